This is an optimization exercise on Yosys and OpenROAD, whose aim is small area, a short achievable clock period and few clock cycles, not a production implementation.
Where RTL was checked, it was by simulation tests only, not by an equivalence proof against the original.
The runs stand in the order in which they began. Some may have run side by side, so a run need not build on the results above it, and the first need not be the original design.
Not every run is shown, and edits may drop behaviour that the tests do not exercise.
The RTL of run 1 was laid out without a check of its function.
Power figures rest on the tool's default switching activity, not on a simulated workload.

**flow/design.v**
```verilog
module MUX_4 #(
    parameter DATA_WIDTH = 32
) (
    input [1:0] sel,
    input [DATA_WIDTH-1:0] data0,
    input [DATA_WIDTH-1:0] data1,
    input [DATA_WIDTH-1:0] data2,
    input [DATA_WIDTH-1:0] data3,
    output reg [DATA_WIDTH-1:0] ans
);
    always @(*) begin
        case (sel)
            3'b000: ans = data0;
            3'b001: ans = data1;
            3'b010: ans = data2;
            3'b011: ans = data3;
        endcase
    end
endmodule
module MUX_8 #(
    parameter DATA_WIDTH = 32
) (
    input [2:0] sel,
    input [DATA_WIDTH-1:0] data0,
    input [DATA_WIDTH-1:0] data1,
    input [DATA_WIDTH-1:0] data2,
    input [DATA_WIDTH-1:0] data3,
    input [DATA_WIDTH-1:0] data4,
    input [DATA_WIDTH-1:0] data5,
    input [DATA_WIDTH-1:0] data6,
    input [DATA_WIDTH-1:0] data7,
    output reg [DATA_WIDTH-1:0] ans
);
    always @(*) begin
        case (sel)
            3'b000: ans = data0;
            3'b001: ans = data1;
            3'b010: ans = data2;
            3'b011: ans = data3;
            3'b100: ans = data4;
            3'b101: ans = data5;
            3'b110: ans = data6;
            3'b111: ans = data7;
        endcase
    end
endmodule
module PC (
    input clk,
    input reset,
    input [2:0] next_pc_op,
    input       stall,
    input [31:0] rs_data_D,
    input [31:0] rt_data_D,
    input [15:0] imm_D,
    input [25:0] j_address_D,
    output [31:0] pc_out
);
    reg [31:0] pc;   
    reg [31:0] next_pc;
    assign pc_out = pc;
    reg [4:0] rs_top;
    reg [4:0] rt_top;
    integer   i;
    always @(*) begin
        rs_top = 5'd0;
        rt_top = 5'd0;
        for (i = 0; i < 32; i = i + 1) begin
            if (rs_data_D[i]) rs_top = i;
            if (rt_data_D[i]) rt_top = i;
        end
    end
    always @(*) begin
        if (stall) next_pc = pc;
        else begin
            case (next_pc_op)
                3'd1:   
                next_pc = (rs_data_D == rt_data_D) ? pc + {{14{imm_D[15]}}, imm_D, 2'b00} : pc + 32'd4;
                3'd2:   
                next_pc = {pc[31:28], j_address_D, 2'b00};
                3'd3:   
                next_pc = rs_data_D;
                3'd4:   
                next_pc = (rs_data_D != rt_data_D) ? pc + {{14{imm_D[15]}}, imm_D, 2'b00} : pc + 32'd4;
                3'd5:   
                next_pc = (rs_data_D != 0 & rt_data_D != 0 & rs_top == rt_top) ? pc + {{14{imm_D[15]}}, imm_D, 2'b00} : pc + 32'd4;
                default: next_pc = pc + 32'd4;
            endcase
        end
    end
    always @(posedge clk) begin
        if (reset) begin
            pc <= 32'h3000;
        end else begin
            pc <= next_pc;
        end
    end
endmodule
module D_reg (
    input clk,
    input reset,
    input [31:0] in_pc,
    input [31:0] in_instr,
    input stall,
    output [31:0] out_pc,
    output [31:0] out_instr
);
    reg [31:0] pc_D;
    reg [31:0] instr_D;
    assign out_pc    = pc_D;
    assign out_instr = instr_D;
    always @(posedge clk) begin
        if (reset) begin
            pc_D    <= 32'h3000;
            instr_D <= 32'b0;
        end else begin
            if (stall) begin
                pc_D    <= pc_D;
                instr_D <= instr_D;
            end else begin
                pc_D    <= in_pc;
                instr_D <= in_instr;
            end
        end
    end
endmodule
module CU_D (
    input [31:0] instr,
    output [25:21] rs,
    output [20:16] rt,
    output [15:11] rd,
    output [ 10:6] shamt,
    output [ 15:0] imm,
    output [ 25:0] j_address,
    output reg [2:0] next_pc_op,   
    output reg [2:0] ext_op,       
    input [4:0] reg_addr_E,   
    input [4:0] reg_addr_M,
    input [4:0] reg_addr_W,
    input      [1:0] Tnew_E,
    input      [1:0] Tnew_M,
    output reg [1:0] Tnew,
    input start,
    input busy,
    output reg stall,
    output reg [1:0] fwd_rs_data_D_op,
    output reg [1:0] fwd_rt_data_D_op,
    input lwm_E,
    input lwm_M
);
    wire [5:0] op = instr[31:26];
    assign rs    = instr[25:21];
    assign rt    = instr[20:16];
    assign rd    = instr[15:11];
    assign shamt = instr[10:6];
    wire [5:0] func = instr[5:0];
    assign imm       = instr[15:0];
    assign j_address = instr[25:0];
    wire R = (op == 6'b000000);
    wire add = R & (func == 6'b100000);
    wire sub = R & (func == 6'b100010);
    wire jr = R & (func == 6'b001000);
    wire sll = R & (func == 6'b000000);
    wire ori = (op == 6'b001101);
    wire lw = (op == 6'b100011);
    wire sw = (op == 6'b101011);
    wire beq = (op == 6'b000100);
    wire lui = (op == 6'b001111);
    wire jal = (op == 6'b000011);
    wire instr_and = R & (func == 6'b100100);
    wire instr_or = R & (func == 6'b100101);
    wire slt = R & (func == 6'b101010);
    wire sltu = R & (func == 6'b101011);
    wire addi = (op == 6'b001000);
    wire andi = (op == 6'b001100);
    wire lb = (op == 6'b100000);
    wire lh = (op == 6'b100001);
    wire sb = (op == 6'b101000);
    wire sh = (op == 6'b101001);
    wire bne = (op == 6'b000101);
    wire mult = R & (func == 6'b011000);
    wire multu = R & (func == 6'b011001);
    wire div = R & (func == 6'b011010);
    wire divu = R & (func == 6'b011011);
    wire mfhi = R & (func == 6'b010000);
    wire mflo = R & (func == 6'b010010);
    wire mthi = R & (func == 6'b010001);
    wire mtlo = R & (func == 6'b010011);
    wire bds = R & (func == 6'b001010);
    wire lwm = (op == 6'b101100);
    wire btheq = (op == 6'b101111);
    wire cal_r = (add | sub | sll | instr_and | instr_or | slt | sltu);
    wire cal_i = (ori | lui | addi | andi);
    wire load = (lw | lb | lh);
    wire store = (sw | sb | sh);
    wire md = (mult | multu | div | divu | bds);
    ;
    reg [1:0] Tuse_rs;
    reg [1:0] Tuse_rt;
    reg       stall_rs_E;
    reg       stall_rs_M;
    reg       stall_rt_E;
    reg       stall_rt_M;
    always @(*) begin
        if (beq) next_pc_op = 3'd1;
        else if (jal) next_pc_op = 3'd2;
        else if (jr) next_pc_op = 3'd3;
        else if (bne) next_pc_op = 3'd4;
        else if (btheq) next_pc_op = 3'd5;
        else next_pc_op = 3'd0;
        if (load | store | addi | lwm) ext_op = 3'd0;   
        else if (ori | lui | andi) ext_op = 3'd1;   
        else if (sll) ext_op = 3'd2;   
        else ext_op = 3'd3;   
        if (beq | jr | bne | btheq) Tuse_rs = 2'd0;
        else if ((cal_r & ~sll) | cal_i | load | store | md | mthi | mtlo | lwm) Tuse_rs = 2'd1;
        else Tuse_rs = 2'd3;   
        if (beq | bne | btheq) Tuse_rt = 2'd0;
        else if (cal_r | md) Tuse_rt = 2'd1;
        else if (store) Tuse_rt = 2'd2;
        else Tuse_rt = 2'd3;   
        if (beq | jr | jal | bne | btheq) Tnew = 2'd0;   
        else if (cal_r | cal_i | mfhi | mflo) Tnew = 2'd1;
        else if (load) Tnew = 2'd2;
        else if (lwm) Tnew = 2'd3;
        else Tnew = 2'd0;   
        stall_rs_E = (Tuse_rs < Tnew_E) & (rs != 5'd0 & rs == reg_addr_E);   
        stall_rs_M = (Tuse_rs < Tnew_M) & (rs != 5'd0 & rs == reg_addr_M);
        stall_rt_E = (Tuse_rt < Tnew_E) & (rt != 5'd0 & rt == reg_addr_E);
        stall_rt_M = (Tuse_rt < Tnew_M) & (rt != 5'd0 & rt == reg_addr_M);
        stall      = (lwm_E | lwm_M) | (stall_rs_E | stall_rs_M) | (stall_rt_E | stall_rt_M) | ((busy | start) & (md | mfhi | mflo | mthi | mtlo));
        if (rs == reg_addr_E & rs != 5'd0 & Tnew_E == 2'b00) fwd_rs_data_D_op = 2'd3;
        else if (rs == reg_addr_M & rs != 5'd0 & Tnew_M == 2'b00) fwd_rs_data_D_op = 2'd2;
        else if (rs == reg_addr_W & rs != 5'd0) fwd_rs_data_D_op = 2'd1;
        else fwd_rs_data_D_op = 2'd0;
        if (rt == reg_addr_E & rt != 5'd0 & Tnew_E == 2'b00) fwd_rt_data_D_op = 2'd3;
        else if (rt == reg_addr_M & rt != 5'd0 & Tnew_M == 2'b00) fwd_rt_data_D_op = 2'd2;
        else if (rt == reg_addr_W & rt != 5'd0) fwd_rt_data_D_op = 2'd1;
        else fwd_rt_data_D_op = 2'd0;
    end
endmodule
module EXT (
    input [2:0] ext_op,
    input [15:0] imm,
    input [ 4:0] shamt,
    output reg [31:0] ext
);
    always @(*) begin
        case (ext_op)
            3'd0: ext = {{16{imm[15]}}, imm};   
            3'd1: ext = {{16{1'b0}}, imm};   
            3'd2: ext = {{27{1'b0}}, shamt};   
            default: ext = 0;   
        endcase
    end
endmodule
module GRF (
    input         reset,
    input         clk,
    input  [31:0] pc,
    input  [ 4:0] rs,
    input  [ 4:0] rt,
    input  [ 4:0] reg_addr,
    input  [31:0] reg_data,
    output [31:0] rs_data,
    output [31:0] rt_data
);
    reg [31:0] registers[31:0];
    assign rs_data = (reg_addr == rs & rs != 5'd0) ? reg_data : registers[rs];
    assign rt_data = (reg_addr == rt & rt != 5'd0) ? reg_data : registers[rt];
    integer i;
    always @(posedge clk) begin
        if (reset) begin
            for (i = 0; i < 32; i = i + 1) begin
                registers[i] <= 0;
            end
        end else begin
            if (reg_addr != 5'd0) begin
                registers[reg_addr] <= reg_data;
            end
        end
    end
endmodule
module E_reg (
    input clk,
    input reset,
    input [31:0] in_pc,
    input [31:0] in_instr,
    input [31:0] in_rs_data,
    input [31:0] in_rt_data,
    input [31:0] in_ext,
    input [ 1:0] in_Tnew,
    input stall,
    output [31:0] out_pc,
    output [31:0] out_instr,
    output [31:0] out_rs_data,
    output [31:0] out_rt_data,
    output [31:0] out_ext,
    output [ 1:0] out_Tnew
);
    reg [31:0] pc_E;
    reg [31:0] instr_E;
    reg [31:0] rs_data_E;
    reg [31:0] rt_data_E;
    reg [31:0] ext_E;
    reg [ 1:0] Tnew_E;
    assign out_pc      = pc_E;
    assign out_instr   = instr_E;
    assign out_rs_data = rs_data_E;
    assign out_rt_data = rt_data_E;
    assign out_ext     = ext_E;
    assign out_Tnew    = Tnew_E;
    always @(posedge clk) begin
        if (reset) begin
            pc_E      <= 32'h3000;
            instr_E   <= 32'b0;
            rs_data_E <= 32'b0;
            rt_data_E <= 32'b0;
            ext_E     <= 32'b0;
            Tnew_E    <= 2'b0;
        end else begin
            pc_E      <= stall ? 32'h3000 : in_pc;
            instr_E   <= stall ? 32'b0 : in_instr;
            rs_data_E <= stall ? 32'b0 : in_rs_data;
            rt_data_E <= stall ? 32'b0 : in_rt_data;
            ext_E     <= stall ? 32'b0 : in_ext;
            Tnew_E    <= stall ? 2'b0 : in_Tnew;
        end
    end
endmodule
module CU_E (
    input [31:0] instr,
    output [25:21] rs,
    output [20:16] rt,
    output [15:11] rd,
    output [ 10:6] shamt,
    output [ 15:0] imm,
    output [ 25:0] j_address,
    output reg [3:0] alu_op,   
    output reg [3:0] md_op,    
    output reg [4:0] reg_addr,   
    input [4:0] reg_addr_M,
    input [4:0] reg_addr_W,
    input [1:0] Tnew_M,
    output reg [1:0] fwd_rs_data_E_op,
    output reg [1:0] fwd_rt_data_E_op,
    output lwm
);
    wire [5:0] op = instr[31:26];
    assign rs    = instr[25:21];
    assign rt    = instr[20:16];
    assign rd    = instr[15:11];
    assign shamt = instr[10:6];
    wire [5:0] func = instr[5:0];
    assign imm       = instr[15:0];
    assign j_address = instr[25:0];
    wire R = (op == 6'b000000);
    wire add = R & (func == 6'b100000);
    wire sub = R & (func == 6'b100010);
    wire jr = R & (func == 6'b001000);
    wire sll = R & (func == 6'b000000);
    wire ori = (op == 6'b001101);
    wire lw = (op == 6'b100011);
    wire sw = (op == 6'b101011);
    wire beq = (op == 6'b000100);
    wire lui = (op == 6'b001111);
    wire jal = (op == 6'b000011);
    wire instr_and = R & (func == 6'b100100);
    wire instr_or = R & (func == 6'b100101);
    wire slt = R & (func == 6'b101010);
    wire sltu = R & (func == 6'b101011);
    wire andi = (op == 6'b001100);
    wire addi = (op == 6'b001000);
    wire lb = (op == 6'b100000);
    wire lh = (op == 6'b100001);
    wire sb = (op == 6'b101000);
    wire sh = (op == 6'b101001);
    wire bne = (op == 6'b000101);
    wire mult = R & (func == 6'b011000);
    wire multu = R & (func == 6'b011001);
    wire div = R & (func == 6'b011010);
    wire divu = R & (func == 6'b011011);
    wire mfhi = R & (func == 6'b010000);
    wire mflo = R & (func == 6'b010010);
    wire mthi = R & (func == 6'b010001);
    wire mtlo = R & (func == 6'b010011);
    wire bds = R & (func == 6'b001010);
    assign lwm = (op == 6'b101100);
    wire btheq = (op == 6'b101111);
    wire cal_r = (add | sub | sll | instr_and | instr_or | slt | sltu);
    wire cal_i = (ori | lui | addi | andi);
    wire load = (lw | lb | lh);
    wire store = (sw | sb | sh);
    wire md = (mult | multu | div | divu | bds);
    always @(*) begin
        if (add) alu_op = 4'd0;
        else if (sub) alu_op = 4'd1;
        else if (ori) alu_op = 4'd2;
        else if (load | store | lwm) alu_op = 4'd3;
        else if (lui) alu_op = 4'd4;
        else if (sll) alu_op = 4'd5;
        else if (addi) alu_op = 4'd6;
        else if (instr_and) alu_op = 4'd7;
        else if (instr_or) alu_op = 4'd8;
        else if (slt) alu_op = 4'd9;
        else if (sltu) alu_op = 4'd10;
        else if (andi) alu_op = 4'd11;
        else alu_op = 4'd0;
        if (mult) md_op = 4'd1;
        else if (multu) md_op = 4'd2;
        else if (div) md_op = 4'd3;
        else if (divu) md_op = 4'd4;
        else if (mfhi) md_op = 4'd5;
        else if (mflo) md_op = 4'd6;
        else if (mthi) md_op = 4'd7;
        else if (mtlo) md_op = 4'd8;
        else if (bds) md_op = 4'd9;
        else md_op = 4'd0;
        if (cal_r | mfhi | mflo) reg_addr = rd;   
        else if (load | cal_i) reg_addr = rt;   
        else if (jal) reg_addr = 5'd31;   
        else reg_addr = 5'd0;   
        if (rs == reg_addr_M & rs != 5'd0 & Tnew_M == 2'b00) fwd_rs_data_E_op = 2'd2;
        else if (rs == reg_addr_W & rs != 5'd0) fwd_rs_data_E_op = 2'd1;
        else fwd_rs_data_E_op = 2'd0;
        if (rt == reg_addr_M & rt != 5'd0 & Tnew_M == 2'b00) fwd_rt_data_E_op = 2'd2;
        else if (rt == reg_addr_W & rt != 5'd0) fwd_rt_data_E_op = 2'd1;
        else fwd_rt_data_E_op = 2'd0;
    end
endmodule
module ALU (
    input  [31:0] rs,
    input  [31:0] rt,
    input  [31:0] ext,
    input  [ 3:0] alu_op,
    output [31:0] alu_out
);
    reg [31:0] ans;
    assign alu_out = ans;
    always @(*) begin
        case (alu_op)
            4'd0: ans = rs + rt;   
            4'd1: ans = rs - rt;   
            4'd2: ans = rs | ext;   
            4'd3: ans = rs + ext;   
            4'd4: ans = ext << 5'd16;   
            4'd5: ans = rt << ext;   
            4'd6: ans = rs + ext;   
            4'd7: ans = rs & rt;   
            4'd8: ans = rs | rt;   
            4'd9: ans = ($signed(rs) < $signed(rt)) ? 1 : 0;   
            4'd10: ans = rs < rt ? 1 : 0;   
            4'd11: ans = rs & ext;   
            default: ans = 0;
        endcase
    end
endmodule
module MD (
    input clk,
    input reset,
    input [ 3:0] md_op,
    input [31:0] rs,
    input [31:0] rt,
    output start,
    output busy,
    output reg [31:0] hi,
    output reg [31:0] lo,
    output [31:0] md_out
);
    reg [ 3:0] md_op_reg;
    reg [31:0] rs_reg;
    reg [31:0] rt_reg;
    reg [ 3:0] cnt;   
    reg [ 3:0] next_cnt;
    reg [31:0] next_hi;
    reg [31:0] next_lo;
    assign start  = (md_op != 4'd0 & md_op <= 4'd4) | md_op == 4'd9;
    assign busy   = (cnt != 4'b0);
    assign md_out = (md_op == 4'd5) ? hi : (md_op == 4'd6) ? lo : 32'b0;
    always @(*) begin
        if (md_op == 4'd1 | md_op == 4'd2) next_cnt = 4'd5;   
        else if (md_op == 4'd3 | md_op == 4'd4) next_cnt = 4'd10;   
        else if (md_op == 4'd9) next_cnt = 4'd10;   
        else if (busy) next_cnt = cnt - 4'd1;
        else next_cnt = 4'd0;
        if (md_op_reg == 4'd1 & cnt == 4'd1)   
            {next_hi, next_lo} = $signed(rs_reg) * $signed(rt_reg);
        else if (md_op_reg == 4'd2 & cnt == 4'd1)   
            {next_hi, next_lo} = rs_reg * rt_reg;
        else if (md_op == 4'd7) begin
            next_hi = rs;
            next_lo = lo;
        end else if (md_op == 4'd8) begin
            next_hi = hi;
            next_lo = rs;
        end else begin
            next_hi = hi;
            next_lo = lo;
        end
    end
    always @(posedge clk) begin
        if (reset) begin
            md_op_reg <= 4'b0;
            cnt       <= 4'b0;
            hi        <= 32'b0;
            lo        <= 32'b0;
            rs_reg    <= 32'b0;
            rt_reg    <= 32'b0;
        end else begin   
            md_op_reg <= start ? md_op : md_op_reg;
            cnt       <= next_cnt;
            hi        <= next_hi;
            lo        <= next_lo;
            rs_reg    <= start ? rs : rs_reg;
            rt_reg    <= start ? rt : rt_reg;
        end
    end
endmodule
module M_reg (
    input clk,
    input reset,
    input [31:0] in_pc,
    input [31:0] in_instr,
    input [31:0] in_rs_data,
    input [31:0] in_rt_data,
    input [31:0] in_ext,
    input [31:0] in_alu_out,
    input [31:0] in_md_out,
    input [ 1:0] in_Tnew,
    output [31:0] out_pc,
    output [31:0] out_instr,
    output [31:0] out_rs_data,
    output [31:0] out_rt_data,
    output [31:0] out_ext,
    output [31:0] out_alu_out,
    output [31:0] out_md_out,
    output [ 1:0] out_Tnew
);
    reg [31:0] pc_M;
    reg [31:0] instr_M;
    reg [31:0] rs_data_M;
    reg [31:0] rt_data_M;
    reg [31:0] ext_M;
    reg [31:0] alu_out_M;
    reg [31:0] md_out_M;
    reg [ 1:0] Tnew_M;
    assign out_pc      = pc_M;
    assign out_instr   = instr_M;
    assign out_rs_data = rs_data_M;
    assign out_rt_data = rt_data_M;
    assign out_ext     = ext_M;
    assign out_alu_out = alu_out_M;
    assign out_md_out  = md_out_M;
    assign out_Tnew    = Tnew_M;
    always @(posedge clk) begin
        if (reset) begin
            pc_M      <= 32'h3000;
            instr_M   <= 32'b0;
            rs_data_M <= 32'b0;
            rt_data_M <= 32'b0;
            ext_M     <= 32'b0;
            alu_out_M <= 32'b0;
            md_out_M  <= 32'b0;
            Tnew_M    <= 2'b0;
        end else begin
            pc_M      <= in_pc;
            instr_M   <= in_instr;
            rs_data_M <= in_rs_data;
            rt_data_M <= in_rt_data;
            ext_M     <= in_ext;
            alu_out_M <= in_alu_out;
            md_out_M  <= in_md_out;
            Tnew_M    <= in_Tnew;
        end
    end
endmodule
module CU_M (
    input [31:0] instr,
    output [25:21] rs,
    output [20:16] rt,
    output [15:11] rd,
    output [ 10:6] shamt,
    output [ 15:0] imm,
    output [ 25:0] j_address,
    input      [31:0] mem_addr,
    input      [31:0] fwd_rt_data,
    output reg [ 2:0] dm_op,
    output reg [ 3:0] m_data_byteen,
    output reg [31:0] m_data_wdata,
    output reg [4:0] reg_addr,   
    output reg [1:0] give_M_op,
    input      [4:0] reg_addr_W,
    output reg       fwd_rt_data_M_op,
    output lwm
);
    wire [5:0] op = instr[31:26];
    assign rs    = instr[25:21];
    assign rt    = instr[20:16];
    assign rd    = instr[15:11];
    assign shamt = instr[10:6];
    wire [5:0] func = instr[5:0];
    assign imm       = instr[15:0];
    assign j_address = instr[25:0];
    wire R = (op == 6'b000000);
    wire add = R & (func == 6'b100000);
    wire sub = R & (func == 6'b100010);
    wire jr = R & (func == 6'b001000);
    wire sll = R & (func == 6'b000000);
    wire ori = (op == 6'b001101);
    wire lw = (op == 6'b100011);
    wire sw = (op == 6'b101011);
    wire beq = (op == 6'b000100);
    wire lui = (op == 6'b001111);
    wire jal = (op == 6'b000011);
    wire instr_and = R & (func == 6'b100100);
    wire instr_or = R & (func == 6'b100101);
    wire slt = R & (func == 6'b101010);
    wire sltu = R & (func == 6'b101011);
    wire andi = (op == 6'b001100);
    wire addi = (op == 6'b001000);
    wire lb = (op == 6'b100000);
    wire lh = (op == 6'b100001);
    wire sb = (op == 6'b101000);
    wire sh = (op == 6'b101001);
    wire bne = (op == 6'b000101);
    wire mult = R & (func == 6'b011000);
    wire multu = R & (func == 6'b011001);
    wire div = R & (func == 6'b011010);
    wire divu = R & (func == 6'b011011);
    wire mfhi = R & (func == 6'b010000);
    wire mflo = R & (func == 6'b010010);
    wire mthi = R & (func == 6'b010001);
    wire mtlo = R & (func == 6'b010011);
    wire bds = R & (func == 6'b001010);
    assign lwm = (op == 6'b101100);
    wire btheq = (op == 6'b101111);
    wire cal_r = (add | sub | sll | instr_and | instr_or | slt | sltu);
    wire cal_i = (ori | lui | addi | andi);
    wire load = (lw | lb | lh);
    wire store = (sw | sb | sh);
    wire md = (mult | multu | div | divu | bds);
    always @(*) begin
        if (0) dm_op = 3'd1;   
        else if (lb) dm_op = 3'd2;   
        else if (0) dm_op = 3'd3;   
        else if (lh) dm_op = 3'd4;   
        else dm_op = 3'd0;   
        if (sw) m_data_byteen = 4'b1111;
        else if (sh) m_data_byteen = mem_addr[1] ? 4'b1100 : 4'b0011;
        else if (sb) begin
            case (mem_addr[1:0])
                2'b00:   m_data_byteen = 4'b0001;
                2'b01:   m_data_byteen = 4'b0010;
                2'b10:   m_data_byteen = 4'b0100;
                2'b11:   m_data_byteen = 4'b1000;
                default: m_data_byteen = 4'b0000;
            endcase
        end else m_data_byteen = 4'b0000;
        if (sb) begin   
            case (mem_addr[1:0])
                2'b00:   m_data_wdata = fwd_rt_data << 5'd0;
                2'b01:   m_data_wdata = fwd_rt_data << 5'd8;
                2'b10:   m_data_wdata = fwd_rt_data << 5'd16;
                2'b11:   m_data_wdata = fwd_rt_data << 5'd24;
                default: m_data_wdata = fwd_rt_data;
            endcase
        end else if (sh) begin   
            case (mem_addr[1])
                1'b0:    m_data_wdata = fwd_rt_data << 5'd0;
                1'b1:    m_data_wdata = fwd_rt_data << 5'd16;
                default: m_data_wdata = fwd_rt_data;
            endcase
        end else if (sw) m_data_wdata = fwd_rt_data;
        else m_data_wdata = fwd_rt_data;
        if (jal) give_M_op = 2'd0;   
        else if (cal_r | cal_i) give_M_op = 2'd1;   
        else if (mfhi | mflo) give_M_op = 2'd2;   
        else give_M_op = 2'd0;
        if (cal_r | mfhi | mflo) reg_addr = rd;   
        else if (load | cal_i) reg_addr = rt;   
        else if (jal) reg_addr = 5'd31;   
        else reg_addr = 5'd0;   
        if (rt == reg_addr_W & rt != 5'd0) fwd_rt_data_M_op = 1'd1;
        else fwd_rt_data_M_op = 1'd0;
    end
endmodule
module BE (
    input [ 1:0] mem_addr,   
    input [31:0] mem_data,   
    input [ 2:0] dm_op,      
    output reg [31:0] dm_out   
);
    always @(*) begin
        case (dm_op)
            3'd0: dm_out = mem_data;   
            3'd1: begin   
                case (mem_addr[1:0])
                    2'b00:   dm_out = {{24{1'b0}}, mem_data[7:0]};
                    2'b01:   dm_out = {{24{1'b0}}, mem_data[15:8]};
                    2'b10:   dm_out = {{24{1'b0}}, mem_data[23:16]};
                    2'b11:   dm_out = {{24{1'b0}}, mem_data[31:24]};
                    default: dm_out = 0;
                endcase
            end
            3'd2: begin   
                case (mem_addr[1:0])
                    2'b00:   dm_out = {{24{mem_data[7]}}, mem_data[7:0]};
                    2'b01:   dm_out = {{24{mem_data[15]}}, mem_data[15:8]};
                    2'b10:   dm_out = {{24{mem_data[23]}}, mem_data[23:16]};
                    2'b11:   dm_out = {{24{mem_data[31]}}, mem_data[31:24]};
                    default: dm_out = 0;
                endcase
            end
            3'd3: begin   
                case (mem_addr[1])
                    1'b0: dm_out = {{16{1'b0}}, mem_data[15:0]};
                    1'b1: dm_out = {{16{1'b0}}, mem_data[31:16]};
                    default: dm_out = 0;
                endcase
            end
            3'd4: begin   
                case (mem_addr[1])
                    1'b0: dm_out = {{16{mem_data[15]}}, mem_data[15:0]};
                    1'b1: dm_out = {{16{mem_data[31]}}, mem_data[31:16]};
                    default: dm_out = 0;
                endcase
            end
            default: dm_out = mem_data;
        endcase
    end
endmodule
module W_reg (
    input clk,
    input reset,
    input [31:0] in_pc,
    input [31:0] in_instr,
    input [31:0] in_rs_data,
    input [31:0] in_rt_data,
    input [31:0] in_ext,
    input [31:0] in_alu_out,
    input [31:0] in_dm_out,
    input [31:0] in_md_out,
    output [31:0] out_pc,
    output [31:0] out_instr,
    output [31:0] out_rs_data,
    output [31:0] out_rt_data,
    output [31:0] out_ext,
    output [31:0] out_alu_out,
    output [31:0] out_dm_out,
    output [31:0] out_md_out
);
    reg [31:0] pc_W;
    reg [31:0] instr_W;
    reg [31:0] rs_data_W;
    reg [31:0] rt_data_W;
    reg [31:0] ext_W;
    reg [31:0] alu_out_W;
    reg [31:0] dm_out_W;
    reg [31:0] md_out_W;
    assign out_pc      = pc_W;
    assign out_instr   = instr_W;
    assign out_rs_data = rs_data_W;
    assign out_rt_data = rt_data_W;
    assign out_ext     = ext_W;
    assign out_alu_out = alu_out_W;
    assign out_dm_out  = dm_out_W;
    assign out_md_out  = md_out_W;
    always @(posedge clk) begin
        if (reset) begin
            pc_W      <= 32'h3000;
            instr_W   <= 32'b0;
            rs_data_W <= 32'b0;
            rt_data_W <= 32'b0;
            ext_W     <= 32'b0;
            alu_out_W <= 32'b0;
            dm_out_W  <= 32'b0;
            md_out_W  <= 32'b0;
        end else begin
            pc_W      <= in_pc;
            instr_W   <= in_instr;
            rs_data_W <= in_rs_data;
            rt_data_W <= in_rt_data;
            ext_W     <= in_ext;
            alu_out_W <= in_alu_out;
            dm_out_W  <= in_dm_out;
            md_out_W  <= in_md_out;
        end
    end
endmodule
module CU_W (
    input [31:0] instr,
    output [25:21] rs,
    output [20:16] rt,
    output [15:11] rd,
    output [ 10:6] shamt,
    output [ 15:0] imm,
    output [ 25:0] j_address,
    output reg [4:0] reg_addr,
    output reg [2:0] give_W_op,
    input [31:0] dm_lwm,
    input [31:0] rt_data
);
    wire [5:0] op = instr[31:26];
    assign rs    = instr[25:21];
    assign rt    = instr[20:16];
    assign rd    = instr[15:11];
    assign shamt = instr[10:6];
    wire [5:0] func = instr[5:0];
    assign imm       = instr[15:0];
    assign j_address = instr[25:0];
    wire R = (op == 6'b000000);
    wire add = R & (func == 6'b100000);
    wire sub = R & (func == 6'b100010);
    wire jr = R & (func == 6'b001000);
    wire sll = R & (func == 6'b000000);
    wire ori = (op == 6'b001101);
    wire lw = (op == 6'b100011);
    wire sw = (op == 6'b101011);
    wire beq = (op == 6'b000100);
    wire lui = (op == 6'b001111);
    wire jal = (op == 6'b000011);
    wire instr_and = R & (func == 6'b100100);
    wire instr_or = R & (func == 6'b100101);
    wire slt = R & (func == 6'b101010);
    wire sltu = R & (func == 6'b101011);
    wire andi = (op == 6'b001100);
    wire addi = (op == 6'b001000);
    wire lb = (op == 6'b100000);
    wire lh = (op == 6'b100001);
    wire sb = (op == 6'b101000);
    wire sh = (op == 6'b101001);
    wire bne = (op == 6'b000101);
    wire mult = R & (func == 6'b011000);
    wire multu = R & (func == 6'b011001);
    wire div = R & (func == 6'b011010);
    wire divu = R & (func == 6'b011011);
    wire mfhi = R & (func == 6'b010000);
    wire mflo = R & (func == 6'b010010);
    wire mthi = R & (func == 6'b010001);
    wire mtlo = R & (func == 6'b010011);
    wire bds = R & (func == 6'b001010);
    wire lwm = (op == 6'b101100);
    wire btheq = (op == 6'b101111);
    wire cal_r = (add | sub | sll | instr_and | instr_or | slt | sltu);
    wire cal_i = (ori | lui | addi | andi);
    wire load = (lw | lb | lh);
    wire store = (sw | sb | sh);
    wire md = (mult | multu | div | divu | bds);
    always @(*) begin
        if (cal_r | mfhi | mflo) reg_addr = rd;   
        else if (load | cal_i) reg_addr = rt;   
        else if (jal) reg_addr = 5'd31;   
        else if (lwm) begin
            reg_addr = dm_lwm - rt_data;
        end else reg_addr = 5'd0;   
        if (jal) give_W_op = 3'd0;   
        else if (cal_r | cal_i) give_W_op = 3'd1;   
        else if (mfhi | mflo) give_W_op = 3'd2;   
        else if (load | lwm) give_W_op = 3'd3;   
        else give_W_op = 3'd0;   
    end
endmodule
module mips (
    input clk,
    input reset,
    output [31:0] i_inst_addr,     
    input  [31:0] i_inst_rdata,    
    input  [31:0] m_data_rdata,    
    output [31:0] m_data_addr,     
    output [31:0] m_data_wdata,    
    output [ 3:0] m_data_byteen,   
    output [31:0] m_inst_addr,     
    output        w_grf_we,
    output [ 4:0] w_grf_addr,
    output [31:0] w_grf_wdata,
    output [31:0] w_inst_addr
);
    wire         lwm_E;
    wire         lwm_M;
    wire [ 31:0] instr_F;
    wire [ 31:0] pc_F;
    wire [25:21] rs_F;
    wire [20:16] rt_F;
    wire [15:11] rd_F;
    wire [ 10:6] shamt_F;
    wire [ 15:0] imm_F;
    wire [ 25:0] j_address_F;
    wire [  2:0] next_pc_op_F;
    wire [ 31:0] pc_D;
    wire [ 31:0] instr_D;
    wire [25:21] rs_D;
    wire [20:16] rt_D;
    wire [15:11] rd_D;
    wire [ 10:6] shamt_D;
    wire [ 15:0] imm_D;
    wire [ 25:0] j_address_D;
    wire [ 31:0] rs_data_D;
    wire [ 31:0] rt_data_D;
    wire [  2:0] ext_op_D;   
    wire [ 31:0] ext_D;
    wire [  1:0] Tuse_rs;   
    wire [  1:0] Tuse_rt;
    wire [  1:0] Tnew;
    wire         stall;
    wire [  1:0] fwd_rs_data_D_op;
    wire [  1:0] fwd_rt_data_D_op;
    wire [ 31:0] fwd_rs_data_D;
    wire [ 31:0] fwd_rt_data_D;
    wire [ 31:0] pc_E;
    wire [ 31:0] instr_E;
    wire [25:21] rs_E;
    wire [20:16] rt_E;
    wire [15:11] rd_E;
    wire [ 10:6] shamt_E;
    wire [ 15:0] imm_E;
    wire [ 25:0] j_address_E;
    wire [ 31:0] rs_data_E;
    wire [ 31:0] rt_data_E;
    wire [ 31:0] ext_E;
    wire [  3:0] alu_op_E;   
    wire [ 31:0] alu_out_E;
    wire [  3:0] md_op;   
    wire         start;
    wire         busy;
    wire [ 31:0] hi;
    wire [ 31:0] lo;
    wire [ 31:0] md_out_E;
    wire [  1:0] Tnew_E;
    wire [  4:0] reg_addr_E;
    wire [ 31:0] give_E;
    wire [  1:0] fwd_rs_data_E_op;
    wire [  1:0] fwd_rt_data_E_op;
    wire [ 31:0] fwd_rs_data_E;
    wire [ 31:0] fwd_rt_data_E;
    wire [ 31:0] pc_M;
    wire [ 31:0] instr_M;
    wire [25:21] rs_M;
    wire [20:16] rt_M;
    wire [15:11] rd_M;
    wire [ 10:6] shamt_M;
    wire [ 15:0] imm_M;
    wire [ 25:0] j_address_M;
    wire [ 31:0] rs_data_M;
    wire [ 31:0] rt_data_M;
    wire [ 31:0] ext_M;
    wire [ 31:0] alu_out_M;
    wire [ 31:0] md_out_M;
    wire [  2:0] dm_op_M;
    wire [ 31:0] dm_out_M;
    wire [  1:0] Tnew_M;
    wire [  4:0] reg_addr_M;
    wire [  1:0] give_M_op;
    wire [ 31:0] give_M;
    wire         fwd_rt_data_M_op;
    wire [ 31:0] fwd_rt_data_M;
    wire [ 31:0] pc_W;
    wire [ 31:0] instr_W;
    wire [25:21] rs_W;
    wire [20:16] rt_W;
    wire [15:11] rd_W;
    wire [ 10:6] shamt_W;
    wire [ 15:0] imm_W;
    wire [ 25:0] j_address_W;
    wire [ 31:0] rs_data_W;
    wire [ 31:0] rt_data_W;
    wire [ 31:0] ext_W;
    wire [ 31:0] alu_out_W;
    wire [ 31:0] md_out_W;
    wire [ 31:0] dm_out_W;
    wire [  4:0] reg_addr_W;   
    wire [  2:0] give_W_op;
    wire [ 31:0] give_W;
    assign i_inst_addr = pc_F;
    assign instr_F     = i_inst_rdata;
    PC u_PC (
        .clk  (clk),
        .reset(reset),
        .next_pc_op(next_pc_op_F),
        .stall     (stall),
        .rs_data_D  (fwd_rs_data_D),   
        .rt_data_D  (fwd_rt_data_D),
        .imm_D      (imm_D),
        .j_address_D(j_address_D),
        .pc_out(pc_F)
    );
    D_reg u_D_reg (
        .clk  (clk),
        .reset(reset),
        .in_pc   (pc_F),
        .in_instr(instr_F),
        .stall(stall),
        .out_pc   (pc_D),
        .out_instr(instr_D)
    );
    MUX_4 u_MUX_4_fwd_rs_data_D (
        .sel  (fwd_rs_data_D_op),
        .data3(give_E),
        .data2(give_M),
        .data1(give_W),
        .data0(rs_data_D),
        .ans(fwd_rs_data_D)
    );
    MUX_4 u_MUX_4_fwd_rt_data_D (
        .sel  (fwd_rt_data_D_op),
        .data3(give_E),
        .data2(give_M),
        .data1(give_W),
        .data0(rt_data_D),
        .ans(fwd_rt_data_D)
    );
    CU_D u_CU_D (
        .instr(instr_D),
        .rs       (rs_D),
        .rt       (rt_D),
        .rd       (rd_D),
        .shamt    (shamt_D),
        .imm      (imm_D),
        .j_address(j_address_D),
        .next_pc_op(next_pc_op_F),
        .ext_op(ext_op_D),
        .reg_addr_E(reg_addr_E),
        .reg_addr_M(reg_addr_M),
        .reg_addr_W(reg_addr_W),
        .Tnew_E(Tnew_E),
        .Tnew_M(Tnew_M),
        .Tnew  (Tnew),
        .busy (busy),   
        .start(start),
        .stall(stall),
        .fwd_rs_data_D_op(fwd_rs_data_D_op),
        .fwd_rt_data_D_op(fwd_rt_data_D_op),
        .lwm_E(lwm_E),
        .lwm_M(lwm_M)
    );
    GRF u_GRF (
        .reset(reset),
        .clk  (clk),
        .pc   (pc_W),
        .rs     (rs_D),
        .rt     (rt_D),
        .rs_data(rs_data_D),
        .rt_data(rt_data_D),
        .reg_data(give_W),
        .reg_addr(reg_addr_W)   
    );
    assign w_grf_we    = 1'b1;
    assign w_grf_addr  = reg_addr_W;
    assign w_grf_wdata = give_W;
    assign w_inst_addr = pc_W;
    EXT u_EXT (
        .ext_op(ext_op_D),
        .imm   (imm_D),
        .shamt (shamt_D),
        .ext(ext_D)
    );
    E_reg u_E_reg (
        .clk  (clk),
        .reset(reset),
        .in_pc     (pc_D),
        .in_instr  (instr_D),
        .in_rs_data(fwd_rs_data_D),
        .in_rt_data(fwd_rt_data_D),
        .in_ext    (ext_D),
        .in_Tnew   (Tnew),
        .stall(stall),
        .out_pc     (pc_E),
        .out_instr  (instr_E),
        .out_rs_data(rs_data_E),
        .out_rt_data(rt_data_E),
        .out_ext    (ext_E),
        .out_Tnew   (Tnew_E)
    );
    assign give_E = pc_E + 32'd8;
    MUX_4 u_MUX_4_fwd_rs_data_E (
        .sel  (fwd_rs_data_E_op),
        .data3(32'd0),
        .data2(give_M),
        .data1(give_W),
        .data0(rs_data_E),
        .ans(fwd_rs_data_E)
    );
    MUX_4 u_MUX_4_fwd_rt_data_E (
        .sel  (fwd_rt_data_E_op),
        .data3(32'd0),
        .data2(give_M),
        .data1(give_W),
        .data0(rt_data_E),
        .ans(fwd_rt_data_E)
    );
    CU_E u_CU_E (
        .instr(instr_E),
        .rs       (rs_E),
        .rt       (rt_E),
        .rd       (rd_E),
        .shamt    (shamt_E),
        .imm      (imm_E),
        .j_address(j_address_E),
        .alu_op(alu_op_E),
        .md_op (md_op),
        .reg_addr(reg_addr_E),
        .reg_addr_M(reg_addr_M),
        .reg_addr_W(reg_addr_W),
        .Tnew_M          (Tnew_M),
        .fwd_rs_data_E_op(fwd_rs_data_E_op),
        .fwd_rt_data_E_op(fwd_rt_data_E_op),
        .lwm(lwm_E)
    );
    ALU u_ALU (
        .rs    (fwd_rs_data_E),
        .rt    (fwd_rt_data_E),
        .ext   (ext_E),
        .alu_op(alu_op_E),
        .alu_out(alu_out_E)
    );
    MD u_MD (
        .clk  (clk),
        .reset(reset),
        .md_op(md_op),
        .rs   (fwd_rs_data_E),
        .rt   (fwd_rt_data_E),
        .start (start),
        .busy  (busy),
        .hi    (hi),
        .lo    (lo),
        .md_out(md_out_E)
    );
    M_reg u_M_reg (
        .clk  (clk),
        .reset(reset),
        .in_pc     (pc_E),
        .in_instr  (instr_E),
        .in_rs_data(fwd_rs_data_E),
        .in_rt_data(fwd_rt_data_E),
        .in_ext    (ext_E),
        .in_alu_out(alu_out_E),
        .in_md_out (md_out_E),
        .in_Tnew   (Tnew_E > 2'b1 ? Tnew_E - 2'b1 : 2'b0),
        .out_pc     (pc_M),
        .out_instr  (instr_M),
        .out_rs_data(rs_data_M),
        .out_rt_data(rt_data_M),
        .out_ext    (ext_M),
        .out_alu_out(alu_out_M),
        .out_md_out (md_out_M),
        .out_Tnew   (Tnew_M)
    );
    MUX_4 u_MUX_4_give_M (
        .sel  (give_M_op),
        .data0(pc_M + 32'd8),
        .data1(alu_out_M),
        .data2(md_out_M),
        .data3(32'd0),
        .ans(give_M)
    );
    assign fwd_rt_data_M = (fwd_rt_data_M_op == 1'd1) ? give_W : rt_data_M;
    CU_M u_CU_M (
        .instr(instr_M),
        .rs       (rs_M),
        .rt       (rt_M),
        .rd       (rd_M),
        .shamt    (shamt_M),
        .imm      (imm_M),
        .j_address(j_address_M),
        .mem_addr     (alu_out_M),
        .fwd_rt_data  (fwd_rt_data_M),   
        .m_data_byteen(m_data_byteen),   
        .dm_op        (dm_op_M),
        .m_data_wdata (m_data_wdata),    
        .reg_addr(reg_addr_M),
        .fwd_rt_data_M_op(fwd_rt_data_M_op),
        .reg_addr_W      (reg_addr_W),
        .give_M_op(give_M_op),
        .lwm(lwm_M)
    );
    assign m_data_addr = alu_out_M;   
    assign m_inst_addr = pc_M;
    BE u_BE (
        .mem_addr(alu_out_M[1:0]),
        .mem_data(m_data_rdata),
        .dm_op   (dm_op_M),
        .dm_out(dm_out_M)
    );
    W_reg u_W_reg (
        .clk  (clk),
        .reset(reset),
        .in_pc     (pc_M),
        .in_instr  (instr_M),
        .in_rs_data(rs_data_M),
        .in_rt_data(fwd_rt_data_M),
        .in_ext    (ext_M),
        .in_alu_out(alu_out_M),
        .in_dm_out (dm_out_M),
        .in_md_out (md_out_M),
        .out_pc     (pc_W),
        .out_instr  (instr_W),
        .out_rs_data(rs_data_W),
        .out_rt_data(rt_data_W),
        .out_ext    (ext_W),
        .out_alu_out(alu_out_W),
        .out_dm_out (dm_out_W),
        .out_md_out (md_out_W)
    );
    MUX_8 u_MUX_8_give_W (   
        .sel  (give_W_op),
        .data0(pc_W + 32'd8),
        .data1(alu_out_W),
        .data2(md_out_W),
        .data3(dm_out_W),
        .data4(32'd0),
        .data5(32'd0),
        .data6(32'd0),
        .data7(32'd0),
        .ans(give_W)
    );
    CU_W u_CU_W (
        .instr(instr_W),
        .rs       (rs_W),
        .rt       (rt_W),
        .rd       (rd_W),
        .shamt    (shamt_W),
        .imm      (imm_W),
        .j_address(j_address_W),
        .reg_addr (reg_addr_W),
        .give_W_op(give_W_op),
        .dm_lwm (dm_out_W),
        .rt_data(rt_data_W)
    );
endmodule
```
**flow/run.sh**
```bash
#!/bin/bash
# synth_recipe.tcl (not shown) runs the flow's synth.tcl, then flattens the netlist and writes it again
# the make line also repeats each setting of config.mk as NAME=value (left out here)
make -C /OpenROAD-flow-scripts/flow DESIGN_CONFIG=/design/flow/config.mk WORK_HOME=/design/flow/orfs CLKGATE_MAP_FILE= SYNTH_SCRIPT=/design/flow/synth_recipe.tcl finish
```
**flow/config.mk**
```make
export PLATFORM = sky130hd
export DESIGN_NAME = mips
export DESIGN_NICKNAME = mips
export VERILOG_FILES = /design/flow/design.v
export SDC_FILE = /design/flow/constraint.sdc
export NUM_CORES = 4
export LEC_CHECK = 0
export CAP_MARGIN = 20
export CORE_MARGIN = 2
export CORE_UTILIZATION = 40
export PLACE_DENSITY = 0.6
export SLEW_MARGIN = 20
```
**flow/constraint.sdc**
```tcl
create_clock -name core_clock -period 15.0 [get_ports {clk}]
set_input_delay 3.0000 -clock core_clock [delete_from_list [all_inputs] [get_ports {clk}]]
set_output_delay 3.0000 -clock core_clock [all_outputs]
set_load 0.01 [all_outputs]
```
==> results of run 1 <==
==> worst register-to-register path: cells and delay by family (launching register included) <==
kind / cells / cell delay (ps)
multiplexers: 2 / 610
buffers and inverters: 5 / 750
adder cells (fa/ha/maj): 3 / 790
flip-flops: 1 / 330
AO/OA/AOI/OAI: 20 / 6140
AND/OR/NAND/NOR: 7 / 2000
==> worst paths after layout <==
path	to	depth (start not counted)
setup / recovery	u_M_reg.alu_out_M[31]$_SDFF_PP0_	37
hold / removal	u_E_reg.pc_E[22]$_SDFF_PP0_	1
setup reg to reg	u_M_reg.alu_out_M[31]$_SDFF_PP0_	37
hold reg to reg	u_E_reg.pc_E[22]$_SDFF_PP0_	1
==> metrics by stage <==
step                util [%]  worst slack [ps]  power (mW)  cells  area, um^2
finish                 44.53              4179       23.00  19302      161200
global route           44.51              3774       23.46  19273      161100
CTS                    44.48              4406       22.42  19255      161000
detailed placement     42.67              4490       17.43  18900      154400
global placement       42.64              4486       17.46  18893      154300
floorplan                  -              6585       12.36  14370      145300
==> kinds of logic after synthesis <==
| group | count (synthesis) | share of synthesized area (%) |
|---|---|---|
| compound gates | 1894 | 8.568 |
| xor+xnor | 372 | 2.244 |
| fa+ha+maj | 1970 | 24.61 |
| buf+inv | 2934 | 7.666 |
| flops | 1715 | 30.71 |
| mux | 964 | 12.31 |
| other cells | 2 | 0.005173 |
| simple gates | 4488 | 13.89 |
==> metal layers <==
layer	part of all wire (%)	vias to the layer above	routed length, um	global-route usage [%]
met5	0.062	-	371	0.1568
met4	8.1	38	48540	21.68
met3	11	1620	64030	7.878
met2	44	7053	261400	48.80
met1	38	58569	225300	41.68
li1	-	48174	-	-
==> layout make-up <==
cell class / instances / area, um^2
fillers: 34290 / 200800
multi-input cells: 9721 / 90440
diodes: 44 / 110.1
inverters: 1967 / 7383
clock buffers: 262 / 5482
clock inverters: 93 / 1065
well taps: 4794 / 5998
flip-flops and latches: 1715 / 44620
repair buffers: 706 / 6071
==> Yosys cell counts (30+ instances only) <==
cell type     n
o211ai_1     63
buf_1        91
edfxtp_1   1024
nor2_1     1775
nor4_1       84
nand2b_1     94
inv_1      1961
fa_1       1476
buf_2        53
a21oi_1     537
mux4_2      651
clkbuf_1    813
a21o_1      106
o221ai_1     32
a22oi_1      95
nand3_1     166
o21bai_1     34
xnor2_1     243
o21a_1       58
ha_1        493
nand4_1      72
o31ai_1      30
a31oi_1      55
xor2_1      129
o21ai_1      38
or3_1        45
a221oi_1     67
and3_1       81
o21ai_0     336
mux2i_1     254
mux2_2       54
o22ai_1      73
nor2b_1     224
dfxtp_1     691
and2_1      331
a211oi_1     82
nor3_1      156
nand2_1    1326
==> power groups by stage <==
stage	Sequential [mW]	Combinational [mW]	Clock (mW)
2_1_floorplan	5.65	6.71	0
5_1_grt	5.93	12.3	5.20
3_5_place_dp	5.98	11.5	0
6_report	5.91	12.1	5.01
3_3_place_gp	5.97	11.5	0
4_1_cts	5.88	11.5	5.02
==> cells in the final DEF, fill, tap and decap left out, types with 55 or more instances in the layout <==
master              n
clkdlybuf4s50_1   265
fa_1             1476
and3_1             81
xor2_1            126
o22ai_1            73
nand2b_1           64
nand2_1          1294
nor3_1            148
o211ai_1           63
nand4_1            72
mux4_2            651
a211oi_1           78
clkbuf_16         201
buf_4             429
and2_1            331
a221oi_1           63
inv_1            1961
nor2b_1           222
a22oi_1            95
a21o_1            105
edfxtp_1         1024
a21oi_1           531
dfxtp_1           675
nor4_1             75
nor2_1           1770
nand3_1           160
xnor2_1           242
a31oi_1            55
mux2i_1           248
o21ai_0           333
ha_1              493
==> metrics.yaml, run 1 <==
power:
  swShare_pct: 46.79
  leakage_nw: 64.94
  p_per_area_nw_per_um2: 142.7
  p_switching_mw: 10.76
  clockPowerShare_pct: 21.8
  ir_drop_mv: 0.2032
  seqPwrFrac_pct: 25.7
  p_int_mw: 12.24
  power_frac_comb_pct: 52.5
cts:
  clkTransAtPathRegs_ps: 60
  clk_latency_ps: 920
  post-cts-setup-buffer-count: 0
  htreeDepth: 4
  postCtsHoldBufs: 0
  clock_sinks: 1715
  cts_buffers: 197
  cts-root-buf: "clkbuf_16"
  ctsResizeCount: 0
  clk_path_buf_depth: 4
  cts_tree: "built"
final_layout:
  drive_gt1_share_pct: 11.79
  area_delta_synth_final_pct: 11.01
  regMostFlops: "u_GRF.registers"
  nets: 16343
  largest_register_ffs: 1024
outcome:
  status: "timing/DRC/antenna clean"
floorplan:
  start_util_pct: 40.11
  die_y_um: 606.5
  core_um2: 362000
  die_area_um2: 367800
  num_rows: 221
  die_x_um: 606.5
  num_io_pins: 268
critical_path:
  end_kind: "flop"
  path_class: "reg -> reg"
  arrival_ps: 11530
  r2r_slack_ps: 4180
  timing.rr.start: "u_W_reg.dm_out_W[0]$_SDFF_PP0_"
  critPathLaunchType: "flop"
  crit_path_top_delay_cell: "o41ai_1"
  crit_family: "compound AO/OA/AOI/OAI gates"
  cp.required_ps: 15710
  cpPeakStageDelay_ps: 940
  critPathMaxFanout: 63
  path_buf_inv: 5
  cpMostUsedCell: "a21oi_1"
  crit_start: "u_W_reg.dm_out_W[0]$_SDFF_PP0_"
grt:
  grt_usage_pct: 32.48
  grt_pass1_wl_um: 850800
  gr-total-overflow: 0
  grt_pass1_vias: 113833
  grt_antenna_before_repair: 57
  grt_max_degree: 95
detailed_routing:
  wl_per_cell_um: 31.07
  totalWireLength_um: 599700
  drc: 0
  first_pass_iters: 10
  vias: 115454
  viasPerCell: 5.981
  drt_iter0_drc: 15084
  ant_nets: 0
timing:
  finalMaxSlewViolations: 0
  min_period_ps: 10820
  setup_violations: 0
  fmax_mhz: 92.41
  holdWs_ps: 389.9
  worst_slew_pin_slew_ps: 1341
  period_share_pct: 72.14
  skew_ps: 103.9
  fin_setup_tns_ps: 0
  rsz0062_at_grt: "no"
  max-slew-margin-rel_pct: 10.62
  hold_viol: 0
yosys:
  synth-seq-cells: 1715
  synthArstFlopShare_pct: 0
  ys_types: 114
  synth.avg_cell_area_um2: 10.12
  syn_inst: 14339
  synth_top_flop_cell: "edfxtp_1"
  yosysSeqAreaShare_pct: 30.71
  ys_warn_count: 16
  netlist.area_leader.share_pct: 21.18
  netlist_area_um2: 145200
  synth_edf_count: 1024
  synth.top_cells.by_area: "edfxtp_1 21%, fa_1 20%, mux4_2 10%"
  yosys.area.top_type: "edfxtp_1"
placed_design:
  io_buffers: 266
  dpl.hpwl_um: 440300
  gp_congestion: 1.069
flow_run:
  maxCapViolCount: 0
hold_path:
  min-delay-start: "u_D_reg.pc_D[22]$_SDFFE_PP0N_"
  hold_class: "reg -> reg"
==> run 2: changes to the inputs <==
==> flow/design.v (replaced) <==
module GRF (
    input         clk,
    input         reset,
    input  [ 4:0] ra1,
    input  [ 4:0] ra2,
    input  [ 4:0] wa,
    input  [31:0] wd,
    output [31:0] rd1,
    output [31:0] rd2
);
    wire [31:0] q[0:31];
    wire [31:0] wdr = wd & {32{~reset}};
    assign q[0] = 32'd0;
    genvar i;
    generate
        for (i = 1; i < 32; i = i + 1) begin : r
            reg [31:0] val;
            always @(posedge clk) begin
                if (reset | (wa == i)) val <= wdr;
            end
            assign q[i] = val;
        end
    endgenerate
    assign rd1 = q[ra1];
    assign rd2 = q[ra2];
endmodule
module ALU (
    input  [31:0] a,         
    input  [31:0] b,         
    input  [15:0] imm,
    input  [31:0] addr,      
    input  [ 4:0] shamt,
    input         sub,       
    input         op_add,    
    input         op_addi,
    input         op_and,
    input         op_or,
    input         op_andi,
    input         op_ori,
    input         op_lui,
    input         op_sll,
    input         op_slt,
    input         op_sltu,
    output [31:0] out
);
    wire [32:0] s33 = {1'b0, a} + {1'b0, sub ? ~b : b} + {32'd0, sub};
    wire lt_s = (a[31] ^ b[31]) ? a[31] : s33[31];
    wire lt_u = ~s33[32];
    assign out = ({32{op_add}} & s33[31:0])
               | ({32{op_addi}} & addr)
               | ({32{op_and}} & (a & b))
               | ({32{op_or}} & (a | b))
               | ({32{op_andi}} & {16'd0, a[15:0] & imm})
               | ({32{op_ori}} & {a[31:16], a[15:0] | imm})
               | ({32{op_lui}} & {imm, 16'd0})
               | ({32{op_sll}} & (b << shamt))
               | {31'd0, op_slt & lt_s}
               | {31'd0, op_sltu & lt_u};
endmodule
module MD #(
    parameter K = 4
) (
    input clk,
    input reset,
    input        start,      
    input        sgn,        
    input        mthi,
    input        mtlo,
    input [31:0] rs,
    input [31:0] rt,
    output        busy,
    output        busy_next,   
    output [31:0] hi,
    output [31:0] lo
);
    localparam STEPS = 32 / K;
    reg [31:0] hi_r, lo_r, mc;
    reg        s;
    reg [ 5:0] cnt;
    assign busy = cnt != 6'd0;
    assign busy_next = start | (cnt > 6'd1);
    assign hi   = hi_r;
    assign lo   = lo_r;
    reg                neg;    
    wire [K-1:0]       d = lo_r[K-1:0];
    wire [33+K:0] hx = {{(K+2){s & hi_r[31]}}, hi_r};
    wire [33+K:0] mx = {{(K+2){s & mc[31]}}, mc};
    reg  [33+K:0] t;
    integer j;
    always @(*) begin
        t = hx;
        for (j = 0; j < K - 1; j = j + 1)
            t = t + ((mx & {(34+K){d[j]}}) << j);
        t = t + (((mx ^ {(34+K){neg}}) & {(34+K){d[K-1]}}) << (K - 1)) + ({{(33+K){1'b0}}, neg & d[K-1]} << (K - 1));
    end
    always @(posedge clk) begin
        if (reset) begin
            neg  <= 1'b0;
            cnt  <= 6'd0;
            hi_r <= 32'd0;
            lo_r <= 32'd0;
        end else if (busy) begin
            neg  <= s & (cnt == 6'd2);
            cnt  <= cnt - 6'd1;
            hi_r <= t[K+31:K];
            lo_r <= {t[K-1:0], lo_r[31:K]};
        end else if (start) begin
            neg  <= sgn & (STEPS == 1);
            cnt  <= STEPS;
            hi_r <= 32'd0;
            lo_r <= rt;
        end else begin
            if (mthi) hi_r <= rs;
            if (mtlo) lo_r <= rs;
        end
    end
    always @(posedge clk) begin
        if (start) begin
            mc <= rs;
            s  <= sgn;
        end
    end
endmodule
module mips (
    input clk,
    input reset,
    output [31:0] i_inst_addr,
    input  [31:0] i_inst_rdata,
    input  [31:0] m_data_rdata,
    output [31:0] m_data_addr,
    output [31:0] m_data_wdata,
    output [ 3:0] m_data_byteen,
    output [31:0] m_inst_addr,
    output        w_grf_we,
    output [ 4:0] w_grf_addr,
    output [31:0] w_grf_wdata,
    output [31:0] w_inst_addr
);
    wire [31:0] fi = i_inst_rdata;
    wire [ 5:0] f_op = fi[31:26];
    wire [ 5:0] f_fn = fi[5:0];
    wire        f_R = f_op == 6'b000000;
    wire f_add   = f_R & (f_fn == 6'b100000);
    wire f_sub   = f_R & (f_fn == 6'b100010);
    wire f_and   = f_R & (f_fn == 6'b100100);
    wire f_or    = f_R & (f_fn == 6'b100101);
    wire f_slt   = f_R & (f_fn == 6'b101010);
    wire f_sltu  = f_R & (f_fn == 6'b101011);
    wire f_sll   = f_R & (f_fn == 6'b000000);
    wire f_jr    = f_R & (f_fn == 6'b001000);
    wire f_mult  = f_R & (f_fn == 6'b011000);
    wire f_multu = f_R & (f_fn == 6'b011001);
    wire f_mfhi  = f_R & (f_fn == 6'b010000);
    wire f_mflo  = f_R & (f_fn == 6'b010010);
    wire f_mthi  = f_R & (f_fn == 6'b010001);
    wire f_mtlo  = f_R & (f_fn == 6'b010011);
    wire f_ori   = f_op == 6'b001101;
    wire f_lui   = f_op == 6'b001111;
    wire f_addi  = f_op == 6'b001000;
    wire f_andi  = f_op == 6'b001100;
    wire f_lw    = f_op == 6'b100011;
    wire f_lh    = f_op == 6'b100001;
    wire f_lb    = f_op == 6'b100000;
    wire f_sw    = f_op == 6'b101011;
    wire f_sh    = f_op == 6'b101001;
    wire f_sb    = f_op == 6'b101000;
    wire f_lwm   = f_op == 6'b101100;
    wire f_beq   = f_op == 6'b000100;
    wire f_bne   = f_op == 6'b000101;
    wire f_btheq = f_op == 6'b101111;
    wire f_jal   = f_op == 6'b000011;
    wire f_load  = f_lw | f_lh | f_lb;
    wire f_store = f_sw | f_sh | f_sb;
    wire f_md    = f_mult | f_multu | f_mfhi | f_mflo | f_mthi | f_mtlo;
    wire [4:0] f_wa = (f_add | f_sub | f_and | f_or | f_slt | f_sltu | f_sll | f_mfhi | f_mflo) ? fi[15:11] :
                      (f_ori | f_lui | f_addi | f_andi | f_load) ? fi[20:16] :
                      f_jal ? 5'd31 : 5'd0;
    wire f_use_rs = f_add | f_sub | f_and | f_or | f_slt | f_sltu | f_jr | f_mult | f_multu |
                    f_mthi | f_mtlo | f_ori | f_addi | f_andi | f_load | f_store | f_lwm |
                    f_beq | f_bne | f_btheq;
    wire f_use_rt = f_add | f_sub | f_and | f_or | f_slt | f_sltu | f_sll | f_mult | f_multu |
                    f_beq | f_bne | f_btheq;
    localparam NC = 24;
    wire [NC-1:0] f_ctl = {
        f_sub | f_slt | f_sltu,              
        f_add | f_sub,                       
        f_addi,                              
        f_and, f_or, f_andi, f_ori, f_lui, f_sll, f_slt, f_sltu,   
        f_lh, f_lb, f_load,                  
        f_sw, f_sh, f_sb, f_lwm,             
        f_beq, f_bne, f_btheq, f_jal, f_jr,  
        f_mult                               
    };
    reg  [31:0] pc_F;
    reg  [31:0] pc_X;
    reg  [25:0] ir;
    reg  [NC-1:0] ctl;
    reg         x_mthi, x_mtlo, x_md, x_mstart, x_mfhi, x_mflo;
    reg  [ 4:0] x_wa;
    reg  [31:0] opA;
    reg  [31:0] opB;
    reg  [31:0] pc_M;
    reg  [31:0] m_val;    
    reg  [31:0] m_b;
    reg  [ 4:0] m_wa;
    reg  [ 3:0] m_be;
    reg         m_lh, m_lb, m_load, m_lwm;
    reg  [ 4:0] wa_T;
    reg  [31:0] wd_T;
    reg  [31:0] pc_T;
    wire c_sub   = ctl[23];
    wire op_add  = ctl[22];
    wire op_addi = ctl[21];
    wire op_and  = ctl[20];
    wire op_or   = ctl[19];
    wire op_andi = ctl[18];
    wire op_ori  = ctl[17];
    wire op_lui  = ctl[16];
    wire op_sll  = ctl[15];
    wire op_slt  = ctl[14];
    wire op_sltu = ctl[13];
    wire lh      = ctl[12];
    wire lb      = ctl[11];
    wire load    = ctl[10];
    wire sw      = ctl[9];
    wire sh_     = ctl[8];
    wire sb      = ctl[7];
    wire lwm     = ctl[6];
    wire beq     = ctl[5];
    wire bne     = ctl[4];
    wire btheq   = ctl[3];
    wire jal     = ctl[2];
    wire jr      = ctl[1];
    wire msigned = ctl[0];
    wire [15:0] imm = ir[15:0];
    wire [ 4:0] sh  = ir[10:6];
    wire [31:0] a = opA;
    wire [31:0] b = opB;
    wire md_busy, md_busy_next;
    wire x_ld   = load & (x_wa != 5'd0);
    wire f_wait = (f_md & md_busy_next) | (lwm & (f_use_rs | f_use_rt)) |
                  (x_ld & ((f_use_rs & (fi[25:21] == x_wa)) | (f_use_rt & (fi[20:16] == x_wa))));
    reg         refetch;
    wire        x_cti = beq | bne | btheq | jal | jr;
    wire [31:0] rf_a, rf_b;
    wire [ 4:0] ra1 = fi[25:21];
    wire [ 4:0] ra2 = fi[20:16];
    wire [ 4:0] wa_M;    
    wire [31:0] wd_M;
    wire [ 4:0] wa_X;    
    wire [31:0] wd_X;
    GRF u_GRF (
        .clk  (clk),
        .reset(reset),
        .ra1  (ra1),
        .ra2  (ra2),
        .wa   (wa_T),
        .wd   (wd_T),
        .rd1  (rf_a),
        .rd2  (rf_b)
    );
    function m_writes(input [4:0] r);
        m_writes = (r != 5'd0) && (m_lwm ? (m_data_rdata[4:0] == r + m_b[4:0]) : (m_wa == r));
    endfunction
    wire        hXa = wa_X != 5'd0 && wa_X == ra1;
    wire        hMa = m_writes(ra1);
    wire        hTa = wa_T != 5'd0 && wa_T == ra1;
    wire        hXb = wa_X != 5'd0 && wa_X == ra2;
    wire        hMb = m_writes(ra2);
    wire        hTb = wa_T != 5'd0 && wa_T == ra2;
    wire [31:0] bypA = hXa ? wd_X : hMa ? wd_M : wd_T;
    wire [31:0] bypB = hXb ? wd_X : hMb ? wd_M : wd_T;
    wire [31:0] opA_n = (hXa | hMa | hTa) ? bypA : rf_a;
    wire [31:0] opB_n = (hXb | hMb | hTb) ? bypB : rf_b;
    wire [31:0] addr = a + {{16{imm[15]}}, imm};
    wire [31:0] alu_out;
    ALU u_ALU (
        .a      (a),
        .b      (b),
        .imm    (imm),
        .addr   (addr),
        .shamt  (sh),
        .sub    (c_sub),
        .op_add (op_add),
        .op_addi(op_addi),
        .op_and (op_and),
        .op_or  (op_or),
        .op_andi(op_andi),
        .op_ori (op_ori),
        .op_lui (op_lui),
        .op_sll (op_sll),
        .op_slt (op_slt),
        .op_sltu(op_sltu),
        .out    (alu_out)
    );
    wire [31:0] hi, lo;
    MD u_MD (
        .clk  (clk),
        .reset(reset),
        .start(x_mstart),
        .sgn  (msigned),
        .mthi (x_mthi),
        .mtlo (x_mtlo),
        .rs   (a),
        .rt   (b),
        .busy (md_busy),
        .busy_next(md_busy_next),
        .hi   (hi),
        .lo   (lo)
    );
    wire [31:0] link = pc_X + 32'd8;
    assign wd_X = jal ? link :
                  x_mfhi ? hi :
                  x_mflo ? lo : alu_out;
    assign wa_X = load ? 5'd0 : x_wa;
    wire taken = (beq & (a == b)) | (bne & (a != b)) | (btheq & ((a & b) > (a ^ b)));
    wire [31:0] pc_seq = pc_F + 32'd4;
    wire [31:0] pc_br  = pc_F + {{14{imm[15]}}, imm, 2'b00};
    wire [31:0] next_pc = jr ? a :
                          jal ? {pc_F[31:28], ir[25:0], 2'b00} :
                          taken ? pc_br : pc_seq;
    assign m_data_addr   = m_val;
    assign m_inst_addr   = pc_M;
    assign m_data_byteen = m_be;
    assign m_data_wdata  = m_b;
    wire [15:0] half = m_val[1] ? m_data_rdata[31:16] : m_data_rdata[15:0];
    wire [ 7:0] byte_ = m_val[0] ? half[15:8] : half[7:0];
    wire [31:0] ld = m_lb ? {{24{byte_[7]}}, byte_} :
                     m_lh ? {{16{half[15]}}, half} : m_data_rdata;
    wire [ 4:0] lwm_dst = m_data_rdata[4:0] - m_b[4:0];
    assign wd_M = (m_load | m_lwm) ? ld : m_val;
    assign wa_M = m_lwm ? lwm_dst : m_wa;
    wire [31:0] b_fw = m_writes(ir[20:16]) ? wd_M : b;
    wire [31:0] pc_Fi = refetch ? pc_X : pc_F;    
    always @(posedge clk) begin
        if (reset) begin
            pc_F     <= 32'h3000;
            refetch  <= 1'b0;
            ctl      <= {NC{1'b0}};
            x_mthi   <= 1'b0;
            x_mtlo   <= 1'b0;
            x_md     <= 1'b0;
            x_mstart <= 1'b0;
            x_mfhi   <= 1'b0;
            x_mflo   <= 1'b0;
            x_wa     <= 5'd0;
            m_wa     <= 5'd0;
            m_load   <= 1'b0;
            m_lwm    <= 1'b0;
            m_be     <= 4'd0;
            wa_T     <= 5'd0;
        end else begin
            if (f_wait) begin
                if (x_cti) begin
                    pc_F    <= next_pc;
                    refetch <= 1'b1;
                end
            end else begin
                if (!refetch) pc_F <= next_pc;
                refetch <= 1'b0;
            end
            ctl      <= f_wait ? {NC{1'b0}} : f_ctl;
            x_mthi   <= f_mthi & ~f_wait;
            x_mtlo   <= f_mtlo & ~f_wait;
            x_md     <= f_md & ~f_wait;
            x_mstart <= (f_mult | f_multu) & ~f_wait;
            x_mfhi   <= f_mfhi & ~f_wait;
            x_mflo   <= f_mflo & ~f_wait;
            x_wa     <= f_wait ? 5'd0 : f_wa;
            m_wa     <= x_wa;
            m_load   <= load;
            m_lwm    <= lwm;
            m_be     <= sw ? 4'b1111 :
                        sh_ ? (addr[1] ? 4'b1100 : 4'b0011) :
                        sb ? (4'b0001 << addr[1:0]) : 4'b0000;
            wa_T     <= wa_M;
        end
    end
    always @(posedge clk) begin
        pc_X   <= pc_Fi;
        ir     <= fi[25:0];
        opA    <= opA_n;
        opB    <= opB_n;
        pc_M   <= pc_X;
        m_val  <= (load | lwm | sw | sh_ | sb) ? addr : wd_X;
        m_b    <= sh_ ? {2{b_fw[15:0]}} : sb ? {4{b_fw[7:0]}} : b_fw;
        m_lh   <= lh;
        m_lb   <= lb;
        wd_T   <= wd_M;
        pc_T   <= pc_M;
    end
    assign i_inst_addr = pc_Fi;
    assign w_grf_we    = 1'b1;
    assign w_grf_addr  = wa_T;
    assign w_grf_wdata = wd_T;
    assign w_inst_addr = pc_T;
endmodule
==> flow/flow/run.sh (new file) <==
#!/bin/bash
# Standard synthesis and layout, with these changes to how the layout is made:
# - timing repair aims for a setup slack of SETUP_SLACK_MARGIN ns below the design's clock
#   period instead of just meeting it, working on the worst path only (TNS_END_PERCENT=0);
# - resizing may change a cell's footprint (MATCH_CELL_FOOTPRINT=0);
# - every input and output port still gets a buffer, a buf_4 instead of the default delay cell.
# Each step's full output goes to its own log file here; ORFS keeps its logs under orfs/logs.
set -euo pipefail
bash standard.sh synth > synth.log 2>&1
bash standard.sh SETUP_SLACK_MARGIN=10 TNS_END_PERCENT=0 MATCH_CELL_FOOTPRINT=0 \
  'BUFFER_PORTS_ARGS=-inputs -outputs -buffer_cell sky130_fd_sc_hd__buf_4' \
  finish > layout.log 2>&1
==> flow/standard.sh (new file) <==
#!/bin/bash
# synth_recipe.tcl (not shown) runs the flow's synth.tcl, then flattens the netlist and writes it again
# the make line also repeats each setting of config.mk as NAME=value (left out here)
make -C /OpenROAD-flow-scripts/flow DESIGN_CONFIG=/design/flow/config.mk WORK_HOME=/design/flow/orfs CLKGATE_MAP_FILE= SYNTH_SCRIPT=/design/flow/synth_recipe.tcl "${@:-finish}"
removed: flow/run.sh
==> run 2 against run 1 <==
Compared with the run above:
- now fails the layout checks on capacitance limit
- sequential share of layout area rose by 17 points
- setup slack improved by 5500 ps
- clock power fell by 18%
- clock skew fell by 52 ps
- first-iteration DRC count down 8.1%
- critical path depth down 28
- area after synthesis decreased by 48%
- sequential power decreased by 16%
- critical path type is now in -> reg
- largest cell class is now sequential cells
==> metrics.yaml, run 2 <==
final_layout:
  nets: 7501  # was 16343
  area_delta_synth_final_pct: 18.01  # was 11.01%
  layout_commonest_cell: "edfxtp_1"  # was inv_1
  largest_register_ffs: 992  # was 1024
  instances_no_fill: 9705  # was 19302
  fin_area_um2: 89740  # was 161200 um^2
  regMostFlops: "u_GRF.r.val"  # was u_GRF.registers
  drive_gt1_share_pct: 18.34  # was 11.79%
  mostFrequentLayoutCells: "1025 x edfxtp_1, 552 x buf_4, 499 x nand2_1"  # was 1961 x inv_1, 1770 x nor2_1, 1476 x fa_1
power:
  p_per_area_nw_per_um2: 139.7  # was 142.7 nW/um^2
  leakage_nw: 34.00  # was 64.94 nW
  ir_drop_mv: 0.09317  # was 0.2032 mV
cts:
  cts-root-buf: "clkbuf_16"  # unchanged
  cts_tree: "built"  # unchanged
  clock_sinks: 1463  # was 1715
  clkTransAtPathRegs_ps: 60  # about the same
  clk_latency_ps: 860  # was 920 ps
  cts_buffers: 159  # was 197
  htreeDepth: 4  # unchanged
  clk_path_buf_depth: 3  # was 4
critical_path:
  end_kind: "flop"  # unchanged
  path_class: "in -> reg"  # was reg -> reg
  critPathMaxFanout: 23  # was 63
  r2r_cells: 13  # was 37
  cp.required_ps: 15660  # was 15710 ps
  arrival_ps: 5970  # was 11530 ps
  critPathLaunchType: "input pin"  # was flop
timing:
  fin_setup_tns_ps: 0  # unchanged
  skew_ps: 51.91  # was 103.9 ps
  max-slew-margin-rel_pct: -3.686  # was 10.62%
  finalMaxSlewViolations: 5  # was 0
  setup_slack_ps: 9686  # was 4179 ps
  setup_violations: 0  # unchanged
  worst_slew_pin_slew_ps: 1541  # was 1341 ps
  fmax_mhz: 188.2  # was 92.41 MHz
  rsz0062_at_grt: "yes"  # was no
  hold_viol: 0  # unchanged
  period_share_pct: 35.43  # was 72.14%
  min_period_ps: 5314  # was 10820 ps
  holdWs_ps: 338.6  # was 389.9 ps
flow_run:
  maxCapViolCount: 1  # was 0
floorplan:
  num_io_pins: 268  # unchanged
  die_x_um: 440.0  # was 606.5 um
  core_um2: 189600  # was 362000 um^2
  num_rows: 160  # was 221
  start_util_pct: 40.11  # about the same
  die_y_um: 440.0  # was 606.5 um
  die_area_um2: 193600  # was 367800 um^2
detailed_routing:
  vias: 69265  # was 115454
  drc: 0  # unchanged
  totalWireLength_um: 394400  # was 599700 um
  viasPerCell: 7.137  # was 5.981
  ant_nets: 0  # unchanged
  first_pass_iters: 13  # was 10
  wl_per_cell_um: 40.64  # was 31.07 um
  drt_iter0_drc: 13869  # was 15084
grt:
  grt_antenna_before_repair: 23  # was 57
  gr-total-overflow: 0  # unchanged
  grt_usage_pct: 39.27  # was 32.48%
  grt_pass1_vias: 64983  # was 113833
  grt_max_degree: 84  # was 95
  grt_pass1_wl_um: 528700  # was 850800 um
yosys:
  syn_inst: 6764  # was 14339
  netlist_area_um2: 76050  # was 145200 um^2
  yosysSeqAreaShare_pct: 52.00  # was 30.71%
  synth.top_cells.by_area: "edfxtp_1 40%, dfxtp_1 12%, a221oi_1 5.4%"  # was edfxtp_1 21%, fa_1 20%, mux4_2 10%
  synth_edf_count: 1025  # was 1024
  synth_top_flop_cell: "edfxtp_1"  # unchanged
  netlist.area_leader.share_pct: 40.47  # was 21.18%
  synthArstFlopShare_pct: 0  # unchanged
  synthTopCellsByCount: "1025 x edfxtp_1, 519 x nand2_1, 465 x a221oi_1, 438 x dfxtp_1, 409 x a22o_1"  # was 1961 x inv_1, 1775 x nor2_1, 1476 x fa_1, 1326 x nand2_1, 1024 x edfxtp_1
  yosys.area.top_type: "edfxtp_1"  # unchanged
  synth.avg_cell_area_um2: 11.24  # was 10.12 um^2
  synth-seq-cells: 1463  # was 1715
  ys_warn_count: 3  # was 16
  ys_types: 95  # was 114
  post-synth-top-count-cell: "edfxtp_1"  # was inv_1
placed_design:
  dpl.hpwl_um: 240000  # was 440300 um
  gp_congestion: 1.026  # was 1.069
  dpl.cell_count: 9301  # was 18900
  dpl_cell_area_um2: 81960  # was 154400 um^2
  pre_cts_slack_ps: 8113  # was 4490 ps
  io_buffers: 266  # unchanged
hold_path:
  hold_class: "reg -> reg"  # unchanged
  holdPathStages: 0  # was 1
outcome:
  status: "complete, but fails checks"  # was timing/DRC/antenna clean
  violatedChecks: "capacitance limit"
==> run 2: cell count changes after synthesis, sizes merged, moves of 113 or more <==
cell    before  now
clkbuf     814  406
and2       331   55
mux2i      254  141
nor2b      224   62
ha         493  273
a21oi      537  329
nand2     1326  519
nor2      1778  362
fa        1476  107
mux4       651   18
a22o        13  409
a221oi      68  468
inv       1963  261
dfxtp      691  438
==> run 2: critical path, stage by stage <==
cell      delay, ps
buf_4           230
nor2b_1         300
nand2b_2        210
nor2_4          560
buf_4           660
a221oi_1        250
nand4_1         170
o21ai_1         140
o211ai_1        370
==> run 2: routing by layer <==
layer / vias to the layer above / wire length (um) / global-route usage (%)
met5: - / 244 / 0.09926
met4: 22 / 42420 / 32.26
met3: 2137 / 57010 / 15.25
met2: 6753 / 165200 / 57.94
li1: 26979 / - / -
met1: 33374 / 129500 / 45.06
==> run 2: logic make-up (layout without fill, tap and decap cells) <==
group / Yosys count / after routing / share of synthesized area (%)
buffers and inverters: 734 / 1149 / 3.659
multiplexers: 213 / 214 / 3.188
flip-flops: 1463 / 1463 / 52.00
AO/OA/AOI/OAI: 2177 / 2178 / 21.26
XOR/XNOR: 259 / 259 / 2.983
adder cells (fa/ha/maj): 380 / 380 / 7.308
other: 1 / 14 / 0.004931
AND/OR/NAND/NOR: 1537 / 1537 / 9.589
==> run 2: repair_timing <==
| action | 4_1_cts | 5_1_grt |
|---|---|---|
| cloned | 5 | 5 |
| endpoints found under the setup margin | 189 | 171 |
| resized for setup | 316 | 115 |
| pin swaps | 48 | 48 |
| setup buffers | 58 | 36 |
| hold buffers | 0 | 0 |
==> run 2: path summary, 6_finish.rpt <==
path,startpoint,to,slack (ps)
worst max-delay path,i_inst_rdata[24],opA[18]$_DFF_P_,9690
worst min-delay path,ctl[12]$_SDFF_PP0_,m_lh$_DFF_P_,340
worst max register to register,ctl[23]$_SDFF_PP0_,opA[18]$_DFF_P_,9720
worst min register to register,ctl[12]$_SDFF_PP0_,m_lh$_DFF_P_,340
==> run 2: power breakdown <==
| part | total (mW) | internal (mW) | switching, mW |
|---|---|---|---|
| sequential | 4.98 | 4.65 | 0.333 |
| clock | 4.09 | 2.30 | 1.79 |
| combinational | 3.47 | 1.21 | 2.26 |
==> run 2: final cells by class <==
type                       count  area (um^2)
sequential                  1463        39690
clock inverter                93         1071
timing repair buffer         597         4876
multi-input combinational   4569        35620
antenna                       13        32.53
clock buffer                 194         4289
inverter                     265         1016
tap                         2511         3142
fill                       17074        99840
==> run 2: per-stage QoR <==
stage                     total power [mW]  util [%]
final                                12.54     47.34
after floorplan                      6.824         -
after CTS                            12.30     46.86
after detailed placement             8.145     43.23
after global routing                 12.91     47.32
after global placement               8.127     43.23
Testbench counts for the RTL of run 2, summed over its fixed seeds: cycles 13,976.
==> run 3: changes to the inputs <==
--- a/flow/design.v
+++ b/flow/design.v
@@ -175,11 +175,8 @@
     wire [4:0] f_wa = (f_add | f_sub | f_and | f_or | f_slt | f_sltu | f_sll | f_mfhi | f_mflo) ? fi[15:11] :
                       (f_ori | f_lui | f_addi | f_andi | f_load) ? fi[20:16] :
                       f_jal ? 5'd31 : 5'd0;
-    wire f_use_rs = f_add | f_sub | f_and | f_or | f_slt | f_sltu | f_jr | f_mult | f_multu |
-                    f_mthi | f_mtlo | f_ori | f_addi | f_andi | f_load | f_store | f_lwm |
-                    f_beq | f_bne | f_btheq;
-    wire f_use_rt = f_add | f_sub | f_and | f_or | f_slt | f_sltu | f_sll | f_mult | f_multu |
-                    f_beq | f_bne | f_btheq;
+    wire f_use_rt = f_R | f_beq | f_bne | f_btheq;
+    wire f_md_w   = f_R & (f_fn[5:4] == 2'b01);
     localparam NC = 24;
     wire [NC-1:0] f_ctl = {
         f_sub | f_slt | f_sltu,              
@@ -238,8 +235,8 @@
     wire [31:0] b = opB;
     wire md_busy, md_busy_next;
     wire x_ld   = load & (x_wa != 5'd0);
-    wire f_wait = (f_md & md_busy_next) | (lwm & (f_use_rs | f_use_rt)) |
-                  (x_ld & ((f_use_rs & (fi[25:21] == x_wa)) | (f_use_rt & (fi[20:16] == x_wa))));
+    wire f_wait = (f_md_w & md_busy_next) | lwm |
+                  (x_ld & ((fi[25:21] == x_wa) | (f_use_rt & (fi[20:16] == x_wa))));
     reg         refetch;
     wire        x_cti = beq | bne | btheq | jal | jr;
     wire [31:0] rf_a, rf_b;
@@ -330,7 +327,7 @@
     wire [ 4:0] lwm_dst = m_data_rdata[4:0] - m_b[4:0];
     assign wd_M = (m_load | m_lwm) ? ld : m_val;
     assign wa_M = m_lwm ? lwm_dst : m_wa;
-    wire [31:0] b_fw = m_writes(ir[20:16]) ? wd_M : b;
+    wire [31:0] b_fw = (m_wa != 5'd0 && m_wa == ir[20:16]) ? wd_M : b;
     wire [31:0] pc_Fi = refetch ? pc_X : pc_F;    
     always @(posedge clk) begin
         if (reset) begin
==> run 3 against run 2 <==
Compared with the run above:
- now clean on timing, DRC and antenna
- non-clock buffer count shrank 26
- critical endpoint is now opB[12]$_DFF_P_
- sequential share of layout area about the same
- largest cell class unchanged
- largest power group unchanged
- utilization is 0.15 points lower
- global-route usage up 0.13 points
- first-iteration DRC count rose by 8.0%
==> metrics.yaml, run 3 <==
outcome:
  status: "timing/DRC/antenna clean"  # was complete, but fails checks
critical_path:
  arrival_ps: 6060  # was 5970 ps
  timing.rr.start: "ir[7]$_DFF_P_"  # was ctl[23]$_SDFF_PP0_
  critPathLaunchType: "input pin"  # unchanged
  path_class: "in -> reg"  # unchanged
  r2r_cells: 10  # was 13
  cp.required_ps: 15770  # was 15660 ps
  end_kind: "flop"  # unchanged
  r2r_end: "opB[31]$_DFF_P_"  # was opA[18]$_DFF_P_
  r2r_slack_ps: 9710  # was 9720 ps
  critPathMaxFanout: 25  # was 23
yosys:
  netlist.area_leader.share_pct: 40.27  # was 40.47%
  synth_top_flop_cell: "edfxtp_1"  # unchanged
  synth.top_cells.by_area: "edfxtp_1 40%, dfxtp_1 11%, a221oi_1 5.3%"  # was edfxtp_1 40%, dfxtp_1 12%, a221oi_1 5.4%
  syn_inst: 6739  # was 6764
  yosysSeqAreaShare_pct: 51.74  # was 52.00%
  synth.avg_cell_area_um2: 11.34  # was 11.24 um^2
  synthArstFlopShare_pct: 0  # unchanged
  synth-seq-cells: 1463  # unchanged
  post-synth-top-count-cell: "edfxtp_1"  # unchanged
  yosys.area.top_type: "edfxtp_1"  # unchanged
  ys_warn_count: 3  # unchanged
  netlist_area_um2: 76440  # was 76050 um^2
  synth_edf_count: 1025  # unchanged
  synthTopCellsByCount: "1025 x edfxtp_1, 459 x a221oi_1, 449 x nand2_1, 438 x dfxtp_1, 402 x a22o_1"  # was 1025 x edfxtp_1, 519 x nand2_1, 465 x a221oi_1, 438 x dfxtp_1, 409 x a22o_1
  ys_types: 108  # was 95
final_layout:
  drive_gt1_share_pct: 17.84  # was 18.34%
  layout_commonest_cell: "edfxtp_1"  # unchanged
  mostFrequentLayoutCells: "1025 x edfxtp_1, 535 x buf_4, 458 x a221oi_1"  # was 1025 x edfxtp_1, 552 x buf_4, 499 x nand2_1
  nets: 7459  # was 7501
  largest_register_ffs: 992  # unchanged
  multiInputGateArea_um2: 35700  # was 35620 um^2
  area_delta_synth_final_pct: 17.29  # was 18.01%
  nFillCells: 17148  # was 17074
  seq_area_um2: 39620  # was 39690 um^2
  regMostFlops: "u_GRF.r.val"  # unchanged
timing:
  setup_slack_ps: 9702  # was 9686 ps
  period_share_pct: 35.32  # was 35.43%
  hold_viol: 0  # unchanged
  skew_ps: 68.67  # was 51.91 ps
  fmax_mhz: 188.8  # was 188.2 MHz
  worst_slew_pin_slew_ps: 1387  # was 1541 ps
  rsz0062_at_grt: "yes"  # unchanged
  setup_violations: 0  # unchanged
  fin_setup_tns_ps: 0  # unchanged
  min_period_ps: 5298  # was 5314 ps
  finalMaxSlewViolations: 0  # was 5
  max-slew-margin-rel_pct: 6.850  # was -3.686%
floorplan:
  start_util_pct: 40.23  # was 40.11%
  num_io_pins: 268  # unchanged
  die_x_um: 441.1  # was 440.0 um
  core_um2: 190000  # was 189600 um^2
  die_area_um2: 194600  # was 193600 um^2
  num_rows: 160  # unchanged
  die_y_um: 441.1  # was 440.0 um
cts:
  clock_sinks: 1463  # unchanged
  clkTransAtPathRegs_ps: 60  # about the same
  cts-root-buf: "clkbuf_16"  # unchanged
  clk_path_buf_depth: 3  # unchanged
  cts_tree: "built"  # unchanged
  cts_buffers: 159  # unchanged
  htreeDepth: 4  # unchanged
  clk_latency_ps: 870  # was 860 ps
hold_path:
  hold_end: "m_lh$_DFF_P_"  # unchanged
  holdPathStages: 0  # unchanged
  hold_class: "reg -> reg"  # unchanged
  min-delay-start: "ctl[12]$_SDFF_PP0_"  # unchanged
detailed_routing:
  wl_per_cell_um: 41.08  # was 40.64 um
  viasPerCell: 7.194  # was 7.137
  totalWireLength_um: 396900  # was 394400 um
  wl_met3_um: 58190  # was 57010 um
  wl_met1_um: 129700  # was 129500 um
  vias: 69506  # was 69265
  dr_wl_met2_um: 163900  # was 165200 um
  first_pass_iters: 14  # was 13
  drc: 0  # unchanged
  top_layer: "met5"  # unchanged
  drt_iter0_drc: 14974  # was 13869
  ant_nets: 0  # unchanged
grt:
  grt_pass1_wl_um: 531900  # was 528700 um
  grt_pass1_vias: 65087  # was 64983
  grt_usage_pct: 39.40  # was 39.27%
  gr-total-overflow: 0  # unchanged
  grt_antenna_before_repair: 25  # was 23
  grt_max_degree: 98  # was 84
placed_design:
  io_buffers: 266  # unchanged
  dpl.hpwl_um: 249700  # was 240000 um
  gp_congestion: 1.081  # was 1.026
  pre_cts_slack_ps: 8284  # was 8113 ps
power:
  p_per_area_nw_per_um2: 139.7  # about the same
  ir_drop_mv: 0.1308  # was 0.09317 mV
  leakage_nw: 34.20  # was 34.00 nW
flow_run:
  maxCapViolCount: 0  # was 1
[run 3: changes by cell type in the layout (fill, tap and decap cells not counted), sizes merged, moves of 22 or more]
cell and delta:
buf -22, a22oi +41, nor2 +22, o211ai -52
nand2 -70, o21ai -45, nor3 +51
[run 3: repair_timing]
action	4_1_cts	5_1_grt
hold buffers	0	0
gates cloned	0	3
setup buffers	12	57
pin swaps	7	40
endpoints found under the hold margin	0	0
resized for setup	108	183
setup endpoints to repair	240	895
[run 3: cells by family after synthesis]
family | synth area share (%)
fa+ha+maj | 7.425
buf+inv | 3.703
flops | 51.74
compound gates | 20.95
xor+xnor | 2.817
other cells | 0.004906
mux | 3.636
simple gates | 9.725
[run 3: worst max-delay path by stage]
stage                startpoint                            to  slack (ps)  cells past startpoint
3_3_place_gp   i_inst_rdata[21]               opA[11]$_DFF_P_        7420                     11
5_1_grt          opA[1]$_DFF_P_         pc_F[31]$_SDFFE_PP0P_        9790                     22
4_1_cts          opB[7]$_DFF_P_         pc_F[20]$_SDFFE_PP0P_        9780                     22
3_5_place_dp   i_inst_rdata[25]               opA[29]$_DFF_P_        8280                     10
2_1_floorplan             reset  u_GRF.r[10].val[0]$_DFFE_PP_        9680                      4
6_report       i_inst_rdata[18]               opB[12]$_DFF_P_        9700                      9
[run 3: worst max-delay path, stage by stage]
cell and delay, ps:
buf_4 200, or3b_2 640, nor2_4 450, buf_4 660
a22o_1 240, a221oi_1 60, nand4_1 500, o21ai_1 130
o221ai_1 90
[run 3: where the power goes]
part | switching (mW) | internal, mW
registers | 0.324 | 4.64
clock network | 1.80 | 2.41
logic | 2.17 | 1.18
total | 4.29 | 8.23
[run 3: cell type report]
| type | count | share of cell area (%) |
|---|---|---|
| antenna | 15 | 0.04187 |
| clock buffer | 185 | 4.660 |
| clock inverter | 108 | 1.563 |
| inverter | 260 | 1.105 |
| multi-input combinational | 4548 | 39.82 |
| sequential | 1463 | 44.19 |
| tap | 2511 | 3.504 |
| timing repair buffer | 571 | 5.113 |
[run 3: per-layer routing]
metal  vias to the layer above  track usage (%)
li1                      26903                -
met1                     33508            44.90
met2                      6780            57.22
met3                      2273            16.26
met4                        42            33.61
met5                         -           0.2199
[run 3: stage by stage]
step                      area, um^2  power, mW  std cells  utilization (%)  hold slack [ps]
after floorplan                76450      6.908       6739                -            309.6
after global placement         82230      8.121       9277            43.28            311.5
after detailed placement       82260      8.152       9278            43.30            318.9
after CTS                      88320      12.34       9583            46.49            328.0
after global routing           89620      12.92       9646            47.17            335.5
final                          89650      12.52       9661            47.19            325.5
Testbench counts for the RTL of run 3, summed over its fixed seeds: cycles 13,989.
==> run 4: changes to the inputs <==
--- a/flow/design.v
+++ b/flow/design.v
@@ -175,8 +175,11 @@
     wire [4:0] f_wa = (f_add | f_sub | f_and | f_or | f_slt | f_sltu | f_sll | f_mfhi | f_mflo) ? fi[15:11] :
                       (f_ori | f_lui | f_addi | f_andi | f_load) ? fi[20:16] :
                       f_jal ? 5'd31 : 5'd0;
-    wire f_use_rt = f_R | f_beq | f_bne | f_btheq;
-    wire f_md_w   = f_R & (f_fn[5:4] == 2'b01);
+    wire f_use_rs = f_add | f_sub | f_and | f_or | f_slt | f_sltu | f_jr | f_mult | f_multu |
+                    f_mthi | f_mtlo | f_ori | f_addi | f_andi | f_load | f_store | f_lwm |
+                    f_beq | f_bne | f_btheq;
+    wire f_use_rt = f_add | f_sub | f_and | f_or | f_slt | f_sltu | f_sll | f_mult | f_multu |
+                    f_beq | f_bne | f_btheq;
     localparam NC = 24;
     wire [NC-1:0] f_ctl = {
         f_sub | f_slt | f_sltu,              
@@ -235,8 +238,8 @@
     wire [31:0] b = opB;
     wire md_busy, md_busy_next;
     wire x_ld   = load & (x_wa != 5'd0);
-    wire f_wait = (f_md_w & md_busy_next) | lwm |
-                  (x_ld & ((fi[25:21] == x_wa) | (f_use_rt & (fi[20:16] == x_wa))));
+    wire f_wait = (f_md & md_busy_next) | (lwm & (f_use_rs | f_use_rt)) |
+                  (x_ld & ((f_use_rs & (fi[25:21] == x_wa)) | (f_use_rt & (fi[20:16] == x_wa))));
     reg         refetch;
     wire        x_cti = beq | bne | btheq | jal | jr;
     wire [31:0] rf_a, rf_b;
@@ -327,7 +330,7 @@
     wire [ 4:0] lwm_dst = m_data_rdata[4:0] - m_b[4:0];
     assign wd_M = (m_load | m_lwm) ? ld : m_val;
     assign wa_M = m_lwm ? lwm_dst : m_wa;
-    wire [31:0] b_fw = (m_wa != 5'd0 && m_wa == ir[20:16]) ? wd_M : b;
+    wire [31:0] b_fw = m_writes(ir[20:16]) ? wd_M : b;
     wire [31:0] pc_Fi = refetch ? pc_X : pc_F;    
     always @(posedge clk) begin
         if (reset) begin
==> flow/flow/run.sh (replaced) <==
#!/bin/bash
# Standard synthesis and layout, with these changes to how the layout is made:
# - timing repair aims for a setup slack of SETUP_SLACK_MARGIN ns below the design's clock
#   period instead of just meeting it, working on the worst path only (TNS_END_PERCENT=0);
# - resizing may change a cell's footprint (MATCH_CELL_FOOTPRINT=0);
# - repair keeps 35% below the max-capacitance and max-slew limits (default 20%);
# - every input and output port still gets a buffer, a buf_4 instead of the default delay cell.
# Each step's full output goes to its own log file here; ORFS keeps its logs under orfs/logs.
set -euo pipefail
bash standard.sh synth > synth.log 2>&1
bash standard.sh SETUP_SLACK_MARGIN=10 TNS_END_PERCENT=0 MATCH_CELL_FOOTPRINT=0 CAP_MARGIN=35 SLEW_MARGIN=35 \
  'BUFFER_PORTS_ARGS=-inputs -outputs -buffer_cell sky130_fd_sc_hd__buf_4' \
  finish > layout.log 2>&1
==> run 4 against run 3 <==
Compared with the run above:
- now fails the layout checks on capacitance limit, slew limit
- clock power hardly changed
- via count is 0.46% higher
- global-route usage is 0.29 points lower
- power is 1.1% higher
- setup slack worse by 100 ps
- non-clock buffer count is 42 higher
- clock skew is 17 ps lower
- sequential cell count stayed put
- die area is 0.50% lower
- sequential power hardly changed
- maximum frequency is 1.9% lower
==> metrics.yaml, run 4 <==
critical_path:
  path_class: "in -> reg"  # unchanged
  critPathMaxFanout: 20  # was 25
  critPathLaunchType: "input pin"  # unchanged
  cpMostUsedCell: "buf_4"  # unchanged
  path_cells: "buf_4, or3_4, nor2_4, buf_4, a22o_1, a221oi_1, nand4_1, o21ai_0, o221ai_1"  # was buf_4, or3b_2, nor2_4, buf_4, a22o_1, a221oi_1, nand4_1, o21ai_1, o221ai_1
  cp.required_ps: 15680  # was 15770 ps
  crit_path_top_delay_cell: "nor2_4"  # was buf_4
  r2r_cells: 13  # was 10
  arrival_ps: 6080  # was 6060 ps
  cpPeakStageDelay_ps: 680  # was 660 ps
  end_kind: "flop"  # unchanged
outcome:
  violatedChecks: "capacitance limit, slew limit"
  status: "complete, but fails checks"  # was timing/DRC/antenna clean
placed_design:
  io_buffers: 266  # unchanged
  dpl.cell_count: 9309  # was 9278
  dpl.hpwl_um: 242300  # was 249700 um
  gp_congestion: 1.026  # was 1.081
floorplan:
  start_util_pct: 40.11  # was 40.23%
  die_y_um: 440.0  # was 441.1 um
  num_rows: 160  # unchanged
  core_um2: 189600  # was 190000 um^2
  die_x_um: 440.0  # was 441.1 um
  num_io_pins: 268  # unchanged
  die_area_um2: 193600  # was 194600 um^2
yosys:
  synth-seq-cells: 1463  # unchanged
  synth.top_cells.by_area: "edfxtp_1 40%, dfxtp_1 12%, a221oi_1 5.4%"  # was edfxtp_1 40%, dfxtp_1 11%, a221oi_1 5.3%
  yosys.area.top_type: "edfxtp_1"  # unchanged
  ys_types: 95  # was 108
  yosysSeqAreaShare_pct: 52.00  # was 51.74%
  post-synth-top-count-cell: "edfxtp_1"  # unchanged
  synth_top_flop_cell: "edfxtp_1"  # unchanged
  synth.avg_cell_area_um2: 11.24  # was 11.34 um^2
  synthArstFlopShare_pct: 0  # unchanged
  synth_edf_count: 1025  # unchanged
  netlist_area_um2: 76050  # was 76440 um^2
  ys_warn_count: 3  # unchanged
  synthTopCellsByCount: "1025 x edfxtp_1, 519 x nand2_1, 465 x a221oi_1, 438 x dfxtp_1, 409 x a22o_1"  # was 1025 x edfxtp_1, 459 x a221oi_1, 449 x nand2_1, 438 x dfxtp_1, 402 x a22o_1
  syn_inst: 6764  # was 6739
  netlist.area_leader.share_pct: 40.47  # was 40.27%
cts:
  clk_latency_ps: 860  # was 870 ps
  cts-root-buf: "clkbuf_16"  # unchanged
  clk_path_buf_depth: 3  # unchanged
  htreeDepth: 4  # unchanged
  clock_sinks: 1463  # unchanged
  clkTransAtPathRegs_ps: 60  # about the same
  cts_tree: "built"  # unchanged
  postCtsHoldBufs: 0  # unchanged
  cts_buffers: 162  # was 159
detailed_routing:
  drc: 0  # unchanged
  ant_nets: 0  # unchanged
  vias: 69823  # was 69506
  wl_per_cell_um: 40.72  # was 41.08 um
  totalWireLength_um: 396300  # was 396900 um
  viasPerCell: 7.173  # was 7.194
  first_pass_iters: 13  # was 14
  drt_iter0_drc: 13964  # was 14974
grt:
  grt_antenna_before_repair: 19  # was 25
  grt_max_degree: 84  # was 98
  grt_pass1_wl_um: 527100  # was 531900 um
  gr-total-overflow: 0  # unchanged
  grt_pass1_vias: 64804  # was 65087
  grt_usage_pct: 39.11  # was 39.40%
hold_path:
  holdPathStages: 0  # unchanged
  hold_class: "reg -> reg"  # unchanged
power:
  leakage_nw: 34.33  # was 34.20 nW
  ir_drop_mv: 0.09755  # was 0.1308 mV
  p_per_area_nw_per_um2: 140.1  # was 139.7 nW/um^2
final_layout:
  mostFrequentLayoutCells: "1025 x edfxtp_1, 542 x buf_4, 498 x nand2_1"  # was 1025 x edfxtp_1, 535 x buf_4, 458 x a221oi_1
  multiInputGateArea_um2: 35670  # was 35700 um^2
  largest_register_ffs: 992  # unchanged
  drive_gt1_share_pct: 18.74  # was 17.84%
  instances_no_fill: 9734  # was 9661
  layout_commonest_cell: "edfxtp_1"  # unchanged
  nets: 7520  # was 7459
  seq_area_um2: 39680  # was 39620 um^2
  regMostFlops: "u_GRF.r.val"  # unchanged
  nFillCells: 17026  # was 17148
  post-route-util_pct: 47.69  # was 47.19%
  area_delta_synth_final_pct: 18.88  # was 17.29%
timing:
  fin_setup_tns_ps: 0  # unchanged
  max-slew-margin-rel_pct: -13.49  # was 6.850%
  min_period_ps: 5399  # was 5298 ps
  worst_slew_pin_slew_ps: 1687  # was 1387 ps
  period_share_pct: 35.99  # was 35.32%
  rsz0062_at_grt: "yes"  # unchanged
  setup_violations: 0  # unchanged
  fmax_mhz: 185.2  # was 188.8 MHz
  finalMaxSlewViolations: 5  # was 0
  skew_ps: 52.09  # was 68.67 ps
  hold_viol: 0  # unchanged
flow_run:
  maxCapViolCount: 1  # was 0
==> run 4: cell types whose count changed after synthesis, moves of 15 or more <==
cell	before	now
buf_2	33	7
clkbuf_1	381	406
and2_1	69	54
o21ai_0	267	334
nor2_1	382	362
mux4_2	33	18
o21ai_1	42	19
nand2_1	449	519
o211ai_1	35	87
nor3_1	137	86
a22oi_1	126	84
==> run 4: cells by family after synthesis <==
group,count (synthesis),synth area share [%]
AOI/OAI and AO/OA,2177,21.26
other,1,0.004931
adders and majority gates,380,7.308
xor gates and xnor gates,259,2.983
muxes,213,3.188
buffers and inverters,734,3.659
and+or+nand+nor,1537,9.589
DFF,1463,52.00
==> run 4: through the flow <==
step / area [um^2] / setup slack, ps / hold WS (ps) / power [mW]
finish: 90410 / 9601 / 340.9 / 12.66
global route: 90380 / 9756 / 340.6 / 13.03
CTS: 89050 / 9827 / 337.6 / 12.42
detailed placement: 82220 / 8206 / 314.3 / 8.152
global placement: 81950 / 8084 / 322.1 / 8.127
floorplan: 76130 / 9723 / 309.6 / 6.824
==> run 4: timing repair <==
action / in CTS / in global routing
setup endpoints to repair: 192 / 179
buffers inserted: 42 / 58
pin swaps: 31 / 56
gates cloned: 1 / 8
resized for setup: 273 / 145
==> run 4: metal layers <==
| metal | track usage (%) | part of all wire, % | vias to the layer above |
|---|---|---|---|
| met2 | 58.42 | 42 | 6925 |
| met5 | 0.5707 | 0.093 | - |
| met3 | 14.22 | 14 | 2149 |
| met1 | 44.82 | 33 | 33705 |
| li1 | - | - | 27028 |
| met4 | 32.20 | 11 | 16 |
==> run 4: power breakdown <==
part	switching, mW	internal (mW)
logic	2.27	1.21
registers	0.332	4.65
clock network	1.80	2.42
total	4.39	8.27
==> run 4: critical path, delay by kind of cell <==
kind / cells / cell delay (ps)
AO/OA/AOI/OAI: 4 / 770
buffers and inverters: 2 / 870
AND/OR/NAND/NOR: 3 / 1350
==> run 4: path summary, 6_finish.rpt <==
kind / to / startpoint / slack (ps)
setup / recovery: opA[2]$_DFF_P_ / i_inst_rdata[22] / 9600
setup reg to reg: opB[27]$_DFF_P_ / ir[1]$_DFF_P_ / 9740
hold / removal: m_lh$_DFF_P_ / ctl[12]$_SDFF_PP0_ / 340
hold reg to reg: m_lh$_DFF_P_ / ctl[12]$_SDFF_PP0_ / 340
==> run 4: final cells by class <==
type                       instances  area share (%)
sequential                      1463           43.89
multi-input combinational       4569           39.45
timing repair buffer             613           5.832
clock buffer                     200           4.942
tap                             2511           3.475
clock inverter                   100           1.243
inverter                         265           1.128
antenna                           13         0.03598
Testbench counts for the RTL of run 4, summed over its fixed seeds: cycles 13,976.

separate check: timing with driven ports:
In the flow no input, the clock included, has a driving cell. The finished layouts below were timed again as built, in two steps. Step 1: set_driving_cell puts a clkbuf_16 on clk and a buf_2 on each other input, an assumption about the parent block. Step 2 times the ports against the registers' clock, not the clock port: input delays grow and output delays shrink by t, the midpoint of the rising clock arrivals with the driver on. Slacks: ideal / step 1 / step 2; pairs: ideal / step 1.
| run | shift t [ns] | setup slack, ns | slew at the worst register clock pin (ns) | worst data-port slew with drivers (ns) |
|---|---|---|---|---|
| run 1 | 0.976 | 4.179 / 4.179 / 4.179 | 0.08 / 0.08 | 0.08 |
| run 2 | 0.923 | 9.686 / 9.723 / 8.824 | 0.07 / 0.07 | 0.14 |
| run 3 | 0.928 | 9.702 / 9.714 / 8.817 | 0.07 / 0.07 | 0.09 |
| run 4 | 0.920 | 9.601 / 9.660 / 8.740 | 0.07 / 0.07 | 0.11 |
For run 3, which loses most, drivers alone change the setup slack by +0.012 ns; drivers and shift together by -0.885 ns.
